What follows belongs to an exercise in optimizing a design on an open flow for small area and a short achievable clock period; a production flow would make more cautious choices. RTL that was checked went through simulation tests only; none was proved equivalent to the original. Order is by start time. A run may have started before the one above it ended, and the first run may already hold edits. Some runs may be left out. An edit can pass the tests and still lose a function that they never use. The RTL of runs 4, 8 to 11 and 13 was laid out without a check of its function.

==> flow/design.v <==
`timescale 1ns / 1ps
`default_nettype none
module cordic #(
    parameter integer C_S00_AXIS_TDATA_WIDTH = 32,
    parameter integer C_M00_AXIS_TDATA_WIDTH = 32,
    parameter integer C_NUM_CORDIC_ITERATIONS = 16,
    parameter integer C_CORDIC_FRAC_WIDTH = 16,
    parameter integer C_CORDIC_GAIN = 39796
)(
    input wire s00_axis_aclk,
    input wire s00_axis_aresetn,
    input wire s00_axis_tlast,
    input wire s00_axis_tvalid,
    input wire [C_S00_AXIS_TDATA_WIDTH-1:0] s00_axis_tdata,
    input wire [(C_S00_AXIS_TDATA_WIDTH/8)-1:0] s00_axis_tstrb,
    output logic s00_axis_tready,
    input wire m00_axis_tready,
    output logic m00_axis_tvalid,
    output logic m00_axis_tlast,
    output logic [C_M00_AXIS_TDATA_WIDTH-1:0] m00_axis_tdata,  
    output logic [(C_M00_AXIS_TDATA_WIDTH/8)-1:0] m00_axis_tstrb
);
    localparam integer C_CORDIC_LOG2_FRAC_WIDTH = $clog2(C_CORDIC_FRAC_WIDTH);
    localparam integer C_CORDIC_FIXED_WIDTH = (C_S00_AXIS_TDATA_WIDTH/2) + C_CORDIC_FRAC_WIDTH + 1;  
    function automatic logic [15:0] angles(input integer idx);
        case (idx)
            0: angles = 16'd8191;
            1: angles = 16'd4835;
            2: angles = 16'd2555;
            3: angles = 16'd1297;
            4: angles = 16'd651;
            5: angles = 16'd325;
            6: angles = 16'd162;
            7: angles = 16'd81;
            8: angles = 16'd40;
            9: angles = 16'd20;
            10: angles = 16'd10;
            11: angles = 16'd5;
            12: angles = 16'd2;
            13: angles = 16'd1;
            14: angles = 16'd0;
            default: angles = 16'd0;
        endcase
    endfunction
    function logic [C_CORDIC_FIXED_WIDTH-1:0] rnd2zerodiv(
        input logic signed [C_CORDIC_FIXED_WIDTH-1:0] x,
        input logic [C_CORDIC_LOG2_FRAC_WIDTH-1:0] i
    );
        logic sign;
        if ($signed(x) < 0) begin
            x = -x;
            sign = 1;
        end else begin
            sign = 0;
        end
        x = x >> i;
        if (sign) begin
            rnd2zerodiv = -x;
        end else begin
            rnd2zerodiv = x;
        end
    endfunction
    function logic [C_CORDIC_FIXED_WIDTH-1:0] abs_scale(
        input logic signed [C_S00_AXIS_TDATA_WIDTH/2-1:0] x
    );
        if ($signed(x) < 0) begin
            abs_scale = $signed(-x) * $signed(C_CORDIC_GAIN);
        end else begin
            abs_scale = x * C_CORDIC_GAIN;
        end
    endfunction
    logic signed [C_CORDIC_FIXED_WIDTH-1:0] x_i [0:C_NUM_CORDIC_ITERATIONS];
    logic signed [C_CORDIC_FIXED_WIDTH-1:0] y_i [0:C_NUM_CORDIC_ITERATIONS];
    logic signed [C_CORDIC_FIXED_WIDTH-1:0] z_i [0:C_NUM_CORDIC_ITERATIONS];
    logic  flips_i [0:C_NUM_CORDIC_ITERATIONS];
    logic tvalid_i [0:C_NUM_CORDIC_ITERATIONS];
    logic tlast_i [0:C_NUM_CORDIC_ITERATIONS];
    logic signed [C_S00_AXIS_TDATA_WIDTH/2-1:0] pre_x_i_0, pre_y_i_0;
    logic signed [C_S00_AXIS_TDATA_WIDTH/2-1:0] x_i_0, y_i_0, z_i_0;
    logic flips_i_0;
    assign pre_x_i_0 = s00_axis_tdata[(C_S00_AXIS_TDATA_WIDTH/2)-1:0];
    assign pre_y_i_0 = s00_axis_tdata[(C_S00_AXIS_TDATA_WIDTH-1):(C_S00_AXIS_TDATA_WIDTH/2)];
    assign x_i_0 = pre_x_i_0<0?-pre_x_i_0:pre_x_i_0;
    assign y_i_0 = pre_x_i_0<0?-pre_y_i_0:pre_y_i_0;
    assign z_i_0 = 0;
    assign flips_i_0 = pre_x_i_0<0;
    always_ff @(posedge s00_axis_aclk) begin
        if (m00_axis_tready) begin
            tvalid_i[0] <= s00_axis_tvalid;
            tlast_i[0] <= s00_axis_tlast;
            x_i[0] <= abs_scale(x_i_0);
            y_i[0] <= abs_scale(y_i_0);
            z_i[0] <= 0;
            flips_i[0] <= flips_i_0;
        end
    end
    genvar i;
    generate for (i = 0; i < C_NUM_CORDIC_ITERATIONS; i = i + 1) begin: cordic_iteration
        always_ff @(posedge s00_axis_aclk) begin
            if (m00_axis_tready) begin
                tvalid_i[i+1] <= tvalid_i[i];
                tlast_i[i+1] <= tlast_i[i];
                flips_i[i+1] <= flips_i[i];
                if ($signed(y_i[i]) < 0) begin
                    x_i[i+1] <= x_i[i] - rnd2zerodiv(y_i[i], i);
                    y_i[i+1] <= y_i[i] + rnd2zerodiv(x_i[i], i);
                    z_i[i+1] <= z_i[i] - angles(i);
                end else begin
                    x_i[i+1] <= x_i[i] + rnd2zerodiv(y_i[i], i);
                    y_i[i+1] <= y_i[i] - rnd2zerodiv(x_i[i], i);
                    z_i[i+1] <= z_i[i] + angles(i);
                end
            end
        end
    end endgenerate
    logic [15:0] mag;
    logic [15:0] rotate_angle, regular_angle;
    assign rotate_angle     = z_i[C_NUM_CORDIC_ITERATIONS]-32768;
    assign regular_angle    =  z_i[C_NUM_CORDIC_ITERATIONS];
    assign mag =  x_i[C_NUM_CORDIC_ITERATIONS][C_CORDIC_FIXED_WIDTH-2:C_CORDIC_FRAC_WIDTH];
    assign m00_axis_tvalid = tvalid_i[C_NUM_CORDIC_ITERATIONS];
    assign m00_axis_tlast = tlast_i[C_NUM_CORDIC_ITERATIONS];
    always_comb begin
        if (flips_i[C_NUM_CORDIC_ITERATIONS]) begin
            m00_axis_tdata = {rotate_angle, mag};
        end else begin
            m00_axis_tdata = {regular_angle, mag};
        end
    end
    assign s00_axis_tready = m00_axis_tready;
    assign m00_axis_tstrb = 4'hf;
endmodule
`default_nettype wire
==> flow/run.sh <==
#!/bin/bash
# synth_recipe.tcl (not shown) runs the flow's synth.tcl, then flattens the netlist and writes it again
# the make line also repeats each setting of config.mk as NAME=value (left out here)
make -C /OpenROAD-flow-scripts/flow DESIGN_CONFIG=/design/flow/config.mk WORK_HOME=/design/flow/orfs CLKGATE_MAP_FILE= SYNTH_SCRIPT=/design/flow/synth_recipe.tcl finish
==> flow/config.mk <==
export PLATFORM = sky130hd
export DESIGN_NAME = cordic
export DESIGN_NICKNAME = cordic
export VERILOG_FILES = /design/flow/design.v
export SDC_FILE = /design/flow/constraint.sdc
export NUM_CORES = 4
export LEC_CHECK = 0
export CAP_MARGIN = 20
export CORE_MARGIN = 2
export CORE_UTILIZATION = 40
export SLEW_MARGIN = 20
==> flow/constraint.sdc <==
create_clock -name core_clock -period 10.0 [get_ports {s00_axis_aclk}]
set_input_delay 2.0000 -clock core_clock [delete_from_list [all_inputs] [get_ports {s00_axis_aclk}]]
set_output_delay 2.0000 -clock core_clock [all_outputs]
set_load 0.01 [all_outputs]
==> results.json, run 1 <==
{
  "grt_pass1_vias": 139000,
  "viasPerCell": 5.80,
  "initialDrtViolationCount": 12400,
  "ys_seq_area_share_pct": 23.8,
  "layout_commonest_cell": "xnor2_1",
  "critPathKind": "in -> reg",
  "fillers": 41500,
  "ant_nets": 0,
  "numCtsBuffers": 169,
  "place_congestion": 0.918,
  "initial_core_util_pct": 40.1,
  "multi_input_area_sq_um": 121000,
  "skew_ns": 0.102,
  "final-hold-violation-count": 0,
  "synth_top_cell_by_area": "edfxtp_1",
  "synth_edf_count": 1334,
  "yosys_warnings": 7,
  "setup_viol": 0,
  "core-area_sq_um": 419000,
  "placed_cell_area_sq_um": 177000,
  "cts_tree": "yes",
  "grt.overflow.total": 0,
  "place.port_buffers": 69,
  "arrival_ns": 10.17,
  "critical-path-max-stage-delay_ns": 0.55,
  "synthCells": 19900,
  "worstMarginPinSlew_ns": 1.22,
  "top_level_ports": 80,
  "die_w_microns": 652,
  "hold_path.class": "reg -> reg",
  "path_max_fanout": 5,
  "timing.final.crit_share_pct": 96.0,
  "wire_per_inst_microns": 19.4,
  "cts_num_sinks": 1334,
  "crit_required_ns": 10.57,
  "h-tree-depth": 4,
  "rsz0062_at_grt": "false",
  "vias": 148000,
  "clockBufferDepth": 4,
  "post-route-min-period_ns": 9.60,
  "async_flop_share_pct": 0,
  "layout_common_cells": "xnor2_1, ha_1, nor2_1",
  "slew_viol_final": 0,
  "clk_latency_ns": 0.94,
  "rows": 238,
  "layout.nets": 22100,
  "drc": 0,
  "crit_path_top_delay_cell": "fa_1",
  "syn-cell-area_sq_um": 168000,
  "yosysTopAreaCellShare_pct": 23.8,
  "end_kind": "flop",
  "synth.area.top_cells": "edfxtp_1, ha_1, xnor2_1, fa_1, xor2_1",
  "area_delta_synth_final_pct": 8.68,
  "final_area_sq_um": 183000,
  "cts_post_setup_buffers_inserted": 0,
  "path_clk_slew_ns": 0.06,
  "synth_flop_cell": "edfxtp_1",
  "fmax_mhz": 104,
  "cts-root-buf": "clkbuf_16",
  "first_pass_iters": 7,
  "regArea_sq_um": 40100,
  "crit_start": "s00_axis_tdata[19]",
  "die_h_microns": 652,
  "dieArea_sq_um": 426000,
  "routed_wl_microns": 496000,
  "drive_gt1_share_pct": 5.59,
  "grt_max_degree": 173,
  "max-cap-violations": 0,
  "ys_types": 108,
  "synth-seq-cells": 1334,
  "status": "finished clean",
  "r2r-start": "x_i[5][1]",
  "min_from": "tvalid_i[8]",
  "dp_hpwl_microns": 398000,
  "track_usage_pct": 22.5,
  "slew_headroom_pct": 17.9,
  "grt_pass1_wl_microns": 778000,
  "start_kind": "input pin",
  "syn_area_per_cell_sq_um": 8.47,
  "grt_antenna_before_repair": 11
}
-- routing by layer --
layer | global-route usage, % | wire, microns | up-vias | share of wire [%]
met3 | 2.58 | 28200 | 838 | 5.7
li1 | - | - | 72900 | -
met1 | 29.7 | 218000 | 70300 | 44
met2 | 37.9 | 231000 | 4339 | 47
met4 | 7.93 | 18500 | 12 | 3.7
met5 | 0 | 86 | - | 0.017
-- Yosys cell counts, drive strengths merged (56+ instances only) --
cell and instances:
and4 80, o21ai 1115, a21oi 1375, o211ai 134, mux2i 186, ha 1664
nand2 1382, inv 1271, or3 299, xor2 879, and3 268, nor3 685
nand4 221, o21bai 137, nor3b 74, a31oi 283, o21a 229, o22ai 109
nand2b 251, fa 438, mux2 75, a41oi 56, or4 150, nor2 1587
a21o 355, edfxtp 1334, a21boi 115, a211o 69, nor4 281, a22oi 59
and2 187, buf 103, or2 180, clkbuf 566, nand3 589, a211oi 146
o41ai 84, xnor2 1692, o31ai 176, nor2b 182
-- cell families (layout without fill, tap and decap cells) --
logic type | Yosys count | count (layout) | share of synthesized area, %
mux | 261 | 261 | 1.61
fa+ha+maj | 2102 | 2102 | 17.6
xor+xnor | 2575 | 2575 | 13.4
compound gates | 5049 | 5049 | 19.4
buf+inv | 1951 | 2135 | 4.43
simple gates | 6592 | 6592 | 19.7
flops | 1334 | 1334 | 23.8
other cells | 1 | 11 | 0.00223
-- critical path: cells and delay by family --
| family | cells | cell delay [ns] |
|---|---|---|
| xor gates and xnor gates | 4 | 0.76 |
| AOI/OAI and AO/OA | 7 | 1.30 |
| adders and majority gates | 8 | 2.89 |
| and+or+nand+nor | 9 | 2.16 |
| buffers and inverters | 6 | 1.03 |
-- cell type report --
class / instances / share of cell area (%)
Multi-Input combinational cell: 16600 / 66.1
Sequential cell: 1334 / 21.9
Tap cell: 5520 / 3.78
Inverter: 1281 / 2.63
Clock buffer: 192 / 2.41
Timing Repair Buffer: 551 / 2.40
Clock inverter: 111 / 0.742
Antenna cell: 6 / 0.00821
-- registers in the layout, summed over array words and instances, names as in the netlist --
register,cells
tlast_i,17
flips_i,17
x_i,536
y_i,523
z_i,224
tvalid_i,17
-- through the flow --
step                worst slack [ns]  hold slack (ns)  cells  TNS (ns)  util [%]
finish                         0.401            0.379  25600         0      43.6
global route                 0.00152            0.406  25600         0      43.6
CTS                            0.309            0.381  25600         0      43.6
detailed placement            -0.582            0.405  25300     -6.31      42.2
global placement              -0.645            0.400  25300     -6.94      42.2
floorplan                     0.0167            0.400  19900         0         -
-- path summary, 6_finish.rpt --
check / endpoint / slack [ns] / depth (start not counted)
min: tvalid_i[9] / 0.38 / 0
min reg2reg: tvalid_i[9] / 0.38 / 0
max: y_i[0][30] / 0.40 / 34
max reg2reg: y_i[6][32] / 1.30 / 25
-- repair_timing --
item / CTS / global route
resized for setup: 0 / 11
hold buffers: 0 / 0
setup endpoints to repair: 0 / 7
Power of run 1 is left out: the tool's default activity adds up to more than one toggle a clock period on the data nets, which glitch-free logic cannot reach.
==> run 2: changes to the inputs <==
==> flow/design.v (replaced) <==
`timescale 1ns / 1ps
`default_nettype none
module cordic #(
    parameter integer C_S00_AXIS_TDATA_WIDTH = 32,
    parameter integer C_M00_AXIS_TDATA_WIDTH = 32,
    parameter integer C_NUM_CORDIC_ITERATIONS = 16,
    parameter integer C_CORDIC_FRAC_WIDTH = 16,
    parameter integer C_CORDIC_GAIN = 39796
)(
    input wire s00_axis_aclk,
    input wire s00_axis_aresetn,
    input wire s00_axis_tlast,
    input wire s00_axis_tvalid,
    input wire [C_S00_AXIS_TDATA_WIDTH-1:0] s00_axis_tdata,
    input wire [(C_S00_AXIS_TDATA_WIDTH/8)-1:0] s00_axis_tstrb,
    output logic s00_axis_tready,
    input wire m00_axis_tready,
    output logic m00_axis_tvalid,
    output logic m00_axis_tlast,
    output logic [C_M00_AXIS_TDATA_WIDTH-1:0] m00_axis_tdata,  
    output logic [(C_M00_AXIS_TDATA_WIDTH/8)-1:0] m00_axis_tstrb
);
    localparam integer HALF_GAIN = C_CORDIC_GAIN / 2;
    localparam logic [256-1:0] ZT0 = {16'hbe12, 16'hfe10, 16'he3d8, 16'h23d6, 16'hd208, 16'h1206, 16'hf7ce, 16'h37cc, 16'hc834, 16'h0832, 16'hedfa, 16'h2df8, 16'hdc2a, 16'h1c28, 16'h01f0, 16'h41ee};
    localparam logic [256-1:0] ZT1 = {16'hfb3d, 16'h0053, 16'hfdc7, 16'h02dd, 16'hfc81, 16'h0197, 16'hff0b, 16'h0421, 16'hfbdf, 16'h00f5, 16'hfe69, 16'h037f, 16'hfd23, 16'h0239, 16'hffad, 16'h04c3};
    localparam logic [1024-1:0] ZT2 = {16'hffb2, 16'h0002, 16'hffda, 16'h002a, 16'hffc6, 16'h0016, 16'hffee, 16'h003e, 16'hffbc, 16'h000c, 16'hffe4, 16'h0034, 16'hffd0, 16'h0020, 16'hfff8, 16'h0048, 16'hffb6, 16'h0006, 16'hffde, 16'h002e, 16'hffca, 16'h001a, 16'hfff2, 16'h0042, 16'hffc0, 16'h0010, 16'hffe8, 16'h0038, 16'hffd4, 16'h0024, 16'hfffc, 16'h004c, 16'hffb4, 16'h0004, 16'hffdc, 16'h002c, 16'hffc8, 16'h0018, 16'hfff0, 16'h0040, 16'hffbe, 16'h000e, 16'hffe6, 16'h0036, 16'hffd2, 16'h0022, 16'hfffa, 16'h004a, 16'hffb8, 16'h0008, 16'hffe0, 16'h0030, 16'hffcc, 16'h001c, 16'hfff4, 16'h0044, 16'hffc2, 16'h0012, 16'hffea, 16'h003a, 16'hffd6, 16'h0026, 16'hfffe, 16'h004e};
    wire en = m00_axis_tready;
    logic v_r [1:17];
    logic l_r [1:17];
    logic f_r [1:16];
    wire [15:0] in_i = s00_axis_tdata[15:0];
    wire [15:0] in_q = s00_axis_tdata[31:16];
    wire [15:0] a_in = in_i[15] ? 16'(-in_i) : in_i;
    wire [15:0] b_in = in_q[15] ? 16'(-in_q) : in_q;
    wire d0_in = b_in[15];
    wire d1_in = d0_in | ($signed({1'b0, b_in}) < $signed({a_in[15], a_in}));
    logic [15:0] a_r, b_r;
    logic d0_r, d1_r;
    always_ff @(posedge s00_axis_aclk) begin
        if (en) begin
            a_r    <= a_in;
            b_r    <= b_in;
            d0_r   <= d0_in;
            d1_r   <= d1_in;
            f_r[1] <= in_i[15];
            v_r[1] <= s00_axis_tvalid;
            l_r[1] <= s00_axis_tlast;
        end
    end
    wire signed [19:0] a_s = {{4{a_r[15]}}, a_r};
    wire signed [19:0] b_t = {4'd0, b_r};
    wire swp = d1_r & ~d0_r;
    wire signed [19:0] p = swp ? b_t : a_s;
    wire signed [19:0] q = swp ? a_s : b_t;
    wire signed [19:0] x2 = p + (q <<< 1) + q;
    wire signed [19:0] y2 = d1_r ? (p <<< 1) + p - q : q - (p <<< 1) - p;
    logic signed [19:0] x2_r, y2_r;
    logic [1:0] dec2_r;
    always_ff @(posedge s00_axis_aclk) begin
        if (en) begin
            x2_r   <= x2;
            y2_r   <= y2;
            dec2_r <= {d1_r, d0_r};
            f_r[2] <= f_r[1];
            v_r[2] <= v_r[1];
            l_r[2] <= l_r[1];
        end
    end
    wire s2 = y2_r[19];
    wire [22:0] wc = {x2_r, 3'b001} + {2'b00, y2_r ^ {20{s2}}, s2};
    wire [22:0] vc = {y2_r, 3'b001} + {{2{x2_r[19] ^ ~s2}}, x2_r ^ {20{~s2}}, ~s2};
    logic signed [21:0] w_r, v3_r;
    logic cy_r;
    logic [2:0] dec3_r;
    always_ff @(posedge s00_axis_aclk) begin
        if (en) begin
            w_r    <= wc[22:1];
            v3_r   <= vc[22:1];
            cy_r   <= x2_r[0] & (s2 == x2_r[19]);
            dec3_r <= {s2, dec2_r};
            f_r[3] <= f_r[2];
            v_r[3] <= v_r[2];
            l_r[3] <= l_r[2];
        end
    end
    logic [32:0] xw [3:15];
    logic [32:0] yw [3:15];
    logic [13:0] dw [4:16];    
    wire [32:0] x3, y3;
    mul9949 mx (.v(w_r), .cy(1'b0), .p(x3));
    mul9949 my (.v(v3_r), .cy(cy_r), .p(y3));
    logic [32:0] x4_r, y4_r;
    logic [2:0] dec4_r;
    always_ff @(posedge s00_axis_aclk) begin
        if (en) begin
            x4_r   <= x3;
            y4_r   <= y3;
            dec4_r <= dec3_r;
            f_r[4] <= f_r[3];
            v_r[4] <= v_r[3];
            l_r[4] <= l_r[3];
        end
    end
    assign xw[3] = x4_r;
    assign yw[3] = y4_r;
    assign dw[4] = {11'd0, dec4_r};
    genvar k;
    generate for (k = 3; k < 15; k = k + 1) begin : it
        localparam integer WI = (k < 4) ? 33 : 32;   
        localparam integer WO = (k < 3) ? 33 : 32;   
        wire [WI-1:0] x = xw[k][WI-1:0];
        wire [WI-1:0] y = yw[k][WI-1:0];
        wire s = y[WI-1];
        wire [WI-1:0] xs = (k < 4) ? WI'($signed(x) >>> k) : (x >> k);
        wire [WI-1:0] ys = WI'($signed(y) >>> k);
        wire ylo = |y[k-1:0];
        wire xlo = |x[k-1:0];
        wire xneg = (k < 4) ? x[WI-1] : 1'b0;
        wire cx = s & ~ylo;
        wire cy = s ? (xneg & xlo) : ~(xneg & xlo);
        wire [WO-1:0] xn, yn;
        wire [WO-1:0] yop = WO'(y[WI-2:k] ^ {(WI-1-k){s}});
        addc #(WO) ax (.a(x[WO-1:0]), .b(yop), .ci(cx), .s(xn));
        addc #(WO) ay (.a(y[WO-1:0]), .b(xs[WO-1:0] ^ {WO{~s}}), .ci(cy), .s(yn));
        logic [WO-1:0] x_r, y_r;
        logic [k:0] d_r;
        always_ff @(posedge s00_axis_aclk) begin
            if (en) begin
                x_r <= xn;
                y_r <= yn;
                d_r <= {s, dw[k+1][k-1:0]};
                f_r[k+2] <= f_r[k+1];
                v_r[k+2] <= v_r[k+1];
                l_r[k+2] <= l_r[k+1];
            end
        end
        assign xw[k+1] = 33'(x_r);
        assign yw[k+1] = 33'($signed(y_r));
        if (k < 13) begin : dfull
            assign dw[k+2] = 14'(d_r);
        end else begin : dtrim
            assign dw[k+2] = d_r[13:0];
        end
    end endgenerate
    wire [31:0] x15 = xw[15][31:0];
    wire [31:0] y15 = yw[15][31:0];
    wire s15 = y15[31];
    wire [31:0] ys15 = 32'($signed(y15) >>> 15);
    wire cx15 = s15 & ~|y15[14:0];
    wire [31:0] x16;
    addc #(32) a16 (.a(x15), .b(ys15 ^ {32{s15}}), .ci(cx15), .s(x16));
    wire [15:0] z = ZT0[16*dw[16][3:0] +: 16] + ZT1[16*dw[16][7:4] +: 16] + ZT2[16*dw[16][13:8] +: 16];
    logic [15:0] mag_r, ang_r;
    always_ff @(posedge s00_axis_aclk) begin
        if (en) begin
            mag_r   <= x16[31:16];
            ang_r   <= {z[15] ^ f_r[16], z[14:0]};
            v_r[17] <= v_r[16];
            l_r[17] <= l_r[16];
        end
    end
    assign m00_axis_tdata  = {ang_r, mag_r};
    assign m00_axis_tvalid = v_r[17];
    assign m00_axis_tlast  = l_r[17];
    assign s00_axis_tready = m00_axis_tready;
    assign m00_axis_tstrb  = 4'hf;
endmodule
module mul9949 (
    input  wire signed [21:0] v,
    input  wire cy,
    output wire [32:0] p
);
    wire [21:0] u = {~v[21], v[20:0]};
    wire [34:0] uz = {13'd0, u};
    wire [34:0] nz = {13'd0, ~u};
    wire [34:0] sum = (uz << 13) + (uz << 11) + (nz << 8) + (nz << 5) + (nz << 2) + uz
                      + 35'd12270436644 + {33'd0, cy, 1'b0};
    assign p = sum[33:1];
endmodule
module addc #(parameter integer N = 32) (
    input  wire [N-1:0] a,
    input  wire [N-1:0] b,
    input  wire ci,
    output wire [N-1:0] s
);
    localparam integer L = $clog2(N + 1);
    wire [N:0] g [0:2*L-1];
    wire [N:0] p [0:2*L-1];
    wire [N:0] p0 = {a ^ b, 1'b0};
    assign g[0] = {a & b, ci};
    assign p[0] = p0;
    genvar l, i;
    generate
        for (l = 0; l < L; l = l + 1) begin : up
            for (i = 0; i <= N; i = i + 1) begin : b
                if (((i + 1) % (2 << l)) == 0) begin : c
                    assign g[l+1][i] = g[l][i] | (p[l][i] & g[l][i - (1 << l)]);
                    assign p[l+1][i] = p[l][i] & p[l][i - (1 << l)];
                end else begin : n
                    assign g[l+1][i] = g[l][i];
                    assign p[l+1][i] = p[l][i];
                end
            end
        end
        for (l = L - 2; l >= 0; l = l - 1) begin : dn
            for (i = 0; i <= N; i = i + 1) begin : b
                if (((i + 1) % (2 << l)) == (1 << l) && i >= (2 << l)) begin : c
                    assign g[2*L-1-l][i] = g[2*L-2-l][i] | (p[2*L-2-l][i] & g[2*L-2-l][i - (1 << l)]);
                    assign p[2*L-1-l][i] = p[2*L-2-l][i] & p[2*L-2-l][i - (1 << l)];
                end else begin : n
                    assign g[2*L-1-l][i] = g[2*L-2-l][i];
                    assign p[2*L-1-l][i] = p[2*L-2-l][i];
                end
            end
        end
    endgenerate
    wire [N:0] c = g[2*L-1];
    assign s = p0[N:1] ^ c[N-1:0];
endmodule
`default_nettype wire
--- a/flow/config.mk
+++ b/flow/config.mk
@@ -8,4 +8,5 @@
 export CAP_MARGIN = 20
 export CORE_MARGIN = 2
 export CORE_UTILIZATION = 40
+export SETUP_SLACK_MARGIN = 5
 export SLEW_MARGIN = 20
==> results.json, run 2 <==
{
  "hold_depth": 0,
  "slew_headroom_pct": 29.5,
  "post-route-min-period_ns": 5.17,
  "path_clk_slew_ns": 0.05,
  "start_kind": "flop",
  "end_kind": "flop",
  "area_delta_synth_final_pct": 12.0,
  "top_level_ports": 80,
  "place.port_buffers": 69,
  "syn-cell-area_sq_um": 86400,
  "worstMarginPinSlew_ns": 1.06,
  "clockBufferDepth": 3,
  "reg_top3": "it.x_r: 384 flops, it.y_r: 384 flops, it.d_r: 113 flops",
  "dpl.cell_count": 10400,
  "hold_path_end": "it[6].d_r[2]",
  "synthCells": 7591,
  "die_h_microns": 469,
  "numCtsBuffers": 143,
  "regArea_sq_um": 34600,
  "grt_antenna_before_repair": 3,
  "routed_wl_microns": 190000,
  "initialDrtViolationCount": 2876,
  "cts_num_sinks": 1153,
  "ys_types": 92,
  "setup_viol": 0,
  "fmax_mhz": 194,
  "yosysMostFrequentCell": "inv_1",
  "cts-root-buf": "clkbuf_16",
  "crit_required_ns": 10.49,
  "yosys.area_share.simple_pct": 6.37,
  "critical-path-max-stage-delay_ns": 0.52,
  "clk_latency_ns": 0.80,
  "final-hold-violation-count": 0,
  "async_flop_share_pct": 0,
  "critical_path.cell_chain": "buf_6, fa_1, inv_1, fa_2, inv_1, fa_1, ha_4, ha_4, and3_4, nand3_2, o21ai_4, o41ai_4, a31oi_2, o21a_1, o21a_1, o41ai_4, o21ai_2, a221oi_2, xnor2_2",
  "grt_pass1_vias": 56300,
  "synth_top_cell_by_area": "edfxtp_1",
  "track_usage_pct": 17.6,
  "initial_core_util_pct": 40.3,
  "wire_per_inst_microns": 17.7,
  "fillers": 19700,
  "max-cap-violations": 0,
  "timing.final.crit_share_pct": 51.7,
  "place_congestion": 0.859,
  "yosys.area_share.xor_xnor_pct": 11.0,
  "hold_path.class": "reg -> reg",
  "stdcell_count": 10800,
  "yosys.area_share.adder_pct": 26.9,
  "slew_viol_final": 0,
  "status": "finished clean",
  "crit_path_top_delay_cell": "fa_1",
  "synth_flop_cell": "edfxtp_1",
  "synth-seq-cells": 1153,
  "min_from": "it[5].d_r[2]",
  "yosysTopAreaCellShare_pct": 40.1,
  "synth.area.top_cells": "edfxtp_1, ha_1, fa_1, xnor2_1, inv_1",
  "rsz0062_at_grt": "true",
  "viasPerCell": 4.96,
  "r2r-start": "v3_r[0]",
  "r2r_setup_slack_ns": 4.83,
  "grt_max_degree": 155,
  "core-area_sq_um": 215000,
  "synth_edf_count": 1153,
  "placed_cell_area_sq_um": 90600,
  "grt_pass1_wl_microns": 304000,
  "hold_ws_ns": 0.411,
  "ant_nets": 0,
  "rr_endpoint": "y4_r[31]",
  "r2r_cells": 19,
  "muxShareOfSynthArea_pct": 0.185,
  "layout_common_cells": "inv_1, edfxtp_1, ha_1",
  "h-tree-depth": 4,
  "tns_ns": 0,
  "synth_top_family_by_area": "adder cells",
  "dp_hpwl_microns": 149000,
  "critPathKind": "reg -> reg",
  "path_max_fanout": 3,
  "arrival_ns": 5.66,
  "die_w_microns": 469,
  "yosys_warnings": 8,
  "drc": 0,
  "cts_tree": "yes",
  "layout_commonest_cell": "inv_1",
  "vias": 53500,
  "rows": 170,
  "final_area_sq_um": 96800,
  "synth-compound-area-share_pct": 9.02,
  "layout.nets": 9410,
  "syn_area_per_cell_sq_um": 11.4,
  "drive_gt1_share_pct": 6.43,
  "synth_common_cells": "inv_1, edfxtp_1, ha_1, xnor2_1, fa_1",
  "ys_seq_area_share_pct": 40.1,
  "skew_ns": 0.0347,
  "first_pass_iters": 7,
  "grt.overflow.total": 0,
  "dieArea_sq_um": 220000,
  "multi_input_area_sq_um": 47000
}
-- run 2: changes by cell type in the layout (fill, tap and decap cells not counted), sizes merged, moves of 253 or more --
cell	change
nor2	-1333
nand2	-1073
a21oi	-982
xnor2	-964
o21ai	-918
ha	-641
nor3	-599
xor2	-518
nand3	-508
buf	-379
or3	-269
nor4	-253
-- run 2: worst max path at each step --
| stage | from | cells after the start | to | slack (ns) |
|---|---|---|---|---|
| final | v3_r[0] | 19 | y4_r[31] | 4.83 |
| after global routing | v3_r[0] | 18 | y4_r[31] | 4.63 |
| after CTS | v3_r[4] | 19 | y4_r[31] | 4.62 |
| after detailed placement | v3_r[13] | 18 | y4_r[29] | 4.07 |
| after global placement | v3_r[4] | 19 | y4_r[29] | 4.07 |
| after floorplan | w_r[3] | 20 | x4_r[30] | 5.00 |
-- run 2: cell families after synthesis --
family                   Yosys count
adder cells (fa/ha/maj)         1546
buffers and inverters           1466
AO/OA/AOI/OAI                   1199
flip-flops                      1153
AND/OR/NAND/NOR                 1123
XOR/XNOR                        1089
multiplexers                      14
other                              1
-- run 2: repair_timing --
item	in CTS	in global routing
pin swaps	41	38
gates resized for setup	105	95
setup endpoints to repair	107	90
gates cloned	0	2
hold buffers	0	0
buffers inserted	43	30
-- run 2: through the flow --
step	setup WS (ns)	util (%)
finish	4.83	45.1
global route	4.63	45.1
CTS	4.62	44.8
detailed placement	4.07	42.2
global placement	4.07	42.2
floorplan	5.00	-
-- run 2: per-layer routing --
metal  global-route usage, %  share of wire (%)
met1                    21.4                 43
met2                    31.5                 50
met3                    2.42                3.2
met4                    6.38                3.7
met5                       0                  0
-- run 2: final cells by class --
| class | count | area share [%] |
|---|---|---|
| Clock inverter | 94 | 1.07 |
| Antenna cell | 1 | 0.00258 |
| Clock buffer | 170 | 3.84 |
| Timing Repair Buffer | 178 | 1.75 |
| Multi-Input combinational cell | 4976 | 48.5 |
| Sequential cell | 1153 | 35.8 |
| Tap cell | 2838 | 3.67 |
| Inverter | 1372 | 5.36 |
-- run 2: worst max-delay path: cells and delay by family (launching register included) --
kind,cells,cell delay (ns)
compound gates,8,1.80
simple gates,2,0.25
buf+inv,3,0.33
fa+ha+maj,5,1.84
flops,1,0.48
xor+xnor,1,0.16
Power of run 2 is left out for the same reason.
==> run 3: changes to the inputs <==
==> flow/flow/run.sh (new file) <==
#!/bin/bash
set -euo pipefail
export SETUP_SLACK_MARGIN=5.7
bash standard.sh > standard.log 2>&1
==> flow/standard.sh (new file) <==
#!/bin/bash
# synth_recipe.tcl (not shown) runs the flow's synth.tcl, then flattens the netlist and writes it again
# the make line also repeats each setting of config.mk as NAME=value (left out here)
make -C /OpenROAD-flow-scripts/flow DESIGN_CONFIG=/design/flow/config.mk WORK_HOME=/design/flow/orfs CLKGATE_MAP_FILE= SYNTH_SCRIPT=/design/flow/synth_recipe.tcl "${@:-finish}"
--- a/flow/config.mk
+++ b/flow/config.mk
@@ -8,5 +8,4 @@
 export CAP_MARGIN = 20
 export CORE_MARGIN = 2
 export CORE_UTILIZATION = 40
-export SETUP_SLACK_MARGIN = 5
 export SLEW_MARGIN = 20
removed: flow/run.sh
==> results.json, run 3 <==
{
  "path_max_fanout": 5,
  "synth.area.top_cells": "edfxtp_1, ha_1, fa_1, xnor2_1, inv_1",
  "critical-path-max-stage-delay_ns": 0.54,
  "critical_path.cell_chain": "inv_4, fa_1, inv_1, fa_1, inv_1, fa_1, inv_1, ha_1, ha_4, nor3_1, a21o_1, a31oi_4, o21a_1, o21a_2, o41ai_4, o21ai_2, a221oi_2, xnor2_1",
  "vias": 54200,
  "syn-cell-area_sq_um": 86400,
  "place_congestion": 0.869,
  "initial_core_util_pct": 40.3,
  "synth_top_family_by_area": "adder cells",
  "timing.final.crit_share_pct": 51.5,
  "start_kind": "flop",
  "final_area_sq_um": 99900,
  "viasPerCell": 4.97,
  "crit_required_ns": 10.54,
  "layout_common_cells": "inv_1, edfxtp_1, ha_1",
  "synth_common_cells": "inv_1, edfxtp_1, ha_1, xnor2_1, fa_1",
  "final-hold-violation-count": 0,
  "wire_per_inst_microns": 17.8,
  "yosys_warnings": 8,
  "clockBufferDepth": 3,
  "yosysMostFrequentCell": "inv_1",
  "hold_buffers": 0,
  "grt_antenna_before_repair": 1,
  "layout_commonest_cell": "inv_1",
  "synth_flop_cell": "edfxtp_1",
  "synth-seq-cells": 1153,
  "rows": 170,
  "grt.overflow.total": 0,
  "numCtsBuffers": 143,
  "place.port_buffers": 69,
  "cts_num_sinks": 1153,
  "crit_path_top_delay_cell": "fa_1",
  "slew_headroom_pct": 27.7,
  "ys_seq_area_share_pct": 40.1,
  "routed_wl_microns": 194000,
  "placed_cell_area_sq_um": 90900,
  "synth-compound-area-share_pct": 9.02,
  "ys_types": 92,
  "yosys.area_share.xor_xnor_pct": 11.0,
  "worstMarginPinSlew_ns": 1.08,
  "yosysTopAreaCellShare_pct": 40.1,
  "muxShareOfSynthArea_pct": 0.185,
  "yosys.area_share.simple_pct": 6.37,
  "cp_top_family": "adder cells",
  "core-area_sq_um": 215000,
  "ant_nets": 0,
  "top_level_ports": 80,
  "tns_ns": 0,
  "dp_hpwl_microns": 148000,
  "hold_ws_ns": 0.404,
  "dieArea_sq_um": 220000,
  "max-cap-violations": 0,
  "post-route-min-period_ns": 5.15,
  "skew_ns": 0.0506,
  "synthCells": 7591,
  "async_flop_share_pct": 0,
  "track_usage_pct": 17.7,
  "die_w_microns": 469,
  "yosys.area_share.adder_pct": 26.9,
  "slew_viol_final": 0,
  "worst-path-buf-inv": 4,
  "syn_area_per_cell_sq_um": 11.4,
  "grt_pass1_vias": 56600,
  "h-tree-depth": 4,
  "arrival_ns": 5.69,
  "initialDrtViolationCount": 2830,
  "grt_max_degree": 174,
  "fmax_mhz": 194,
  "rsz0062_at_grt": "true",
  "drive_gt1_share_pct": 10.8,
  "setup_viol": 0,
  "reg_top3": "it.x_r: 384 flops, it.y_r: 384 flops, it.d_r: 113 flops",
  "die_h_microns": 469,
  "cts_tree": "yes",
  "status": "finished clean",
  "cts-root-buf": "clkbuf_16",
  "synth_edf_count": 1153,
  "drc": 0,
  "r2r_setup_slack_ns": 4.85,
  "synth_top_cell_by_area": "edfxtp_1",
  "layout.nets": 9546,
  "path_clk_slew_ns": 0.06,
  "first_pass_iters": 5,
  "critPathKind": "reg -> reg",
  "grt_pass1_wl_microns": 306000,
  "clk_latency_ns": 0.80,
  "area_delta_synth_final_pct": 15.6,
  "end_kind": "flop",
  "hold_path.class": "reg -> reg"
}
run 3: worst reg2reg max path, cell delays in order, from the launching register on:
cell and delay (ns):
edfxtp_1 0.44, inv_4 0.11, fa_1 0.52, inv_1 0.05, fa_1 0.54, inv_1 0.07
fa_1 0.53, inv_1 0.04, ha_1 0.32, ha_4 0.19, nor3_1 0.48, a21o_1 0.24
a31oi_4 0.05, o21a_1 0.22, o21a_2 0.22, o41ai_4 0.35, o21ai_2 0.13, a221oi_2 0.27
xnor2_1 0.12
run 3: layout make-up:
class,instances,area (sq um)
Multi-Input combinational cell,4978,48500
Tap cell,2838,3550
Fill cell,19300,115000
Inverter,1372,5220
Clock inverter,89,1150
Antenna cell,2,5.00
Timing Repair Buffer,312,3130
Sequential cell,1153,34600
Clock buffer,172,3730
run 3: what timing repair did:
| action | 4_1_cts | 5_1_grt |
|---|---|---|
| setup endpoints to repair | 392 | 268 |
| gates cloned | 8 | 5 |
| pin swaps | 91 | 135 |
| setup buffers | 101 | 100 |
| resized for setup | 262 | 233 |
run 3: path summary, 6_finish.rpt:
path / startpoint / to / depth (start not counted)
setup / recovery: v3_r[7] / y4_r[31] / 18
hold / removal: it[11].d_r[7] / it[12].d_r[7] / 0
setup reg to reg: v3_r[7] / y4_r[31] / 18
hold reg to reg: it[11].d_r[7] / it[12].d_r[7] / 0
run 3: cell families after synthesis:
family,count (synthesis)
buf+inv,1466
other cells,1
xor+xnor,1089
mux,14
flops,1153
compound gates,1199
fa+ha+maj,1546
simple gates,1123
run 3: metrics by stage:
| step | util, % | setup WS, ns | instances |
|---|---|---|---|
| 3_3_place_gp | 42.4 | 4.49 | 10400 |
| 6_report | 46.5 | 4.85 | 10900 |
| 4_1_cts | 45.6 | 4.97 | 10800 |
| 2_1_floorplan | - | 5.17 | 7595 |
| 5_1_grt | 46.5 | 4.64 | 10900 |
| 3_5_place_dp | 42.4 | 4.43 | 10400 |
run 3: layer usage:
metal | vias to the layer above | track usage, % | wire (microns) | part of all wire, %
met5 | - | 0 | 0 | 0
met4 | 0 | 5.81 | 6840 | 3.5
met3 | 318 | 2.52 | 6440 | 3.3
met2 | 724 | 32.1 | 98700 | 51
met1 | 26600 | 21.4 | 82500 | 42
li1 | 26600 | - | - | -
Power of run 3 is left out for the same reason.
==> run 4: changes to the inputs <==
--- a/flow/design.v
+++ b/flow/design.v
@@ -69,14 +69,20 @@
     wire s2 = y2_r[19];
     wire [22:0] wc = {x2_r, 3'b001} + {2'b00, y2_r ^ {20{s2}}, s2};
     wire [22:0] vc = {y2_r, 3'b001} + {{2{x2_r[19] ^ ~s2}}, x2_r ^ {20{~s2}}, ~s2};
-    logic signed [21:0] w_r, v3_r;
-    logic cy_r;
+    wire signed [21:0] w = wc[22:1];
+    wire signed [21:0] v = vc[22:1];
+    wire cy = x2_r[0] & (s2 == x2_r[19]);
+    wire [33:0] xs_c, xc_c, ys_c, yc_c;
+    csa9949 cmx (.v(w), .cy(1'b0), .s(xs_c), .c(xc_c));
+    csa9949 cmy (.v(v), .cy(cy), .s(ys_c), .c(yc_c));
+    logic [33:0] xs_r, xc_r, ys_r, yc_r;
     logic [2:0] dec3_r;
     always_ff @(posedge s00_axis_aclk) begin
         if (en) begin
-            w_r    <= wc[22:1];
-            v3_r   <= vc[22:1];
-            cy_r   <= x2_r[0] & (s2 == x2_r[19]);
+            xs_r   <= xs_c;
+            xc_r   <= xc_c;
+            ys_r   <= ys_c;
+            yc_r   <= yc_c;
             dec3_r <= {s2, dec2_r};
             f_r[3] <= f_r[2];
             v_r[3] <= v_r[2];
@@ -86,15 +92,15 @@
     logic [32:0] xw [3:15];
     logic [32:0] yw [3:15];
     logic [13:0] dw [4:16];    
-    wire [32:0] x3, y3;
-    mul9949 mx (.v(w_r), .cy(1'b0), .p(x3));
-    mul9949 my (.v(v3_r), .cy(cy_r), .p(y3));
+    wire [33:0] x3, y3;
+    cpa9949 fx (.s(xs_r), .c(xc_r), .p(x3));
+    cpa9949 fy (.s(ys_r), .c(yc_r), .p(y3));
     logic [32:0] x4_r, y4_r;
     logic [2:0] dec4_r;
     always_ff @(posedge s00_axis_aclk) begin
         if (en) begin
-            x4_r   <= x3;
-            y4_r   <= y3;
+            x4_r   <= x3[33:1];
+            y4_r   <= y3[33:1];
             dec4_r <= dec3_r;
             f_r[4] <= f_r[3];
             v_r[4] <= v_r[3];
@@ -165,17 +171,39 @@
     assign s00_axis_tready = m00_axis_tready;
     assign m00_axis_tstrb  = 4'hf;
 endmodule
-module mul9949 (
+module csa9949 (
     input  wire signed [21:0] v,
     input  wire cy,
-    output wire [32:0] p
+    output wire [33:0] s,
+    output wire [33:0] c
 );
     wire [21:0] u = {~v[21], v[20:0]};
-    wire [34:0] uz = {13'd0, u};
-    wire [34:0] nz = {13'd0, ~u};
-    wire [34:0] sum = (uz << 13) + (uz << 11) + (nz << 8) + (nz << 5) + (nz << 2) + uz
-                      + 35'd12270436644 + {33'd0, cy, 1'b0};
-    assign p = sum[33:1];
+    wire [33:0] uz = {12'd0, u};
+    wire [33:0] nz = {12'd0, ~u};
+    wire [33:0] ta = (uz << 13) | {32'd0, cy, 1'b0};
+    wire [33:0] tb = uz << 11;
+    wire [33:0] tc = nz << 8;
+    wire [33:0] td = nz << 5;
+    wire [33:0] te = nz << 2;
+    wire [33:0] tf = uz;
+    wire [33:0] s1 = ta ^ tb ^ tc;
+    wire [33:0] c1 = ((ta & tb) | (ta & tc) | (tb & tc)) << 1;
+    wire [33:0] s2 = td ^ te ^ tf;
+    wire [33:0] c2 = ((td & te) | (td & tf) | (te & tf)) << 1;
+    wire [33:0] s3 = s1 ^ c1 ^ s2;
+    wire [33:0] c3 = ((s1 & c1) | (s1 & s2) | (c1 & s2)) << 1;
+    assign s = s3 ^ c3 ^ c2;
+    assign c = ((s3 & c3) | (s3 & c2) | (c3 & c2)) << 1;
+endmodule
+module cpa9949 (
+    input  wire [33:0] s,
+    input  wire [33:0] c,
+    output wire [33:0] p
+);
+    localparam logic [33:0] K = 34'd12270436644;
+    wire [33:0] hs = s ^ c ^ K;
+    wire [33:0] hc = ((s & c) | (s & K) | (c & K)) << 1;
+    addc #(34) fin (.a(hs), .b(hc), .ci(1'b0), .s(p));
 endmodule
 module addc #(parameter integer N = 32) (
     input  wire [N-1:0] a,
==> results.json, run 4 <==
{
  "max-cap-violations": 0,
  "grt_pass1_vias": 57500,
  "r2r_setup_slack_ns": 5.11,
  "h-tree-depth": 4,
  "clk_latency_ns": 0.79,
  "grt_max_degree": 171,
  "wire_per_inst_microns": 17.6,
  "cts-root-buf": "clkbuf_16",
  "path_max_fanout": 7,
  "synth_top_family_by_area": "adder cells",
  "muxShareOfSynthArea_pct": 0.171,
  "yosys.area_share.simple_pct": 6.08,
  "layout_commonest_cell": "inv_1",
  "cts_num_sinks": 1235,
  "syn-cell-area_sq_um": 88600,
  "routed_wl_microns": 196000,
  "worst-path-buf-inv": 3,
  "initialDrtViolationCount": 2774,
  "worstMarginPinSlew_ns": 1.08,
  "drc": 0,
  "place.port_buffers": 69,
  "synth_common_cells": "inv_1, edfxtp_1, ha_1, xnor2_1, fa_1",
  "reg_top3": "it.x_r: 384 flops, it.y_r: 384 flops, it.d_r: 113 flops",
  "rows": 172,
  "arrival_ns": 5.40,
  "fmax_mhz": 205,
  "initial_core_util_pct": 40.3,
  "track_usage_pct": 17.4,
  "yosys.area_share.xor_xnor_pct": 10.6,
  "slew_viol_final": 0,
  "path_clk_slew_ns": 0.07,
  "crit_required_ns": 10.52,
  "dp_hpwl_microns": 146000,
  "synth_flop_cell": "edfxtp_1",
  "synth_top_cell_by_area": "edfxtp_1",
  "async_flop_share_pct": 0,
  "cts_tree": "yes",
  "r2r_cells": 18,
  "setup_viol": 0,
  "post-route-min-period_ns": 4.89,
  "status": "finished clean",
  "numCtsBuffers": 148,
  "fillers": 19600,
  "grt_pass1_wl_microns": 309000,
  "skew_ns": 0.0336,
  "critPathKind": "reg -> reg",
  "area_delta_synth_final_pct": 17.7,
  "placed_cell_area_sq_um": 93300,
  "min_from": "l_r[6]",
  "layout.nets": 9645,
  "r2r-start": "y2_r[19]",
  "synth.area.top_cells": "edfxtp_1, ha_1, fa_1, xnor2_1, inv_1",
  "tns_ns": 0,
  "drive_gt1_share_pct": 13.0,
  "grt.overflow.total": 0,
  "end_kind": "flop",
  "final-hold-violation-count": 0,
  "final_area_sq_um": 104000,
  "multi_input_area_sq_um": 49200,
  "first_pass_iters": 7,
  "hold_path_end": "l_r[7]",
  "place_congestion": 0.877,
  "grt_antenna_before_repair": 2,
  "hold_depth": 0,
  "dieArea_sq_um": 225000,
  "clockBufferDepth": 3,
  "die_w_microns": 475,
  "viasPerCell": 4.92,
  "start_kind": "flop",
  "ys_seq_area_share_pct": 41.8,
  "synth-seq-cells": 1235,
  "hold_path.class": "reg -> reg",
  "ant_nets": 0,
  "yosysMostFrequentCell": "inv_1",
  "top_level_ports": 80,
  "regArea_sq_um": 37100,
  "core-area_sq_um": 220000,
  "slew_headroom_pct": 28.2,
  "critical-path-max-stage-delay_ns": 0.56,
  "cp_top_family": "adder cells",
  "rr_endpoint": "xs_r[20]",
  "vias": 54700,
  "rsz0062_at_grt": "true",
  "critical_path.cell_chain": "buf_12, xor2_2, ha_1, a21o_1, buf_6, a2bb2oi_4, a21o_1, a21oi_4, a221oi_4, a211oi_2, a2111oi_4, nor2b_1, o21ai_2, xor2_4, fa_1, inv_2, fa_1, fa_2",
  "yosysTopAreaCellShare_pct": 41.8,
  "yosys.area_share.adder_pct": 26.9,
  "synth_edf_count": 1235,
  "syn_area_per_cell_sq_um": 11.7,
  "crit_path_top_delay_cell": "fa_1",
  "synth-compound-area-share_pct": 8.45,
  "timing.final.crit_share_pct": 48.9,
  "die_h_microns": 475,
  "synthCells": 7545,
  "ys_types": 88,
  "yosys_warnings": 9,
  "layout_common_cells": "inv_1, edfxtp_1, ha_1"
}
[run 4: cell types whose count changed in the layout (fill, tap and decap cells not counted), moves of 17 or more]
cell | previous run | this run
xnor2_1 | 712 | 638
buf_4 | 192 | 254
buf_6 | 20 | 57
edfxtp_1 | 1153 | 1235
inv_1 | 1310 | 1254
nand2_1 | 296 | 265
xor2_1 | 357 | 380
nand4_1 | 58 | 41
fa_1 | 508 | 489
o21ai_1 | 24 | 42
a21o_1 | 202 | 232
a21oi_1 | 339 | 306
fa_2 | 14 | 58
[run 4: worst max path at each step]
stage          slack [ns]  depth (start not counted)       end  startpoint
2_1_floorplan        5.13                         19  xs_r[20]    y2_r[19]
3_3_place_gp         4.33                         18  xs_r[19]    y2_r[19]
3_5_place_dp         4.27                         18  xs_r[19]    y2_r[19]
4_1_cts              5.16                         20  xs_r[19]    y2_r[19]
5_1_grt              4.97                         18  xs_r[20]    y2_r[19]
6_report             5.11                         18  xs_r[20]    y2_r[19]
[run 4: through the flow]
stage / setup slack [ns] / hold slack [ns] / std cells / utilization, %
finish: 5.11 / 0.400 / 11100 / 47.4
global route: 4.97 / 0.405 / 11100 / 47.4
CTS: 5.16 / 0.394 / 11000 / 46.4
detailed placement: 4.27 / 0.405 / 10500 / 42.4
global placement: 4.33 / 0.401 / 10500 / 42.4
floorplan: 5.13 / 0.400 / 7549 / -
[run 4: logic make-up after synthesis]
logic type / Yosys count
adders and majority gates: 1574
xor gates and xnor gates: 1073
buffers and inverters: 1402
muxes: 13
and+or+nand+nor: 1089
DFF: 1235
AOI/OAI and AO/OA: 1158
other: 1
[run 4: layout make-up]
| class | instances | share of cell area, % |
|---|---|---|
| Clock buffer | 172 | 3.64 |
| Multi-Input combinational cell | 4913 | 47.1 |
| Sequential cell | 1235 | 35.6 |
| Antenna cell | 1 | 0.00240 |
| Clock inverter | 103 | 1.22 |
| Timing Repair Buffer | 422 | 4.12 |
| Inverter | 1311 | 4.77 |
| Tap cell | 2958 | 3.55 |
[run 4: per-layer routing]
metal / vias up / track usage, % / share of wire [%]
met3: 325 / 2.40 / 3.5
met4: 0 / 6.19 / 3.2
met2: 795 / 30.4 / 50
met5: - / 0 / 0
li1: 26700 / - / -
met1: 26900 / 21.9 / 44
[run 4: timing repair]
| item | CTS | global route |
|---|---|---|
| gates cloned | 14 | 6 |
| pin swaps | 154 | 195 |
| buffers inserted | 156 | 138 |
| hold buffers | 0 | 0 |
| endpoints found under the hold margin | 0 | 0 |
| gates resized for setup | 393 | 266 |
| endpoints found under the setup margin | 509 | 392 |
Power of run 4 is left out for the same reason.
==> run 5: changes to the inputs <==
--- a/flow/design.v
+++ b/flow/design.v
@@ -67,15 +67,17 @@
         end
     end
     wire s2 = y2_r[19];
-    wire [22:0] wc = {x2_r, 3'b001} + {2'b00, y2_r ^ {20{s2}}, s2};
-    wire [22:0] vc = {y2_r, 3'b001} + {{2{x2_r[19] ^ ~s2}}, x2_r ^ {20{~s2}}, ~s2};
-    wire signed [21:0] w = wc[22:1];
-    wire signed [21:0] v = vc[22:1];
+    wire [19:0] u1 = {~x2_r[19], x2_r[18:0]};
+    wire [18:0] t1 = y2_r[18:0] ^ {19{s2}};
+    wire [19:0] u2 = {~y2_r[19], y2_r[18:0]};
+    wire [19:0] t2n = x2_r ^ {20{~s2}};
+    wire [19:0] t2 = {~t2n[19], t2n[18:0]};
     wire cy = x2_r[0] & (s2 == x2_r[19]);
     wire [33:0] xs_c, xc_c, ys_c, yc_c;
-    csa9949 cmx (.v(w), .cy(1'b0), .s(xs_c), .c(xc_c));
-    csa9949 cmy (.v(v), .cy(cy), .s(ys_c), .c(yc_c));
+    csa9949 #(.WB(19)) cmx (.a(u1), .b(t1), .s(xs_c), .c(xc_c));
+    csa9949 #(.WB(20)) cmy (.a(u2), .b(t2), .s(ys_c), .c(yc_c));
     logic [33:0] xs_r, xc_r, ys_r, yc_r;
+    logic cy_r;
     logic [2:0] dec3_r;
     always_ff @(posedge s00_axis_aclk) begin
         if (en) begin
@@ -83,6 +85,7 @@
             xc_r   <= xc_c;
             ys_r   <= ys_c;
             yc_r   <= yc_c;
+            cy_r   <= cy;
             dec3_r <= {s2, dec2_r};
             f_r[3] <= f_r[2];
             v_r[3] <= v_r[2];
@@ -90,11 +93,15 @@
         end
     end
     logic [32:0] xw [3:15];
-    logic [32:0] yw [3:15];
+    logic [32:0] yw [3:14];
+    logic [17:0] y15c;         
     logic [13:0] dw [4:16];    
     wire [33:0] x3, y3;
-    cpa9949 fx (.s(xs_r), .c(xc_r), .p(x3));
-    cpa9949 fy (.s(ys_r), .c(yc_r), .p(y3));
+    wire [33:0] kx = dec3_r[2] ? 34'd12117355665 : 34'd12117345716;
+    wire [33:0] ky = dec3_r[2] ? (cy_r ? 34'd6748112310 : 34'd6748112308)
+                               : (cy_r ? 34'd6748122259 : 34'd6748122257);
+    cpa3 fx (.s(xs_r), .c(xc_r), .k(kx), .p(x3));
+    cpa3 fy (.s(ys_r), .c(yc_r), .k(ky), .p(y3));
     logic [32:0] x4_r, y4_r;
     logic [2:0] dec4_r;
     always_ff @(posedge s00_axis_aclk) begin
@@ -128,12 +135,11 @@
         wire [WO-1:0] yop = WO'(y[WI-2:k] ^ {(WI-1-k){s}});
         addc #(WO) ax (.a(x[WO-1:0]), .b(yop), .ci(cx), .s(xn));
         addc #(WO) ay (.a(y[WO-1:0]), .b(xs[WO-1:0] ^ {WO{~s}}), .ci(cy), .s(yn));
-        logic [WO-1:0] x_r, y_r;
+        logic [WO-1:0] x_r;
         logic [k:0] d_r;
         always_ff @(posedge s00_axis_aclk) begin
             if (en) begin
                 x_r <= xn;
-                y_r <= yn;
                 d_r <= {s, dw[k+1][k-1:0]};
                 f_r[k+2] <= f_r[k+1];
                 v_r[k+2] <= v_r[k+1];
@@ -141,7 +147,19 @@
             end
         end
         assign xw[k+1] = 33'(x_r);
-        assign yw[k+1] = 33'($signed(y_r));
+        if (k < 14) begin : yfull
+            logic [WO-1:0] y_r;
+            always_ff @(posedge s00_axis_aclk) begin
+                if (en) y_r <= yn;
+            end
+            assign yw[k+1] = 33'($signed(y_r));
+        end else begin : ylast
+            logic [17:0] y_r;
+            always_ff @(posedge s00_axis_aclk) begin
+                if (en) y_r <= {yn[31:15], |yn[14:0]};
+            end
+            assign y15c = y_r;
+        end
         if (k < 13) begin : dfull
             assign dw[k+2] = 14'(d_r);
         end else begin : dtrim
@@ -149,10 +167,9 @@
         end
     end endgenerate
     wire [31:0] x15 = xw[15][31:0];
-    wire [31:0] y15 = yw[15][31:0];
-    wire s15 = y15[31];
-    wire [31:0] ys15 = 32'($signed(y15) >>> 15);
-    wire cx15 = s15 & ~|y15[14:0];
+    wire s15 = y15c[17];
+    wire [31:0] ys15 = {{15{y15c[17]}}, y15c[17:1]};
+    wire cx15 = s15 & ~y15c[0];
     wire [31:0] x16;
     addc #(32) a16 (.a(x15), .b(ys15 ^ {32{s15}}), .ci(cx15), .s(x16));
     wire [15:0] z = ZT0[16*dw[16][3:0] +: 16] + ZT1[16*dw[16][7:4] +: 16] + ZT2[16*dw[16][13:8] +: 16];
@@ -171,38 +188,70 @@
     assign s00_axis_tready = m00_axis_tready;
     assign m00_axis_tstrb  = 4'hf;
 endmodule
-module csa9949 (
-    input  wire signed [21:0] v,
-    input  wire cy,
+module csa9949 #(parameter integer WB = 20) (
+    input  wire [19:0] a,
+    input  wire [WB-1:0] b,
     output wire [33:0] s,
     output wire [33:0] c
 );
-    wire [21:0] u = {~v[21], v[20:0]};
-    wire [33:0] uz = {12'd0, u};
-    wire [33:0] nz = {12'd0, ~u};
-    wire [33:0] ta = (uz << 13) | {32'd0, cy, 1'b0};
-    wire [33:0] tb = uz << 11;
-    wire [33:0] tc = nz << 8;
-    wire [33:0] td = nz << 5;
-    wire [33:0] te = nz << 2;
-    wire [33:0] tf = uz;
-    wire [33:0] s1 = ta ^ tb ^ tc;
-    wire [33:0] c1 = ((ta & tb) | (ta & tc) | (tb & tc)) << 1;
-    wire [33:0] s2 = td ^ te ^ tf;
-    wire [33:0] c2 = ((td & te) | (td & tf) | (te & tf)) << 1;
-    wire [33:0] s3 = s1 ^ c1 ^ s2;
-    wire [33:0] c3 = ((s1 & c1) | (s1 & s2) | (c1 & s2)) << 1;
-    assign s = s3 ^ c3 ^ c2;
-    assign c = ((s3 & c3) | (s3 & c2) | (c3 & c2)) << 1;
-endmodule
-module cpa9949 (
+    wire [19:0] ai = ~a;
+    wire [WB-1:0] bi = ~b;
+    wire [33:0] az = {14'd0, a};
+    wire [33:0] an = {14'd0, ai};
+    wire [33:0] bz = {{(34-WB){1'b0}}, b};
+    wire [33:0] bn = {{(34-WB){1'b0}}, bi};
+    wire [33:0] r [0:11];
+    assign r[0]  = az << 15;
+    assign r[1]  = az << 13;
+    assign r[2]  = an << 10;
+    assign r[3]  = an << 7;
+    assign r[4]  = an << 4;
+    assign r[5]  = az << 2;
+    assign r[6]  = bz << 13;
+    assign r[7]  = bz << 11;
+    assign r[8]  = bn << 8;
+    assign r[9]  = bn << 5;
+    assign r[10] = bn << 2;
+    assign r[11] = bz;
+    wire [33:0] l1 [0:7];
+    wire [33:0] l2 [0:5];
+    wire [33:0] l3 [0:3];
+    wire [33:0] l4 [0:2];
+    genvar g;
+    generate
+        for (g = 0; g < 4; g = g + 1) begin : lv1
+            csa3 m (.x(r[3*g]), .y(r[3*g+1]), .z(r[3*g+2]), .s(l1[2*g]), .c(l1[2*g+1]));
+        end
+        for (g = 0; g < 2; g = g + 1) begin : lv2
+            csa3 m (.x(l1[3*g]), .y(l1[3*g+1]), .z(l1[3*g+2]), .s(l2[2*g]), .c(l2[2*g+1]));
+        end
+    endgenerate
+    assign l2[4] = l1[6];
+    assign l2[5] = l1[7];
+    csa3 m3a (.x(l2[0]), .y(l2[1]), .z(l2[2]), .s(l3[0]), .c(l3[1]));
+    csa3 m3b (.x(l2[3]), .y(l2[4]), .z(l2[5]), .s(l3[2]), .c(l3[3]));
+    csa3 m4 (.x(l3[0]), .y(l3[1]), .z(l3[2]), .s(l4[0]), .c(l4[1]));
+    assign l4[2] = l3[3];
+    csa3 m5 (.x(l4[0]), .y(l4[1]), .z(l4[2]), .s(s), .c(c));
+endmodule
+module csa3 (
+    input  wire [33:0] x,
+    input  wire [33:0] y,
+    input  wire [33:0] z,
+    output wire [33:0] s,
+    output wire [33:0] c
+);
+    assign s = x ^ y ^ z;
+    assign c = ((x & y) | (x & z) | (y & z)) << 1;
+endmodule
+module cpa3 (
     input  wire [33:0] s,
     input  wire [33:0] c,
+    input  wire [33:0] k,
     output wire [33:0] p
 );
-    localparam logic [33:0] K = 34'd12270436644;
-    wire [33:0] hs = s ^ c ^ K;
-    wire [33:0] hc = ((s & c) | (s & K) | (c & K)) << 1;
+    wire [33:0] hs, hc;
+    csa3 m (.x(s), .y(c), .z(k), .s(hs), .c(hc));
     addc #(34) fin (.a(hs), .b(hc), .ci(1'b0), .s(p));
 endmodule
 module addc #(parameter integer N = 32) (
==> results.json, run 5 <==
{
  "synth_edf_count": 1223,
  "path_max_fanout": 3,
  "synth_common_cells": "inv_1, edfxtp_1, ha_1, xnor2_1, fa_1",
  "rows": 177,
  "setup_viol": 0,
  "drc": 0,
  "crit_path_top_delay_cell": "fa_2",
  "status": "finished clean",
  "slew_viol_final": 0,
  "numCtsBuffers": 147,
  "crit_required_ns": 10.53,
  "hold_depth": 0,
  "ys_seq_area_share_pct": 39.1,
  "arrival_ns": 5.07,
  "critical-path-max-stage-delay_ns": 0.52,
  "start_kind": "flop",
  "slew_headroom_pct": 25.4,
  "ys_types": 84,
  "hold_path.class": "reg -> reg",
  "die_h_microns": 489,
  "syn-cell-area_sq_um": 93900,
  "r2r_setup_slack_ns": 5.47,
  "r2r_cells": 17,
  "cts_tree": "yes",
  "die_w_microns": 489,
  "path_clk_slew_ns": 0.06,
  "first_pass_iters": 5,
  "initialDrtViolationCount": 3046,
  "grt_pass1_vias": 61500,
  "grt_pass1_wl_microns": 347000,
  "async_flop_share_pct": 0,
  "top_usage_layer": "met2",
  "top_register": "it.x_r",
  "largest_reg_flops": 384,
  "rr_endpoint": "it[12].x_r[30]",
  "synth.area.top_cells": "edfxtp_1, fa_1, ha_1, xnor2_1, inv_1",
  "cts_num_sinks": 1223,
  "stdcell_count": 11700,
  "dieArea_sq_um": 239000,
  "yosysMostFrequentCell": "inv_1",
  "skew_ns": 0.0327,
  "layout_commonest_cell": "inv_1",
  "grt_antenna_before_repair": 2,
  "synth_top_cell_by_area": "edfxtp_1",
  "hold_ws_ns": 0.412,
  "dp_hpwl_microns": 168000,
  "yosys_warnings": 11,
  "synthCells": 8049,
  "dpl.cell_count": 11200,
  "viasPerCell": 4.98,
  "drive_gt1_share_pct": 10.8,
  "vias": 58400,
  "layout_common_cells": "inv_1, edfxtp_1, ha_1",
  "clockBufferDepth": 3,
  "track_usage_pct": 18.9,
  "tns_ns": 0,
  "met1_usage_pct": 23.0,
  "synth-seq-cells": 1223,
  "yosysTopAreaCellShare_pct": 39.1,
  "core-area_sq_um": 233000,
  "fmax_mhz": 221,
  "top_level_ports": 80,
  "critPathKind": "reg -> reg",
  "grt_use_met3_pct": 2.49,
  "routed_wl_microns": 224000,
  "syn_area_per_cell_sq_um": 11.7,
  "max-cap-violations": 0,
  "critical_path.cell_chain": "or4_4, nor4_4, nand4b_1, fa_2, nor2b_2, o21ai_2, a21boi_2, o211a_1, o211ai_1, a211oi_2, buf_4, o21ai_4, o21a_4, nor4_4, and4_4, ha_4, xor2_1",
  "clk_latency_ns": 0.82,
  "cts-root-buf": "clkbuf_16",
  "grt_max_degree": 189,
  "timing.final.crit_share_pct": 45.3,
  "initial_core_util_pct": 40.3,
  "end_kind": "flop",
  "post-route-min-period_ns": 4.53,
  "use_met2_pct": 33.9,
  "place_congestion": 0.878,
  "crit_path_frequent_cell": "nor4_4",
  "wire_per_inst_microns": 19.1,
  "synth_flop_cell": "edfxtp_1",
  "layout.nets": 10300,
  "area_delta_synth_final_pct": 15.4,
  "hold_path_end": "v_r[15]",
  "rsz0062_at_grt": "true",
  "grt.overflow.total": 0,
  "worstMarginPinSlew_ns": 1.12,
  "ant_nets": 0,
  "min_from": "v_r[14]",
  "final-hold-violation-count": 0,
  "h-tree-depth": 4,
  "r2r-start": "it[11].yfull.y_r[11]",
  "reg_top3": "it.x_r: 384 flops, it.yfull.y_r: 352 flops, it.d_r: 113 flops",
  "place.port_buffers": 69
}
==> run 5: changes by cell type after synthesis, sizes merged, moves of 17 or more <==
cell,delta
a21oi,+22
nor3,-17
nor2,+23
clkbuf,+28
inv,+153
fa,+158
mux2,+25
xnor2,+59
maj3,+19
a21o,-37
ha,+59
==> run 5: per-layer routing <==
layer | up-vias | share of wire [%]
met5 | - | 0
met4 | 0 | 3.9
met3 | 418 | 3.8
met2 | 1042 | 51
met1 | 28900 | 42
li1 | 28000 | -
==> run 5: kinds of logic after synthesis <==
kind of cell | share of synthesized area, %
simple gates | 5.55
compound gates | 8.25
mux | 0.416
buf+inv | 6.37
flops | 39.1
fa+ha+maj | 29.7
xor+xnor | 10.6
other cells | 0.00399
==> run 5: critical path, delay by kind of cell (launching register included) <==
family	cells	cell delay, ns
AO/OA/AOI/OAI	7	1.20
buffers and inverters	1	0.18
AND/OR/NAND/NOR	6	1.63
adder cells (fa/ha/maj)	2	0.64
XOR/XNOR	1	0.06
flip-flops	1	0.51
==> run 5: per-stage QoR <==
stage	setup slack, ns	area (sq um)	utilization, %
after global placement	4.26	98500	42.3
after CTS	5.48	106000	45.5
after global routing	5.31	108000	46.5
after detailed placement	4.19	98500	42.3
after floorplan	5.42	94000	-
final	5.47	108000	46.5
==> run 5: repair_timing <==
action / 4_1_cts / 5_1_grt
hold buffers: 0 / 0
cloned: 16 / 5
pin swaps: 68 / 131
endpoints found under the hold margin: 0 / 0
setup buffers: 125 / 128
setup endpoints to repair: 410 / 270
resized for setup: 288 / 253
==> run 5: worst max path at each step <==
stage                              start             end  slack [ns]  depth (start not counted)
global placement                y2_r[19]        xs_r[23]        4.26                         13
global route        it[11].yfull.y_r[11]  it[12].x_r[30]        5.31                         17
finish              it[11].yfull.y_r[11]  it[12].x_r[30]        5.47                         17
detailed placement              y2_r[19]        xs_r[23]        4.19                         13
CTS                 it[11].yfull.y_r[11]  it[12].x_r[30]        5.48                         17
floorplan              s00_axis_tdata[1]            d1_r        5.42                         15
==> run 5: layout make-up <==
cell class                 count  area [sq um]
timing repair buffer         383          3960
clock buffer                 178          3920
inverter                    1465          5620
multi-input combinational   5245         53400
antenna                        2          5.00
clock inverter                90           861
sequential                  1223         36700
fill                       21200        125000
tap                         3132          3920
Power of run 5 is left out for the same reason.
==> run 6: changes to the inputs <==
--- a/flow/config.mk
+++ b/flow/config.mk
@@ -7,5 +7,6 @@
 export LEC_CHECK = 0
 export CAP_MARGIN = 20
 export CORE_MARGIN = 2
-export CORE_UTILIZATION = 40
+export CORE_UTILIZATION = 60
+export PLACE_DENSITY = 0.72
 export SLEW_MARGIN = 20
==> results.json, run 6 <==
{
  "status": "finished clean",
  "synth-seq-cells": 1223,
  "synthCells": 8049,
  "die_h_microns": 400,
  "reg_top3": "it.x_r: 384 flops, it.yfull.y_r: 352 flops, it.d_r: 113 flops",
  "hold_path.class": "reg -> reg",
  "yosysMostFrequentCell": "inv_1",
  "start_kind": "flop",
  "layout.nets": 10300,
  "rsz0062_at_grt": "true",
  "grt_pass1_wl_microns": 337000,
  "grt_pass1_vias": 61800,
  "critPathKind": "reg -> reg",
  "clockBufferDepth": 3,
  "cts_num_sinks": 1223,
  "final_area_sq_um": 106000,
  "timing.final.crit_share_pct": 43.4,
  "post-route-min-period_ns": 4.34,
  "grt_max_degree": 179,
  "syn-cell-area_sq_um": 93900,
  "initialDrtViolationCount": 3711,
  "top_level_ports": 80,
  "drc": 0,
  "numCtsBuffers": 141,
  "setup_viol": 0,
  "stdcell_count": 10600,
  "wire_per_inst_microns": 20.6,
  "first_pass_iters": 5,
  "synth_flop_cell": "edfxtp_1",
  "grt_antenna_before_repair": 2,
  "place.port_buffers": 69,
  "initial_core_util_pct": 60.3,
  "syn_area_per_cell_sq_um": 11.7,
  "ant_nets": 0,
  "dp_hpwl_microns": 165000,
  "path_max_fanout": 89,
  "cts_tree": "yes",
  "final-hold-violation-count": 0,
  "skew_ns": 0.0243,
  "synth_top_cell_by_area": "edfxtp_1",
  "tns_ns": 0,
  "largest_reg_flops": 384,
  "viasPerCell": 5.58,
  "slew_headroom_pct": 6.85,
  "place_congestion": 0.949,
  "core-area_sq_um": 156000,
  "n_antenna_cell": 0,
  "fmax_mhz": 230,
  "h-tree-depth": 4,
  "cts-root-buf": "clkbuf_16",
  "dpl.cell_count": 10100,
  "top_register": "it.x_r",
  "worstMarginPinSlew_ns": 1.38,
  "track_usage_pct": 27.5,
  "async_flop_share_pct": 0,
  "placed_cell_area_sq_um": 97200,
  "slew_viol_final": 0,
  "yosys_warnings": 11,
  "ys_seq_area_share_pct": 39.1,
  "dieArea_sq_um": 160000,
  "critical-path-max-stage-delay_ns": 0.56,
  "synth_common_cells": "inv_1, edfxtp_1, ha_1, xnor2_1, fa_1",
  "layout_common_cells": "inv_1, edfxtp_1, ha_1",
  "yosysTopAreaCellShare_pct": 39.1,
  "die_w_microns": 400,
  "ys_types": 84,
  "end_kind": "flop",
  "arrival_ns": 4.79,
  "crit_path_top_delay_cell": "fa_1",
  "max-cap-violations": 0,
  "crit_path_frequent_cell": "fa_1",
  "drive_gt1_share_pct": 9.88,
  "layout_commonest_cell": "inv_1",
  "vias": 59200,
  "clk_latency_ns": 0.76,
  "synth.area.top_cells": "edfxtp_1, fa_1, ha_1, xnor2_1, inv_1",
  "crit_required_ns": 10.45,
  "critical_path.cell_chain": "buf_16, xnor2_4, inv_1, ha_1, a211oi_1, fa_1, fa_1, inv_1, fa_1",
  "routed_wl_microns": 218000,
  "path_clk_slew_ns": 0.07,
  "grt.overflow.total": 0,
  "hold_buffers": 0,
  "area_delta_synth_final_pct": 13.0,
  "synth_edf_count": 1223,
  "rows": 145
}
run 6: logic make-up (layout without fill, tap and decap cells):
| family | count (synthesis) | count (layout) | share of synthesized area [%] |
|---|---|---|---|
| muxes | 35 | 35 | 0.416 |
| AOI/OAI and AO/OA | 1194 | 1194 | 8.25 |
| DFF | 1223 | 1223 | 39.1 |
| other | 1 | 5 | 0.00399 |
| and+or+nand+nor | 1063 | 1063 | 5.55 |
| xor gates and xnor gates | 1138 | 1138 | 10.6 |
| buffers and inverters | 1585 | 2078 | 6.37 |
| adders and majority gates | 1810 | 1810 | 29.7 |
run 6: final timing paths:
path,slack (ns),from,depth (start not counted),endpoint
max,5.66,y2_r[19],9,ys_r[20]
min,0.41,it[13].d_r[5],0,it[14].d_r[5]
max reg2reg,5.66,y2_r[19],9,ys_r[20]
min reg2reg,0.41,it[13].d_r[5],0,it[14].d_r[5]
run 6: layout make-up:
type	instances	area [sq um]
clock buffers	165	3720
fillers	11300	49700
well taps	2058	2570
flip-flops and latches	1223	36700
inverters	1465	5600
clock inverters	84	901
multi-input cells	5245	52800
repair buffers	364	3780
run 6: metal layers:
metal  track usage, %  wire length (microns)  up-vias  share of wire [%]
met3             3.48                   9710      531                4.4
met5                0                     13        -             0.0060
li1                 -                      -    27900                  -
met2             49.1                 111000     1454                 51
met4             12.8                  11800        2                5.4
met1             33.0                  85600    29300                 39
run 6: metrics by stage:
stage,utilization (%),setup slack [ns],hold WS [ns]
3_3_place_gp,62.4,4.50,0.400
6_report,68.1,5.66,0.408
4_1_cts,66.7,5.54,0.404
3_5_place_dp,62.4,4.43,0.405
5_1_grt,68.1,5.51,0.417
2_1_floorplan,-,5.42,0.400
run 6: worst max-delay path, delay by kind of cell, from the launching register on:
kind / cells / cell delay, ns
compound gates: 1 / 0.39
xor+xnor: 1 / 0.51
fa+ha+maj: 4 / 1.87
buf+inv: 3 / 0.67
flops: 1 / 0.45
run 6: repair_timing:
action / 4_1_cts / 5_1_grt
setup buffers: 108 / 115
setup endpoints to repair: 617 / 224
cloned: 13 / 6
pin swaps: 50 / 118
gates resized for setup: 228 / 255
Power of run 6 is left out for the same reason.
==> run 7: changes to the inputs <==
--- a/flow/config.mk
+++ b/flow/config.mk
@@ -7,6 +7,6 @@
 export LEC_CHECK = 0
 export CAP_MARGIN = 20
 export CORE_MARGIN = 2
-export CORE_UTILIZATION = 60
-export PLACE_DENSITY = 0.72
+export CORE_UTILIZATION = 72
+export PLACE_DENSITY = 0.84
 export SLEW_MARGIN = 20
==> results.json, run 7 <==
{
  "end_kind": "flop",
  "slew_viol_final": 0,
  "synth.area.top_cells": "edfxtp_1, fa_1, ha_1, xnor2_1, inv_1",
  "top_level_ports": 80,
  "initial_core_util_pct": 72.5,
  "dp_hpwl_microns": 163000,
  "cts_tree": "yes",
  "syn_area_per_cell_sq_um": 11.7,
  "crit_path_top_delay_cell": "fa_2",
  "initialDrtViolationCount": 4993,
  "first_pass_iters": 6,
  "largest_reg_flops": 384,
  "hold_ws_ns": 0.415,
  "top_register": "it.x_r",
  "vias": 61600,
  "viasPerCell": 5.99,
  "arrival_ns": 4.97,
  "worstMarginPinSlew_ns": 1.14,
  "path_clk_slew_ns": 0.06,
  "ys_seq_area_share_pct": 39.1,
  "clockBufferDepth": 3,
  "yosys_warnings": 11,
  "skew_ns": 0.0255,
  "drc": 0,
  "critPathKind": "reg -> reg",
  "clk_latency_ns": 0.79,
  "grt_pass1_wl_microns": 347000,
  "layout.nets": 10300,
  "die_h_microns": 365,
  "cts_num_sinks": 1223,
  "yosysTopAreaCellShare_pct": 39.1,
  "critical_path.cell_chain": "buf_12, buf_4, buf_12, clkinvlp_4, buf_4, nor4_4, nand4_1, fa_2, nor2b_2, o21a_1, o21ai_2, a21oi_2, a31oi_4, o211ai_1, buf_4, nand3_2, a31o_4, nor4_1, xor2_1",
  "grt.overflow.total": 0,
  "path_max_fanout": 4,
  "n_antenna_cell": 0,
  "die_w_microns": 365,
  "area_delta_synth_final_pct": 12.7,
  "fmax_mhz": 224,
  "rsz0062_at_grt": "true",
  "start_kind": "flop",
  "ys_types": 84,
  "crit_path_frequent_cell": "buf_4",
  "rows": 132,
  "worst-path-buf-inv": 6,
  "layout_common_cells": "inv_1, edfxtp_1, ha_1",
  "ant_nets": 0,
  "drive_gt1_share_pct": 10.1,
  "layout_commonest_cell": "inv_1",
  "slew_headroom_pct": 23.0,
  "crit_required_ns": 10.51,
  "critical-path-max-stage-delay_ns": 0.51,
  "synth_common_cells": "inv_1, edfxtp_1, ha_1, xnor2_1, fa_1",
  "post-route-min-period_ns": 4.46,
  "grt_antenna_before_repair": 0,
  "synth-seq-cells": 1223,
  "final-hold-violation-count": 0,
  "wire_per_inst_microns": 22.3,
  "place.port_buffers": 69,
  "timing.final.crit_share_pct": 44.6,
  "core-area_sq_um": 129000,
  "max-cap-violations": 0,
  "syn-cell-area_sq_um": 93900,
  "synth_edf_count": 1223,
  "cp_top_family": "compound AO/OA/AOI/OAI gates",
  "hold_path.class": "reg -> reg",
  "cp.depth": 19,
  "r2r_setup_slack_ns": 5.54,
  "numCtsBuffers": 137,
  "status": "finished clean",
  "grt_max_degree": 170,
  "tns_ns": 0,
  "hold_depth": 0,
  "h-tree-depth": 4,
  "setup_viol": 0,
  "track_usage_pct": 34.1,
  "synth_top_cell_by_area": "edfxtp_1",
  "yosysMostFrequentCell": "inv_1",
  "reg_top3": "it.x_r: 384 flops, it.yfull.y_r: 352 flops, it.d_r: 113 flops",
  "grt_pass1_vias": 64500,
  "async_flop_share_pct": 0,
  "r2r_cells": 19,
  "dieArea_sq_um": 133000,
  "place_congestion": 0.975,
  "synthCells": 8049,
  "synth_flop_cell": "edfxtp_1",
  "cts-root-buf": "clkbuf_16",
  "routed_wl_microns": 230000
}
run 7: cell types whose count changed in the layout (fill, tap and decap cells not counted), sizes merged:
cell / change
clkinv: -11
buf: +10
clkbuf: +5
bufinv: +4
bufbuf: -1
clkinvlp: -1
dlygate4sd2: -1
dlymetal6s2s: +1
run 7: cells by family after synthesis:
| family | after synthesis | share of synthesized area, % |
|---|---|---|
| fa+ha+maj | 1810 | 29.7 |
| xor+xnor | 1138 | 10.6 |
| buf+inv | 1585 | 6.37 |
| compound gates | 1194 | 8.25 |
| simple gates | 1063 | 5.55 |
| flops | 1223 | 39.1 |
| other cells | 1 | 0.00399 |
| mux | 35 | 0.416 |
run 7: timing repair:
action,in CTS,in global routing
endpoints found under the hold margin,0,0
gates cloned,10,8
setup buffers,126,111
hold buffers,0,0
pin swaps,53,106
resized for setup,231,245
setup endpoints to repair,403,194
run 7: per-layer routing:
layer / track usage [%] / part of all wire (%) / wire [microns]
met4: 19.8 / 7.1 / 16400
met1: 39.4 / 36 / 81900
met3: 5.20 / 6.5 / 14900
met2: 60.3 / 51 / 116000
met5: 0 / 0 / 0
run 7: worst reg2reg max path: stages, from the launching register on:
cell,delay (ns)
edfxtp_1,0.41
buf_12,0.14
buf_4,0.16
buf_12,0.11
clkinvlp_4,0.05
buf_4,0.17
nor4_4,0.15
nand4_1,0.30
fa_2,0.51
nor2b_2,0.16
o21a_1,0.21
o21ai_2,0.09
a21oi_2,0.25
a31oi_4,0.18
o211ai_1,0.21
buf_4,0.16
nand3_2,0.08
a31o_4,0.31
nor4_1,0.42
xor2_1,0.13
run 7: cell type report:
class | count | area, sq um
Clock buffer | 169 | 3680
Clock inverter | 76 | 895
Fill cell | 7309 | 23700
Inverter | 1465 | 5580
Multi-Input combinational cell | 5245 | 53000
Sequential cell | 1223 | 36700
Tap cell | 1742 | 2180
Timing Repair Buffer | 374 | 3770
run 7: final timing paths:
| check | from | endpoint |
|---|---|---|
| max | it[12].yfull.y_r[31] | it[13].x_r[31] |
| min | it[7].d_r[0] | it[8].d_r[0] |
| max reg2reg | it[12].yfull.y_r[31] | it[13].x_r[31] |
| min reg2reg | it[7].d_r[0] | it[8].d_r[0] |
run 7: stage by stage:
stage          util (%)  std cells  cell area [sq um]  worst slack, ns
6_report           81.7      10300             106000             5.54
5_1_grt            81.7      10300             106000             5.48
4_1_cts            80.0      10200             104000             5.62
3_5_place_dp       74.7       9794              96800             4.54
3_3_place_gp       74.7       9794              96800             4.61
2_1_floorplan         -       8053              94000             5.42
Power of run 7 is left out for the same reason.
==> run 8: changes to the inputs <==
--- a/flow/design.v
+++ b/flow/design.v
@@ -35,13 +35,14 @@
     wire d0_in = b_in[15];
     wire d1_in = d0_in | ($signed({1'b0, b_in}) < $signed({a_in[15], a_in}));
     logic [15:0] a_r, b_r;
-    logic d0_r, d1_r;
+    logic d0_r, d1_r, swp_r;
     always_ff @(posedge s00_axis_aclk) begin
         if (en) begin
             a_r    <= a_in;
             b_r    <= b_in;
             d0_r   <= d0_in;
             d1_r   <= d1_in;
+            swp_r  <= d1_in & ~d0_in;
             f_r[1] <= in_i[15];
             v_r[1] <= s00_axis_tvalid;
             l_r[1] <= s00_axis_tlast;
@@ -49,11 +50,19 @@
     end
     wire signed [19:0] a_s = {{4{a_r[15]}}, a_r};
     wire signed [19:0] b_t = {4'd0, b_r};
-    wire swp = d1_r & ~d0_r;
+    wire swp = swp_r;
     wire signed [19:0] p = swp ? b_t : a_s;
     wire signed [19:0] q = swp ? a_s : b_t;
-    wire signed [19:0] x2 = p + (q <<< 1) + q;
-    wire signed [19:0] y2 = d1_r ? (p <<< 1) + p - q : q - (p <<< 1) - p;
+    wire [19:0] nd = {20{~d1_r}};
+    wire [19:0] xa = p, xb = q << 1, xc = q;
+    wire [19:0] ya = (p << 1) ^ nd, yb = p ^ nd, yc = q ^ ~nd;
+    wire [19:0] xs2 = xa ^ xb ^ xc;
+    wire [19:0] xc2 = {(xa[18:0] & xb[18:0]) | (xa[18:0] & xc[18:0]) | (xb[18:0] & xc[18:0]), 1'b0};
+    wire [19:0] ys2 = ya ^ yb ^ yc;
+    wire [19:0] yc2 = {(ya[18:0] & yb[18:0]) | (ya[18:0] & yc[18:0]) | (yb[18:0] & yc[18:0]), 1'b1};
+    wire signed [19:0] x2, y2;
+    addc #(20) ax2 (.a(xs2), .b(xc2), .ci(1'b0), .s(x2));
+    addc #(20) ay2 (.a(ys2), .b(yc2), .ci(~d1_r), .s(y2));
     logic signed [19:0] x2_r, y2_r;
     logic [1:0] dec2_r;
     always_ff @(posedge s00_axis_aclk) begin
@@ -95,6 +104,7 @@
     logic [32:0] xw [3:15];
     logic [32:0] yw [3:14];
     logic [17:0] y15c;         
+    logic ylo_w [3:14];        
     logic [13:0] dw [4:16];    
     wire [33:0] x3, y3;
     wire [33:0] kx = dec3_r[2] ? 34'd12117355665 : 34'd12117345716;
@@ -104,10 +114,13 @@
     cpa3 fy (.s(ys_r), .c(yc_r), .k(ky), .p(y3));
     logic [32:0] x4_r, y4_r;
     logic [2:0] dec4_r;
+    logic xlo3_r;
     always_ff @(posedge s00_axis_aclk) begin
         if (en) begin
             x4_r   <= x3[33:1];
             y4_r   <= y3[33:1];
+            xlo3_r <= |x3[3:1];
+            ylo_w[3] <= |y3[3:1];
             dec4_r <= dec3_r;
             f_r[4] <= f_r[3];
             v_r[4] <= v_r[3];
@@ -126,8 +139,8 @@
         wire s = y[WI-1];
         wire [WI-1:0] xs = (k < 4) ? WI'($signed(x) >>> k) : (x >> k);
         wire [WI-1:0] ys = WI'($signed(y) >>> k);
-        wire ylo = |y[k-1:0];
-        wire xlo = |x[k-1:0];
+        wire ylo = ylo_w[k];
+        wire xlo = (k == 3) ? xlo3_r : 1'b0;   
         wire xneg = (k < 4) ? x[WI-1] : 1'b0;
         wire cx = s & ~ylo;
         wire cy = s ? (xneg & xlo) : ~(xneg & xlo);
@@ -150,7 +163,10 @@
         if (k < 14) begin : yfull
             logic [WO-1:0] y_r;
             always_ff @(posedge s00_axis_aclk) begin
-                if (en) y_r <= yn;
+                if (en) begin
+                    y_r <= yn;
+                    ylo_w[k+1] <= |yn[k:0];
+                end
             end
             assign yw[k+1] = 33'($signed(y_r));
         end else begin : ylast
--- a/flow/config.mk
+++ b/flow/config.mk
@@ -7,6 +7,6 @@
 export LEC_CHECK = 0
 export CAP_MARGIN = 20
 export CORE_MARGIN = 2
-export CORE_UTILIZATION = 72
-export PLACE_DENSITY = 0.84
+export CORE_UTILIZATION = 60
+export PLACE_DENSITY = 0.72
 export SLEW_MARGIN = 20
==> results.json, run 8 <==
{
  "die_w_microns": 396,
  "top_register": "it.x_r",
  "grt_antenna_before_repair": 4,
  "dp_hpwl_microns": 160000,
  "synth_edf_count": 1238,
  "dieArea_sq_um": 157000,
  "place_congestion": 0.959,
  "initial_core_util_pct": 60.6,
  "synth_common_cells": "edfxtp_1, inv_1, ha_1, fa_1, xnor2_1",
  "cts_num_sinks": 1238,
  "top_level_ports": 80,
  "tns_ns": 0,
  "status": "finished clean",
  "grt_max_degree": 174,
  "drc": 0,
  "track_usage_pct": 26.7,
  "yosysMostFrequentCell": "edfxtp_1",
  "rows": 143,
  "layout_common_cells": "edfxtp_1, inv_1, ha_1",
  "hold_path.class": "reg -> reg",
  "arrival_ns": 5.00,
  "layout_commonest_cell": "edfxtp_1",
  "synth-seq-cells": 1238,
  "layout.nets": 9655,
  "hold_buffers": 0,
  "async_flop_share_pct": 0,
  "synth_top_cell_by_area": "edfxtp_1",
  "post-route-min-period_ns": 4.36,
  "first_pass_iters": 7,
  "skew_ns": 0.0303,
  "core-area_sq_um": 152000,
  "synth_flop_cell": "edfxtp_1",
  "h-tree-depth": 4,
  "clk_latency_ns": 0.80,
  "vias": 55700,
  "synthCells": 7560,
  "wire_per_inst_microns": 20.6,
  "synth.area.top_cells": "edfxtp_1, fa_1, ha_1, xnor2_1, inv_1",
  "max-cap-violations": 0,
  "routed_wl_microns": 206000,
  "worstMarginPinSlew_ns": 1.14,
  "grt_pass1_wl_microns": 323000,
  "end_kind": "flop",
  "path_max_fanout": 2,
  "slew_headroom_pct": 24.1,
  "final-hold-violation-count": 0,
  "rsz0062_at_grt": "true",
  "yosys_warnings": 13,
  "crit_required_ns": 10.64,
  "fin_ws_ns": 5.64,
  "cts_tree": "yes",
  "yosysTopAreaCellShare_pct": 40.3,
  "hold_ws_ns": 0.414,
  "path_clk_slew_ns": 0.06,
  "area_delta_synth_final_pct": 10.6,
  "viasPerCell": 5.58,
  "cts-root-buf": "clkbuf_16",
  "clockBufferDepth": 3,
  "setup_viol": 0,
  "drive_gt1_share_pct": 7.40,
  "numCtsBuffers": 140,
  "initialDrtViolationCount": 3331,
  "reg_top3": "it.x_r: 384 flops, it.yfull.y_r: 352 flops, it.d_r: 113 flops",
  "ys_types": 81,
  "timing.final.crit_share_pct": 43.6,
  "ant_nets": 0,
  "grt.overflow.total": 0,
  "syn_area_per_cell_sq_um": 12.2,
  "grt_pass1_vias": 59300,
  "fillers": 11200,
  "slew_viol_final": 0,
  "place_ws_ns": 4.30,
  "largest_reg_flops": 384,
  "fmax_mhz": 229,
  "start_kind": "input pin",
  "ys_seq_area_share_pct": 40.3,
  "critPathKind": "in -> reg",
  "die_h_microns": 396,
  "place.port_buffers": 69,
  "syn-cell-area_sq_um": 92200
}
## run 8: worst max-delay path, cell delays in order
cell     delay (ns)
buf_8          0.09
or4_4          0.53
or3_4          0.35
or3_4          0.37
o31ai_4        0.28
xnor2_2        0.16
inv_2          0.07
ha_4           0.22
nand2_4        0.07
nor2_4         0.04
a221o_1        0.28
nor3_1         0.17
o21ai_1        0.09
nor2_1         0.15
or2_4          0.13
## run 8: final cells by class
cell class,count,area (sq um),share of cell area [%]
clock inverters,81,898,0.881
well taps,2030,2540,2.49
inverters,1175,4480,4.40
clock buffers,169,3630,3.56
multi-input cells,5039,50800,49.8
repair buffers,246,2420,2.37
diodes,2,5.00,0.00491
flip-flops and latches,1238,37200,36.4
## run 8: kinds of logic after synthesis
group,synth area share (%)
buffers and inverters,5.27
other,0.00407
muxes,0.467
adders and majority gates,29.9
AOI/OAI and AO/OA,7.77
and+or+nand+nor,5.17
xor gates and xnor gates,11.1
DFF,40.3
## run 8: through the flow
stage	cells	utilization (%)	area, sq um
2_1_floorplan	7564	-	92300
3_3_place_gp	9592	62.6	95400
3_5_place_dp	9592	62.6	95400
4_1_cts	9908	66.3	101000
5_1_grt	9978	67.0	102000
6_report	9980	67.0	102000
## run 8: worst paths after layout
path                     startpoint        end  slack [ns]  cells after the start
hold / removal            dec2_r[0]  dec3_r[0]        0.41                      0
hold reg to reg           dec2_r[0]  dec3_r[0]        0.41                      0
setup reg to reg              swp_r   x2_r[18]        5.71                     16
setup / recovery  s00_axis_tdata[4]       d1_r        5.64                     15
## run 8: routing by layer
metal / global-route usage, % / wire [microns]
met2: 47.9 / 105000
met4: 13.0 / 11100
met3: 3.47 / 9460
met5: 0 / 13
met1: 31.6 / 79800
## run 8: what timing repair did
| item | 4_1_cts | 5_1_grt |
|---|---|---|
| buffers inserted | 64 | 67 |
| endpoints found under the setup margin | 398 | 395 |
| gates cloned | 2 | 3 |
| gates resized for setup | 133 | 110 |
| pin swaps | 23 | 50 |
Power of run 8 is left out for the same reason.
==> run 9: changes to the inputs <==
--- a/flow/config.mk
+++ b/flow/config.mk
@@ -8,5 +8,6 @@
 export CAP_MARGIN = 20
 export CORE_MARGIN = 2
 export CORE_UTILIZATION = 60
+export CTS_BUF_LIST = sky130_fd_sc_hd__clkbuf_8
 export PLACE_DENSITY = 0.72
 export SLEW_MARGIN = 20
==> results.json, run 9 <==
{
  "status": "finished clean",
  "top_level_ports": 80,
  "end_kind": "flop",
  "viasPerCell": 5.55,
  "reg_top3": "it.x_r: 384 flops, it.yfull.y_r: 352 flops, it.d_r: 113 flops",
  "layout_commonest_cell": "edfxtp_1",
  "hold_path.class": "reg -> reg",
  "routed.top_layer": "met5",
  "slew_viol_final": 0,
  "setup_viol": 0,
  "cts_num_sinks": 1238,
  "drc": 0,
  "path_max_fanout": 5,
  "start_kind": "flop",
  "rsz0062_at_grt": "true",
  "syn_area_per_cell_sq_um": 12.2,
  "timing.final.crit_share_pct": 43.7,
  "synth_top_cell_by_area": "edfxtp_1",
  "wire_per_inst_microns": 20.4,
  "async_flop_share_pct": 0,
  "track_usage_pct": 26.7,
  "largest_reg_flops": 384,
  "layout.nets": 9730,
  "cts_tree": "yes",
  "critical_path.cell_chain": "buf_6, clkbuf_16, mux2_4, xor2_2, fa_1, inv_2, ha_4, o21ai_2, nand2b_1, a21oi_2, a211oi_4, a211oi_2, nor3_2, nor2_1, a21oi_2, fa_1",
  "hold_buffers": 0,
  "synthCells": 7560,
  "first_pass_iters": 7,
  "critical-path-max-stage-delay_ns": 0.59,
  "post-route-min-period_ns": 4.37,
  "place.port_buffers": 69,
  "core-area_sq_um": 152000,
  "arrival_ns": 5.04,
  "yosysTopAreaCellShare_pct": 40.3,
  "syn-cell-area_sq_um": 92200,
  "routed_wl_microns": 207000,
  "regArea_sq_um": 37200,
  "clk_latency_ns": 0.96,
  "skew_ns": 0.0600,
  "multi_input_area_sq_um": 50900,
  "die_w_microns": 396,
  "layout_common_cells": "edfxtp_1, inv_1, ha_1",
  "grt_antenna_before_repair": 7,
  "cts-root-buf": "clkbuf_8",
  "grt_pass1_vias": 59600,
  "ys_types": 81,
  "synth.area.top_cells": "edfxtp_1, fa_1, ha_1, xnor2_1, inv_1",
  "place_congestion": 0.959,
  "area_delta_synth_final_pct": 10.1,
  "crit_required_ns": 10.67,
  "slew_headroom_pct": 26.8,
  "initialDrtViolationCount": 3360,
  "dieArea_sq_um": 157000,
  "grt_pass1_wl_microns": 323000,
  "crit_path_top_delay_cell": "fa_1",
  "rows": 143,
  "synth-seq-cells": 1238,
  "ant_nets": 0,
  "synth_edf_count": 1238,
  "die_h_microns": 396,
  "vias": 56100,
  "fin_ws_ns": 5.63,
  "fmax_mhz": 229,
  "synth_common_cells": "edfxtp_1, inv_1, ha_1, fa_1, xnor2_1",
  "place_ws_ns": 4.30,
  "dp_hpwl_microns": 160000,
  "ys_seq_area_share_pct": 40.3,
  "h-tree-depth": 4,
  "final-hold-violation-count": 0,
  "yosysMostFrequentCell": "edfxtp_1",
  "yosys_warnings": 13,
  "drt-met1-wl_microns": 80000,
  "grt_max_degree": 174,
  "critPathKind": "reg -> reg",
  "tns_ns": 0,
  "clockBufferDepth": 3,
  "grt.overflow.total": 0,
  "drive_gt1_share_pct": 8.23,
  "route.met3.wl_microns": 9880,
  "fillers": 11300,
  "numCtsBuffers": 209,
  "max-cap-violations": 0,
  "wl_met2_microns": 105000,
  "path_clk_slew_ns": 0.06,
  "initial_core_util_pct": 60.6,
  "worstMarginPinSlew_ns": 1.10,
  "synth_flop_cell": "edfxtp_1",
  "top_register": "it.x_r"
}
[run 9: cell counts after synthesis]
Identical to the previous run, type by type.
[run 9: metal layers]
layer	global-route usage (%)	vias to the layer above
met4	13.4	2
met1	31.5	27600
li1	-	26600
met2	47.7	1391
met5	0	-
met3	3.77	552
[run 9: timing repair]
item                                    in CTS  in global routing
setup buffers                               62                 74
gates cloned                                 2                  4
pin swaps                                   19                 50
endpoints found under the setup margin     233                340
resized for setup                          111                131
[run 9: cells by family (layout without fill, tap and decap cells)]
family | count (synthesis) | count (layout) | share of synthesized area [%]
XOR/XNOR | 1164 | 1164 | 11.1
flip-flops | 1238 | 1238 | 40.3
buffers and inverters | 1287 | 1803 | 5.27
other | 1 | 8 | 0.00407
adder cells (fa/ha/maj) | 1790 | 1790 | 29.9
multiplexers | 37 | 37 | 0.467
AO/OA/AOI/OAI | 1110 | 1110 | 7.77
AND/OR/NAND/NOR | 933 | 933 | 5.17
[run 9: metrics by stage]
stage	instances	hold WS [ns]	cell area, sq um	util, %
global placement	9592	0.401	95400	62.6
floorplan	7564	0.400	92300	-
CTS	10000	0.392	100000	65.9
detailed placement	9592	0.405	95400	62.6
global route	10100	0.405	102000	66.7
finish	10100	0.405	102000	66.7
[run 9: final cells by class]
| type | instances | area share (%) |
|---|---|---|
| Clock inverter | 166 | 1.06 |
| Clock buffer | 210 | 2.85 |
| Multi-Input combinational cell | 5039 | 50.1 |
| Antenna cell | 3 | 0.00739 |
| Tap cell | 2030 | 2.50 |
| Inverter | 1175 | 4.42 |
| Timing Repair Buffer | 252 | 2.44 |
| Sequential cell | 1238 | 36.6 |
[run 9: worst max-delay path, delay by kind of cell, from the launching register on]
kind            cells  cell delay, ns
simple gates        3            0.55
buf+inv             3            0.36
fa+ha+maj           3            1.32
xor+xnor            1            0.16
compound gates      5            0.92
mux                 1            0.33
flops               1            0.46
[run 9: final timing paths]
check	cells past startpoint	endpoint	start	slack, ns
setup / recovery	16	y2_r[17]	swp_r	5.63
hold / removal	0	v_r[15]	v_r[14]	0.40
hold reg to reg	0	v_r[15]	v_r[14]	0.40
setup reg to reg	16	y2_r[17]	swp_r	5.63
Power of run 9 is left out for the same reason.
==> run 10: changes to the inputs <==
==> flow/flow/run.sh (replaced) <==
#!/bin/bash
set -euo pipefail
export SETUP_SLACK_MARGIN=5.5
bash standard.sh > standard.log 2>&1
--- a/flow/config.mk
+++ b/flow/config.mk
@@ -8,6 +8,5 @@
 export CAP_MARGIN = 20
 export CORE_MARGIN = 2
 export CORE_UTILIZATION = 60
-export CTS_BUF_LIST = sky130_fd_sc_hd__clkbuf_8
 export PLACE_DENSITY = 0.72
 export SLEW_MARGIN = 20
==> results.json, run 10 <==
{
  "cts_tree": "yes",
  "n_antenna_cell": 0,
  "layout_commonest_cell": "edfxtp_1",
  "yosys.area_share.adder_pct": 29.9,
  "slew_headroom_pct": 35.5,
  "yosys_warnings": 13,
  "syn-cell-area_sq_um": 92200,
  "rows": 143,
  "core-area_sq_um": 152000,
  "drive_gt1_share_pct": 6.40,
  "status": "finished clean",
  "path_clk_slew_ns": 0.06,
  "clockBufferDepth": 3,
  "first_pass_iters": 6,
  "hold_buffers": 0,
  "post-route-min-period_ns": 4.46,
  "place_congestion": 0.946,
  "muxShareOfSynthArea_pct": 0.467,
  "synth_top_cell_by_area": "edfxtp_1",
  "stdcell_count": 9946,
  "synth-compound-area-share_pct": 7.77,
  "reg_top3": "it.x_r: 384 flops, it.yfull.y_r: 352 flops, it.d_r: 113 flops",
  "final-hold-violation-count": 0,
  "largest_reg_flops": 384,
  "vias": 55600,
  "skew_ns": 0.0251,
  "max-cap-violations": 0,
  "area_delta_synth_final_pct": 9.92,
  "hold_path.class": "reg -> reg",
  "die_h_microns": 396,
  "critPathKind": "in -> reg",
  "slew_viol_final": 0,
  "routed_wl_microns": 206000,
  "tns_ns": 0,
  "synth.area.top_cells": "edfxtp_1, fa_1, ha_1, xnor2_1, inv_1",
  "fmax_mhz": 224,
  "initial_core_util_pct": 60.6,
  "rsz0062_at_grt": "true",
  "layout_common_cells": "edfxtp_1, inv_1, ha_1",
  "synth_common_cells": "edfxtp_1, inv_1, ha_1, fa_1, xnor2_1",
  "top_level_ports": 80,
  "yosys.area_share.xor_xnor_pct": 11.1,
  "start_kind": "input pin",
  "viasPerCell": 5.59,
  "synth_top_family_by_area": "adder cells",
  "path_max_fanout": 3,
  "track_usage_pct": 26.9,
  "grt_pass1_vias": 58900,
  "drc": 0,
  "async_flop_share_pct": 0,
  "synthCells": 7560,
  "grt_antenna_before_repair": 3,
  "synth_edf_count": 1238,
  "clk_latency_ns": 0.77,
  "die_w_microns": 396,
  "dpl.cell_count": 9606,
  "ys_seq_area_share_pct": 40.3,
  "yosysTopAreaCellShare_pct": 40.3,
  "arrival_ns": 5.09,
  "yosysMostFrequentCell": "edfxtp_1",
  "dieArea_sq_um": 157000,
  "end_kind": "flop",
  "setup_viol": 0,
  "ant_nets": 0,
  "ys_types": 81,
  "dp_hpwl_microns": 163000,
  "syn_area_per_cell_sq_um": 12.2,
  "h-tree-depth": 4,
  "grt.overflow.total": 0,
  "crit_required_ns": 10.63,
  "place.port_buffers": 69,
  "synth-seq-cells": 1238,
  "grt_pass1_wl_microns": 324000,
  "postLayoutCoreUtil_pct": 66.6,
  "worstMarginPinSlew_ns": 0.967,
  "fillers": 11300,
  "grt_max_degree": 77,
  "cts_num_sinks": 1238,
  "top_register": "it.x_r",
  "cts-root-buf": "clkbuf_16",
  "wire_per_inst_microns": 20.7,
  "layout.nets": 9618,
  "synth_flop_cell": "edfxtp_1",
  "initialDrtViolationCount": 3123,
  "timing.final.crit_share_pct": 44.6,
  "yosys.area_share.simple_pct": 5.17,
  "numCtsBuffers": 144
}
-- run 10: cell count changes in the layout (fill, tap and decap cells not counted), sizes merged --
cell,change
buf,-44
bufbuf,+1
bufinv,+4
clkbuf,-38
clkdlybuf4s15,+2
clkdlybuf4s50,-2
clkinv,-22
clkinvlp,-9
diode,-3
inv,-56
-- run 10: worst paths after layout --
| path | end | slack, ns | depth (start not counted) | startpoint |
|---|---|---|---|---|
| max reg2reg | ys_r[14] | 5.59 | 10 | x2_r[5] |
| max | d1_r | 5.54 | 15 | s00_axis_tdata[7] |
| min reg2reg | it[13].d_r[7] | 0.41 | 0 | it[12].d_r[7] |
| min | it[13].d_r[7] | 0.41 | 0 | it[12].d_r[7] |
-- run 10: logic make-up (layout without fill, tap and decap cells) --
family	count (synthesis)	in the layout
muxes	37	37
buffers and inverters	1287	1639
xor gates and xnor gates	1164	1164
adders and majority gates	1790	1790
and+or+nand+nor	933	933
other	1	5
AOI/OAI and AO/OA	1110	1110
DFF	1238	1238
-- run 10: critical path, stage by stage --
cell,delay (ns)
buf_6,0.09
or4_4,0.52
or3_4,0.38
or3_4,0.38
o31ai_4,0.22
xnor2_2,0.15
inv_1,0.06
ha_1,0.28
nand2_2,0.09
nor2_4,0.05
a221o_1,0.30
nor3_2,0.16
o21ai_2,0.10
nor2_2,0.17
or2_4,0.13
-- run 10: layer usage --
metal	vias up	share of wire, %	track usage [%]	wire [microns]
li1	26300	-	-	-
met1	27500	39	31.8	80300
met2	1264	52	48.6	107000
met3	484	4.2	3.46	8680
met4	2	5.1	12.4	10500
met5	-	0.0082	0	17
-- run 10: cell type report --
cell class | instances | area (sq um) | share of cell area [%]
repair buffers | 205 | 1970 | 1.94
inverters | 1175 | 4450 | 4.39
flip-flops and latches | 1238 | 37200 | 36.7
clock buffers | 176 | 3810 | 3.76
well taps | 2030 | 2540 | 2.51
multi-input cells | 5039 | 50600 | 50.0
clock inverters | 83 | 786 | 0.775
-- run 10: metrics by stage --
| step | cell area (sq um) | setup slack (ns) | hold slack, ns |
|---|---|---|---|
| 6_report | 101000 | 5.54 | 0.414 |
| 5_1_grt | 101000 | 5.46 | 0.419 |
| 4_1_cts | 101000 | 5.48 | 0.415 |
| 3_5_place_dp | 95400 | 4.15 | 0.405 |
| 3_3_place_gp | 95400 | 4.12 | 0.401 |
| 2_1_floorplan | 92200 | 5.15 | 0.400 |
-- run 10: repair_timing --
action,in CTS,in global routing
gates resized for setup,93,71
buffers inserted,39,38
pin swaps,22,26
endpoints found under the setup margin,425,266
gates cloned,3,1
Power of run 10 is left out for the same reason.
==> run 11: changes to the inputs <==
==> flow/flow/run.sh (replaced) <==
#!/bin/bash
set -euo pipefail
export SETUP_SLACK_MARGIN=5.8
bash standard.sh > standard.log 2>&1
==> results.json, run 11 <==
{
  "skew_ns": 0.0348,
  "rows": 143,
  "grt_pass1_wl_microns": 332000,
  "n_antenna_cell": 0,
  "synth_top_cell_by_area": "edfxtp_1",
  "grt_antenna_before_repair": 2,
  "stdcell_count": 10000,
  "post-route-min-period_ns": 4.37,
  "layout_commonest_cell": "edfxtp_1",
  "crit_path_end": "d1_r",
  "die_h_microns": 396,
  "r2r_cells": 18,
  "wire_per_inst_microns": 21.3,
  "crit_required_ns": 10.52,
  "yosys_warnings": 13,
  "end_kind": "flop",
  "clockBufferDepth": 3,
  "synth_edf_count": 1238,
  "vias": 56200,
  "fillers": 11200,
  "tns_ns": 0,
  "path_max_fanout": 2,
  "layout.nets": 9721,
  "status": "finished clean",
  "area_delta_synth_final_pct": 11.8,
  "path_clk_slew_ns": 0.06,
  "fmax_mhz": 229,
  "syn-cell-area_sq_um": 92200,
  "setup_viol": 0,
  "synthCells": 7560,
  "hold_path.class": "reg -> reg",
  "place_congestion": 0.944,
  "layout_common_cells": "edfxtp_1, inv_1, ha_1",
  "cts-root-buf": "clkbuf_16",
  "slew_headroom_pct": 24.3,
  "grt_pass1_vias": 59600,
  "ys_seq_area_share_pct": 40.3,
  "top_register": "it.x_r",
  "die_w_microns": 396,
  "viasPerCell": 5.60,
  "initialDrtViolationCount": 3523,
  "h-tree-depth": 4,
  "reg_top3": "it.x_r: 384 flops, it.yfull.y_r: 352 flops, it.d_r: 113 flops",
  "yosysTopAreaCellShare_pct": 40.3,
  "drive_gt1_share_pct": 8.75,
  "critical_path.cell_chain": "buf_6, or4_4, or3_4, or3_4, buf_6, nand2_2, xnor2_2, inv_2, ha_4, nand4_1, nor2_4, a221o_1, nor3_2, o21ai_1, nor2_1, or2_4",
  "top_level_ports": 80,
  "fin_ws_ns": 5.63,
  "dieArea_sq_um": 157000,
  "clk_latency_ns": 0.80,
  "r2r-start": "swp_r",
  "max-cap-violations": 0,
  "arrival_ns": 4.89,
  "async_flop_share_pct": 0,
  "dpl.cell_count": 9601,
  "crit_path_top_delay_cell": "or4_4",
  "critPathKind": "in -> reg",
  "synth_common_cells": "edfxtp_1, inv_1, ha_1, fa_1, xnor2_1",
  "dp_hpwl_microns": 165000,
  "synth-seq-cells": 1238,
  "ys_types": 81,
  "critical-path-max-stage-delay_ns": 0.53,
  "synth_flop_cell": "edfxtp_1",
  "first_pass_iters": 5,
  "start_kind": "input pin",
  "final-hold-violation-count": 0,
  "synth.area.top_cells": "edfxtp_1, fa_1, ha_1, xnor2_1, inv_1",
  "rsz0062_at_grt": "true",
  "syn_area_per_cell_sq_um": 12.2,
  "cts_num_sinks": 1238,
  "worstMarginPinSlew_ns": 1.14,
  "numCtsBuffers": 141,
  "largest_reg_flops": 384,
  "timing.final.crit_share_pct": 43.7,
  "place.port_buffers": 69,
  "cts_tree": "yes",
  "grt_max_degree": 165,
  "rr_endpoint": "x2_r[18]",
  "slew_viol_final": 0,
  "track_usage_pct": 27.6,
  "core-area_sq_um": 152000,
  "routed_wl_microns": 214000,
  "place_ws_ns": 4.27,
  "grt.overflow.total": 0,
  "ant_nets": 0,
  "initial_core_util_pct": 60.6,
  "drc": 0,
  "r2r_setup_slack_ns": 5.68,
  "crit_start": "s00_axis_tdata[7]",
  "yosysMostFrequentCell": "edfxtp_1"
}
run 11: cell counts after synthesis:
Identical to the previous run, type by type.
run 11: worst max-delay path, delay by kind of cell:
family / cells / cell delay (ns)
AO/OA/AOI/OAI: 2 / 0.26
XOR/XNOR: 1 / 0.14
adder cells (fa/ha/maj): 1 / 0.26
buffers and inverters: 3 / 0.29
AND/OR/NAND/NOR: 9 / 1.94
run 11: how the worst min path moves through the flow:
stage / startpoint / endpoint / slack [ns] / depth (start not counted)
final: it[6].d_r[0] / it[7].d_r[0] / 0.41 / 0
after global routing: v_r[13] / v_r[14] / 0.42 / 0
after CTS: it[4].d_r[2] / it[5].d_r[2] / 0.41 / 0
after detailed placement: it[9].d_r[7] / it[10].d_r[7] / 0.40 / 0
after global placement: v_r[14] / v_r[15] / 0.40 / 0
after floorplan: dec2_r[0] / dec3_r[0] / 0.40 / 0
run 11: area by class of cell:
class | instances | area [sq um] | share of cell area, %
Multi-Input combinational cell | 5039 | 51300 | 49.8
Sequential cell | 1238 | 37200 | 36.1
Inverter | 1175 | 4500 | 4.37
Clock buffer | 174 | 3670 | 3.56
Timing Repair Buffer | 311 | 3070 | 2.98
Tap cell | 2030 | 2540 | 2.46
Clock inverter | 73 | 813 | 0.789
run 11: layer usage:
layer,global-route usage (%),up-vias,share of wire (%)
met5,0,-,0
met4,12.8,0,5.4
met3,3.36,473,4.3
met2,50.3,1376,52
met1,32.3,27900,38
li1,-,26500,-
run 11: through the flow:
stage / utilization [%] / instance area [sq um] / hold WS [ns]
2_1_floorplan: - / 92300 / 0.400
3_5_place_dp: 62.7 / 95400 / 0.405
4_1_cts: 66.6 / 101000 / 0.412
6_report: 67.7 / 103000 / 0.413
5_1_grt: 67.7 / 103000 / 0.421
3_3_place_gp: 62.7 / 95400 / 0.401
run 11: cells by family (layout without fill, tap and decap cells):
group | Yosys count | in the layout | synth area share [%]
AOI/OAI and AO/OA | 1110 | 1110 | 7.77
and+or+nand+nor | 933 | 933 | 5.17
DFF | 1238 | 1238 | 40.3
muxes | 37 | 37 | 0.467
xor gates and xnor gates | 1164 | 1164 | 11.1
other | 1 | 5 | 0.00407
buffers and inverters | 1287 | 1733 | 5.27
adders and majority gates | 1790 | 1790 | 29.9
run 11: repair_timing:
item,4_1_cts,5_1_grt
hold buffers,0,0
pin swaps,31,72
setup buffers,101,83
endpoints found under the setup margin,429,269
resized for setup,171,182
cloned,4,4
Power of run 11 is left out for the same reason.
==> run 12: changes to the inputs <==
--- a/flow/design.v
+++ b/flow/design.v
@@ -56,13 +56,8 @@
     wire [19:0] nd = {20{~d1_r}};
     wire [19:0] xa = p, xb = q << 1, xc = q;
     wire [19:0] ya = (p << 1) ^ nd, yb = p ^ nd, yc = q ^ ~nd;
-    wire [19:0] xs2 = xa ^ xb ^ xc;
-    wire [19:0] xc2 = {(xa[18:0] & xb[18:0]) | (xa[18:0] & xc[18:0]) | (xb[18:0] & xc[18:0]), 1'b0};
-    wire [19:0] ys2 = ya ^ yb ^ yc;
-    wire [19:0] yc2 = {(ya[18:0] & yb[18:0]) | (ya[18:0] & yc[18:0]) | (yb[18:0] & yc[18:0]), 1'b1};
-    wire signed [19:0] x2, y2;
-    addc #(20) ax2 (.a(xs2), .b(xc2), .ci(1'b0), .s(x2));
-    addc #(20) ay2 (.a(ys2), .b(yc2), .ci(~d1_r), .s(y2));
+    wire signed [19:0] x2 = xa + xb + xc;
+    wire signed [19:0] y2 = ya + yb + yc + {18'd0, ~d1_r, d1_r};
     logic signed [19:0] x2_r, y2_r;
     logic [1:0] dec2_r;
     always_ff @(posedge s00_axis_aclk) begin
==> flow/flow/run.sh (replaced) <==
#!/bin/bash
set -euo pipefail
export SETUP_SLACK_MARGIN=5.7
bash standard.sh > standard.log 2>&1
==> results.json, run 12 <==
{
  "synth_top_cell_by_area": "edfxtp_1",
  "die_w_microns": 396,
  "crit_required_ns": 10.52,
  "grt_pass1_wl_microns": 326000,
  "tns_ns": 0,
  "path_clk_slew_ns": 0.06,
  "synth.area.top_cells": "edfxtp_1, fa_1, ha_1, xnor2_1, xor2_1",
  "rsz0062_at_grt": "true",
  "synth_common_cells": "edfxtp_1, inv_1, ha_1, fa_1, xnor2_1",
  "fillers": 11200,
  "grt_antenna_before_repair": 2,
  "clk_latency_ns": 0.78,
  "path_max_fanout": 6,
  "grt_max_degree": 172,
  "dp_hpwl_microns": 160000,
  "timing.final.crit_share_pct": 43.3,
  "synth_flop_cell": "edfxtp_1",
  "initial_core_util_pct": 60.6,
  "initialDrtViolationCount": 3417,
  "r2r_setup_slack_ns": 5.67,
  "layout_commonest_cell": "edfxtp_1",
  "slew_viol_final": 0,
  "critPathKind": "reg -> reg",
  "synth-seq-cells": 1238,
  "slew_headroom_pct": 29.1,
  "die_h_microns": 396,
  "post-route-min-period_ns": 4.33,
  "place.port_buffers": 69,
  "critical-path-max-stage-delay_ns": 0.59,
  "final-hold-violation-count": 0,
  "grt.overflow.total": 0,
  "cts_tree": "yes",
  "cts-root-buf": "clkbuf_16",
  "hold_path.class": "reg -> reg",
  "yosysMostFrequentCell": "edfxtp_1",
  "yosysTopAreaCellShare_pct": 40.3,
  "routed_wl_microns": 208000,
  "critical_path.cell_chain": "buf_6, buf_12, buf_6, mux2i_4, xor2_2, buf_4, fa_1, ha_4, ha_4, a21o_1, a21oi_4, o21ai_2, a31oi_1, buf_4, o21ai_4, nand4_1, a31oi_2, a21o_1, a21oi_2, xor2_1",
  "cts_num_sinks": 1238,
  "start_kind": "flop",
  "largest_reg_flops": 384,
  "ant_nets": 0,
  "crit_path_top_delay_cell": "fa_1",
  "synth_edf_count": 1238,
  "drive_gt1_share_pct": 7.78,
  "area_delta_synth_final_pct": 11.0,
  "top_register": "it.x_r",
  "status": "finished clean",
  "setup_viol": 0,
  "n_antenna_cell": 0,
  "track_usage_pct": 26.9,
  "numCtsBuffers": 141,
  "viasPerCell": 5.64,
  "place_congestion": 0.945,
  "skew_ns": 0.0289,
  "vias": 56100,
  "max-cap-violations": 0,
  "layout_common_cells": "edfxtp_1, inv_1, ha_1",
  "ys_types": 88,
  "end_kind": "flop",
  "h-tree-depth": 4,
  "worstMarginPinSlew_ns": 1.06,
  "fmax_mhz": 231,
  "layout.nets": 9640,
  "async_flop_share_pct": 0,
  "yosys_warnings": 12,
  "arrival_ns": 4.85,
  "top_level_ports": 80,
  "synthCells": 7536,
  "final_area_sq_um": 102000,
  "grt_pass1_vias": 59500,
  "dieArea_sq_um": 157000,
  "clockBufferDepth": 3,
  "syn_area_per_cell_sq_um": 12.2,
  "core-area_sq_um": 152000,
  "reg_top3": "it.x_r: 384 flops, it.yfull.y_r: 352 flops, it.d_r: 113 flops",
  "first_pass_iters": 6,
  "wire_per_inst_microns": 20.9,
  "placed_cell_area_sq_um": 95500,
  "drc": 0,
  "ys_seq_area_share_pct": 40.3,
  "rows": 143,
  "syn-cell-area_sq_um": 92300
}
==> run 12: worst max-delay path, delay by kind of cell (launching register included) <==
kind / cells / cell delay [ns]
xor+xnor: 2 / 0.29
fa+ha+maj: 3 / 1.11
flops: 1 / 0.40
compound gates: 8 / 1.16
simple gates: 1 / 0.22
mux: 1 / 0.18
buf+inv: 5 / 0.72
==> run 12: metrics by stage <==
stage	utilization (%)	cells	hold WS (ns)	setup slack [ns]
6_report	67.3	9956	0.407	5.67
5_1_grt	67.3	9956	0.411	5.53
4_1_cts	66.5	9886	0.400	5.62
3_5_place_dp	62.7	9567	0.405	4.65
3_3_place_gp	62.7	9567	0.401	4.70
2_1_floorplan	-	7540	0.400	5.57
==> run 12: cell families (layout without fill, tap and decap cells) <==
group | Yosys count | in the layout | share of synthesized area (%)
mux | 37 | 37 | 0.437
other cells | 1 | 5 | 0.00406
simple gates | 900 | 900 | 5.07
compound gates | 1135 | 1135 | 8.04
flops | 1238 | 1238 | 40.3
xor+xnor | 1163 | 1163 | 11.0
fa+ha+maj | 1795 | 1795 | 29.9
buf+inv | 1267 | 1653 | 5.19
==> run 12: cell type report <==
| cell class | count | area, sq um | area share [%] |
|---|---|---|---|
| multi-input cells | 5035 | 51300 | 50.1 |
| flip-flops and latches | 1238 | 37200 | 36.3 |
| inverters | 1147 | 4380 | 4.28 |
| clock buffers | 164 | 3640 | 3.55 |
| repair buffers | 256 | 2610 | 2.55 |
| well taps | 2030 | 2540 | 2.48 |
| clock inverters | 86 | 761 | 0.743 |
==> run 12: what timing repair did <==
item | CTS | global route
buffers inserted | 64 | 67
cloned | 5 | 3
hold buffers | 0 | 0
setup endpoints to repair | 440 | 235
gates resized for setup | 144 | 132
pin swaps | 27 | 53
==> run 12: path summary, 6_finish.rpt <==
kind | cells past startpoint | from | to
worst max-delay path | 20 | swp_r | y2_r[19]
worst min-delay path | 0 | it[5].d_r[5] | it[6].d_r[5]
worst max register to register | 20 | swp_r | y2_r[19]
worst min register to register | 0 | it[5].d_r[5] | it[6].d_r[5]
==> run 12: layer usage <==
| metal | wire length (microns) | vias up | share of wire (%) | GRT usage (%) |
|---|---|---|---|---|
| met1 | 80600 | 28000 | 39 | 31.6 |
| met5 | 0 | - | 0 | 0 |
| li1 | - | 26400 | - | - |
| met4 | 10200 | 0 | 4.9 | 11.7 |
| met3 | 8300 | 488 | 4.0 | 3.37 |
| met2 | 109000 | 1275 | 52 | 49.3 |
Power of run 12 is left out for the same reason.
==> run 13: changes to the inputs <==
--- a/flow/design.v
+++ b/flow/design.v
@@ -32,27 +32,36 @@
     wire [15:0] in_q = s00_axis_tdata[31:16];
     wire [15:0] a_in = in_i[15] ? 16'(-in_i) : in_i;
     wire [15:0] b_in = in_q[15] ? 16'(-in_q) : in_q;
-    wire d0_in = b_in[15];
-    wire d1_in = d0_in | ($signed({1'b0, b_in}) < $signed({a_in[15], a_in}));
-    logic [15:0] a_r, b_r;
-    logic d0_r, d1_r, swp_r;
+    wire i_min = in_i[15] & ~|in_i[14:0];
+    wire d0_in = in_q[15] & ~|in_q[14:0];
+    wire signed [16:0] i_s = {in_i[15], in_i};
+    wire signed [16:0] q_s = {in_q[15], in_q};
+    wire signed [16:0] sum_iq = i_s + q_s;
+    wire [16:0] zb = (i_s ^ q_s) ^ {i_s[15:0] | q_s[15:0], 1'b0};
+    wire lt_pp = q_s < i_s;                       
+    wire lt_pn = ~sum_iq[16] & (|zb);             
+    wire lt_np = sum_iq[16];                      
+    wire lt_nn = i_s < q_s;                       
+    wire lt = in_i[15] ? (in_q[15] ? lt_nn : lt_np) : (in_q[15] ? lt_pn : lt_pp);
+    wire d1_in = d0_in | (lt & ~i_min);
+    wire swp_in = ~d0_in & lt & ~i_min;
+    wire signed [17:0] a_x = {{2{a_in[15]}}, a_in};
+    wire signed [17:0] b_x = {2'd0, b_in};
+    logic signed [17:0] p_r, q_r;
+    logic d0_r, d1_r;
     always_ff @(posedge s00_axis_aclk) begin
         if (en) begin
-            a_r    <= a_in;
-            b_r    <= b_in;
+            p_r    <= swp_in ? b_x : a_x;
+            q_r    <= swp_in ? a_x : b_x;
             d0_r   <= d0_in;
             d1_r   <= d1_in;
-            swp_r  <= d1_in & ~d0_in;
             f_r[1] <= in_i[15];
             v_r[1] <= s00_axis_tvalid;
             l_r[1] <= s00_axis_tlast;
         end
     end
-    wire signed [19:0] a_s = {{4{a_r[15]}}, a_r};
-    wire signed [19:0] b_t = {4'd0, b_r};
-    wire swp = swp_r;
-    wire signed [19:0] p = swp ? b_t : a_s;
-    wire signed [19:0] q = swp ? a_s : b_t;
+    wire signed [19:0] p = 20'(p_r);
+    wire signed [19:0] q = 20'(q_r);
     wire [19:0] nd = {20{~d1_r}};
     wire [19:0] xa = p, xb = q << 1, xc = q;
     wire [19:0] ya = (p << 1) ^ nd, yb = p ^ nd, yc = q ^ ~nd;
==> results.json, run 13 <==
{
  "cts-root-buf": "clkbuf_16",
  "tns_ns": 0,
  "die_h_microns": 399,
  "numCtsBuffers": 145,
  "ys_types": 82,
  "async_flop_share_pct": 0,
  "synth_top_cell_by_area": "edfxtp_1",
  "setup_viol": 0,
  "critical_path.cell_chain": "buf_16, buf_6",
  "cts_tree": "yes",
  "synth_common_cells": "edfxtp_1, inv_1, ha_1, fa_1, xnor2_1",
  "h-tree-depth": 4,
  "yosysTopAreaCellShare_pct": 39.8,
  "grt_antenna_before_repair": 4,
  "routed_wl_microns": 210000,
  "skew_ns": 0.0364,
  "max-cap-violations": 0,
  "core-area_sq_um": 154000,
  "synth-seq-cells": 1239,
  "place_congestion": 0.915,
  "synth.area.top_cells": "edfxtp_1, ha_1, fa_1, xnor2_1, xor2_1",
  "largest_reg_flops": 384,
  "worst-path-buf-inv": 2,
  "ant_nets": 0,
  "first_pass_iters": 5,
  "synth_flop_cell": "edfxtp_1",
  "yosysMostFrequentCell": "edfxtp_1",
  "slew_viol_final": 0,
  "place.port_buffers": 69,
  "initial_core_util_pct": 60.5,
  "timing.final.crit_share_pct": 43.0,
  "synth_edf_count": 1239,
  "placed_cell_area_sq_um": 96700,
  "hold_buffers": 0,
  "regArea_sq_um": 37200,
  "drc": 0,
  "clockBufferDepth": 3,
  "arrival_ns": 2.30,
  "vias": 57400,
  "multi_input_area_sq_um": 52400,
  "fillers": 11400,
  "critical-path-max-stage-delay_ns": 0.14,
  "worstMarginPinSlew_ns": 1.04,
  "final_area_sq_um": 104000,
  "syn-cell-area_sq_um": 93400,
  "viasPerCell": 5.65,
  "final-hold-violation-count": 0,
  "path_clk_slew_ns": 0.06,
  "end_kind": "primary output",
  "reg_top3": "it.x_r: 384 flops, it.yfull.y_r: 352 flops, it.d_r: 113 flops",
  "fmax_mhz": 233,
  "hold_path.class": "reg -> reg",
  "dieArea_sq_um": 159000,
  "crit_required_ns": 8.00,
  "post-route-min-period_ns": 4.30,
  "layout_common_cells": "edfxtp_1, inv_1, ha_1",
  "layout.nets": 9856,
  "grt.overflow.total": 0,
  "grt_pass1_wl_microns": 329000,
  "grt_max_degree": 174,
  "top_register": "it.x_r",
  "cts_num_sinks": 1239,
  "start_kind": "input pin",
  "status": "finished clean",
  "dp_hpwl_microns": 159000,
  "slew_headroom_pct": 30.9,
  "grt_pass1_vias": 59600,
  "synthCells": 7699,
  "drive_gt1_share_pct": 7.77,
  "die_w_microns": 399,
  "path_max_fanout": 4,
  "top_level_ports": 80,
  "yosys_warnings": 12,
  "layout_commonest_cell": "edfxtp_1",
  "rsz0062_at_grt": "true",
  "initialDrtViolationCount": 3808,
  "crit_path_top_delay_cell": "buf_16",
  "ys_seq_area_share_pct": 39.8,
  "track_usage_pct": 26.7,
  "rows": 144,
  "syn_area_per_cell_sq_um": 12.1,
  "area_delta_synth_final_pct": 11.3,
  "r2r_setup_slack_ns": 5.71,
  "cp_top_family": "buffers and inverters",
  "clk_latency_ns": 0.78,
  "wire_per_inst_microns": 20.7,
  "critPathKind": "in -> out"
}
-- run 13: path summary, 6_finish.rpt --
path                                 startpoint         endpoint  depth (start not counted)
worst max register to register        dec3_r[2]         y4_r[30]                         16
worst min-delay path               it[5].d_r[0]     it[6].d_r[0]                          0
worst min register to register     it[5].d_r[0]     it[6].d_r[0]                          0
worst max-delay path            m00_axis_tready  s00_axis_tready                          2
-- run 13: kinds of logic after synthesis --
| family | count (synthesis) | synth area share (%) |
|---|---|---|
| AO/OA/AOI/OAI | 1167 | 8.20 |
| XOR/XNOR | 1177 | 11.0 |
| adder cells (fa/ha/maj) | 1834 | 29.9 |
| buffers and inverters | 1287 | 5.22 |
| flip-flops | 1239 | 39.8 |
| multiplexers | 40 | 0.445 |
| other | 1 | 0.00401 |
| AND/OR/NAND/NOR | 954 | 5.33 |
-- run 13: layout make-up --
type | count | area share, %
inverter | 1163 | 4.28
tap | 2044 | 2.46
clock buffer | 171 | 3.63
clock inverter | 89 | 0.768
multi-input combinational | 5178 | 50.4
timing repair buffer | 276 | 2.69
sequential | 1239 | 35.8
antenna | 1 | 0.00241
-- run 13: what timing repair did --
action / in CTS / in global routing
pin swaps: 13 / 43
endpoints found under the setup margin: 389 / 268
resized for setup: 132 / 170
cloned: 5 / 6
buffers inserted: 78 / 73
-- run 13: per-layer routing --
metal	routed length, microns	global-route usage [%]
met4	6810	8.47
met3	10300	3.62
met2	103000	45.0
met5	27	0
met1	90500	35.8
-- run 13: through the flow --
step	worst slack, ns	hold slack, ns	std cells	utilization [%]
floorplan	5.70	0.400	7703	-
detailed placement	3.77	0.405	9738	62.6
global route	5.56	0.403	10200	67.3
CTS	5.60	0.392	10100	66.4
global placement	3.79	0.401	9738	62.6
finish	5.70	0.389	10200	67.3
Power of run 13 is left out for the same reason.

re-timing with driven ports:
The results above use ideal ports. As a check the final layouts listed here were re-extracted and re-timed, cells and wires unchanged.
Step 1 (the two cells are an assumption about what drives the block):
set clk [get_ports {s00_axis_aclk}]
set_driving_cell -lib_cell sky130_fd_sc_hd__clkbuf_16 $clk
set_driving_cell -lib_cell sky130_fd_sc_hd__buf_2 [delete_from_list [all_inputs] $clk]
Step 2, shift: input delay + t, output delay - t, t = (earliest + latest rising clock arrival at the registers) / 2. This alone moves slack from input paths to output paths.
Three values: no drivers, after step 1, after step 2; two values: the first two.
run	t, ns	setup slack, ns	worst setup path after step 2	worst data-port slew with drivers (ns)
run 1	0.992	0.401 / 0.479 / -0.513	input to register	0.10
run 2	0.863	4.833 / 4.833 / 4.702	input to register	0.07
run 3	0.865	4.848 / 4.848 / 4.848	register to register	0.21
run 4	0.863	5.113 / 5.113 / 4.827	input to register	0.52
run 5	0.889	5.468 / 5.468 / 4.839	input to register	0.15
run 6	0.830	5.657 / 5.512 / 4.994	input to register	0.17
run 7	0.860	5.542 / 5.335 / 4.722	input to register	0.41
run 8	0.859	5.640 / 5.341 / 4.748	input to register	0.38
run 9	1.009	5.626 / 5.405 / 4.626	input to register	0.35
run 10	0.834	5.542 / 5.271 / 4.653	input to register	0.31
run 11	0.861	5.627 / 5.382 / 4.820	input to register	0.35
run 12	0.854	5.670 / 5.544 / 4.892	input to register	0.20
run 13	0.843	5.703 / 5.426 / 4.869	input to register	0.31
With both steps, setup timing fails in run 1, where it was met with ideal ports. The setup slack of run 9, which loses most, moves by -0.221 ns with the drivers and by -1.000 ns with both steps.
